This design comes from an exercise in tuning for small area on the open sky130 flow, not from production work. At most, simulation tests tie the RTL to the original design; equivalence was not proved. Runs are listed by start time; runs that overlapped did not see each other's results, and the first one shown may already differ from the original design. The series may have gaps, and a smaller design here may also do less where the tests do not look. No functional check of the RTL was part of run 1.

### design/flow/run.sh
#!/bin/bash
# synth_recipe.tcl (not shown) runs the flow's synth.tcl, then flattens the netlist and writes it again
# the make line also repeats each setting of config.mk as NAME=value (left out here)
make -C /OpenROAD-flow-scripts/flow DESIGN_CONFIG=/design/flow/config.mk WORK_HOME=/design/flow/orfs CLKGATE_MAP_FILE= SYNTH_SCRIPT=/design/flow/synth_recipe.tcl finish
### design/flow/config.mk
export PLATFORM = sky130hd
export DESIGN_NAME = frag_to_world_vector
export DESIGN_NICKNAME = frag_to_world_vector
export VERILOG_FILES = /design/flow/design.v
export SDC_FILE = /design/flow/constraint.sdc
export NUM_CORES = 4
export LEC_CHECK = 0
export CAP_MARGIN = 20
export CORE_MARGIN = 2
export CORE_UTILIZATION = 45
export SLEW_MARGIN = 20
### design/flow/constraint.sdc
create_clock -name core_clock -period 35.0 [get_ports {i_clk}]
set_input_delay 7.0000 -clock core_clock [delete_from_list [all_inputs] [get_ports {i_clk}]]
set_output_delay 7.0000 -clock core_clock [all_outputs]
set_load 0.01 [all_outputs]
### design/flow/design.v
/*verilator lint_off DECLFILENAME*/
/*verilator lint_off WIDTHEXPAND*/
/*verilator lint_off WIDTHTRUNC*/
/*verilator lint_off UNUSEDSIGNAL*/
module Int2Fp (
    input signed [15:0] iInteger,
    output [26:0] oA
);
    wire        A_s;
    wire [ 7:0] A_e;
    wire [17:0] A_f;
    wire [15:0] abs_input;
    assign A_s = (iInteger < 0);
    assign abs_input = (iInteger < 0) ? -iInteger : iInteger;
    wire [7:0] shft_amt;
    assign shft_amt = abs_input[15] ? 8'd3 :
                      abs_input[14] ? 8'd4 : abs_input[13] ? 8'd5 :
                      abs_input[12] ? 8'd6 : abs_input[11] ? 8'd7 :
                      abs_input[10] ? 8'd8 : abs_input[9]  ? 8'd9 :
                      abs_input[8]  ? 8'd10 : abs_input[7]  ? 8'd11 :
                      abs_input[6]  ? 8'd12 : abs_input[5]  ? 8'd13 :
                      abs_input[4]  ? 8'd14 : abs_input[3]  ? 8'd15 :
                      abs_input[2]  ? 8'd16 : abs_input[1]  ? 8'd17 :
                      abs_input[0]  ? 8'd18 : 8'd19;
    assign A_e = 127 + 18 - shft_amt;
    wire [33:0] shift_buffer;
    assign shift_buffer = {16'b0, abs_input} << shft_amt;
    assign A_f = shift_buffer[17:0];
    assign oA = (iInteger == 0) ? 27'b0 : {A_s, A_e, A_f};
endmodule   
module Fp2Int (
    input [26:0] iA,
    output reg [15:0] oInteger
);
    wire        A_s;
    wire [ 7:0] A_e;
    wire [17:0] A_f;
    assign A_s = iA[26];
    assign A_e = iA[25:18];
    assign A_f = iA[17:0];
    wire [15:0] max_int = 16'h7fff;   
    wire [33:0] shift_buffer;
    assign shift_buffer = {15'b0, 1'b1, A_f} << (A_e - 127);
    always @(*) begin
        if (A_e < 127) oInteger = 16'b0;
        else if (A_e > 141) begin
            if (A_s) oInteger = -max_int;
            else oInteger = max_int;
        end else begin
            if (A_s) oInteger = -shift_buffer[33:18];
            else oInteger = shift_buffer[33:18];
        end
    end
endmodule   
module FpShift (
    input  [26:0] iA,
    input  [ 7:0] iShift,
    output [26:0] oShifted
);
    wire        A_s;
    wire [ 7:0] A_e;
    wire [17:0] A_f;
    assign A_s = iA[26];
    assign A_e = iA[25:18];
    assign A_f = iA[17:0];
    assign oShifted = {A_s, A_e + iShift, A_f};
endmodule   
module FpNegate (
    input  [26:0] iA,
    output [26:0] oNegative
);
    wire        A_s;
    wire [ 7:0] A_e;
    wire [17:0] A_f;
    assign A_s = iA[26];
    assign A_e = iA[25:18];
    assign A_f = iA[17:0];
    assign oNegative = {~A_s, A_e, A_f};
endmodule   
module FpAbs (
    input  [26:0] iA,
    output [26:0] oAbs
);
    wire        A_s;
    wire [ 7:0] A_e;
    wire [17:0] A_f;
    assign A_s  = iA[26];
    assign A_e  = iA[25:18];
    assign A_f  = iA[17:0];
    assign oAbs = {1'b0, A_e, A_f};
endmodule   
module FpCompare (
    input [26:0] iA,
    input [26:0] iB,
    output reg oA_larger
);
    wire        A_s;
    wire [ 7:0] A_e;
    wire [17:0] A_f;
    wire        B_s;
    wire [ 7:0] B_e;
    wire [17:0] B_f;
    assign A_s = iA[26];
    assign A_e = iA[25:18];
    assign A_f = iA[17:0];
    assign B_s = iB[26];
    assign B_e = iB[25:18];
    assign B_f = iB[17:0];
    wire A_mag_larger;
    assign A_mag_larger = (A_e > B_e) ? 1'b1 : ((A_e == B_e) && (A_f >= B_f)) ? 1'b1 : 1'b0;
    always @(*) begin
        if (A_s == 0 && B_s == 1) begin   
            oA_larger = 1'b1;
        end else if (A_s == 1 && B_s == 0) begin   
            oA_larger = 1'b0;
        end else if (A_s == 0 && B_s == 0) begin   
            oA_larger = A_mag_larger;
        end else if (A_s == 1 && B_s == 1) begin   
            oA_larger = ~A_mag_larger;
        end else begin
            oA_larger = 0;
        end
    end
endmodule   
module FpInvSqrt (
    input         iCLK,
    input  [26:0] iA,
    output [26:0] oInvSqrt
);
    wire        A_s;
    wire [ 7:0] A_e;
    wire [17:0] A_f;
    assign A_s = iA[26];
    assign A_e = iA[25:18];
    assign A_f = iA[17:0];
    wire [26:0] y_1, y_1_out, half_iA_1;
    assign y_1 = 27'd49920718 - (iA >> 1);
    assign half_iA_1 = {A_s, A_e - 8'd1, A_f};
    FpMul s1_mult (
        .iA(y_1),
        .iB(y_1),
        .oProd(y_1_out)
    );
    reg [26:0] y_2, mult_2_in, half_iA_2;
    wire [26:0] y_2_out;
    FpMul s2_mult (
        .iA(half_iA_2),
        .iB(mult_2_in),
        .oProd(y_2_out)
    );
    reg [26:0] y_3, add_3_in;
    wire [26:0] y_3_out;
    FpAdd s3_add (
        .iCLK(iCLK),
        .iA  ({~add_3_in[26], add_3_in[25:0]}),
        .iB  (27'd33423360),
        .oSum(y_3_out)
    );
    reg [26:0] y_4;
    reg [26:0] y_5, mult_5_in;
    FpMul s5_mult (
        .iA(y_5),
        .iB(mult_5_in),
        .oProd(oInvSqrt)
    );
    always @(posedge iCLK) begin
        y_2 <= y_1;
        mult_2_in <= y_1_out;
        half_iA_2 <= half_iA_1;
        y_3 <= y_2;
        add_3_in <= y_2_out;
        y_4 <= y_3;
        y_5 <= y_4;
        mult_5_in <= y_3_out;
    end
endmodule
module FpMul (
    input  [26:0] iA,     
    input  [26:0] iB,     
    output [26:0] oProd   
);
    wire        A_s;
    wire [ 7:0] A_e;
    wire [17:0] A_f;
    wire        B_s;
    wire [ 7:0] B_e;
    wire [17:0] B_f;
    assign A_s = iA[26];
    assign A_e = iA[25:18];
    assign A_f = {1'b1, iA[17:1]};
    assign B_s = iB[26];
    assign B_e = iB[25:18];
    assign B_f = {1'b1, iB[17:1]};
    wire oProd_s;
    assign oProd_s = A_s ^ B_s;
    wire [35:0] pre_prod_frac;
    assign pre_prod_frac = A_f * B_f;
    wire [8:0] pre_prod_exp;
    assign pre_prod_exp = A_e + B_e;
    wire [ 7:0] oProd_e;
    wire [17:0] oProd_f;
    assign oProd_e = pre_prod_frac[35] ? (pre_prod_exp - 9'd126) : (pre_prod_exp - 9'd127);
    assign oProd_f = pre_prod_frac[35] ? pre_prod_frac[34:17] : pre_prod_frac[33:16];
    wire underflow;
    assign underflow = pre_prod_exp < 9'h80;
    assign oProd = underflow        ? 27'b0 :
                   (B_e == 8'd0)    ? 27'b0 :
                   (A_e == 8'd0)    ? 27'b0 :
                   {oProd_s, oProd_e, oProd_f};
endmodule
module FpAdd (
    input             iCLK,
    input      [26:0] iA,
    input      [26:0] iB,
    output reg [26:0] oSum
);
    wire        A_s;
    wire [ 7:0] A_e;
    wire [17:0] A_f;
    wire        B_s;
    wire [ 7:0] B_e;
    wire [17:0] B_f;
    assign A_s = iA[26];
    assign A_e = iA[25:18];
    assign A_f = {1'b1, iA[17:1]};
    assign B_s = iB[26];
    assign B_e = iB[25:18];
    assign B_f = {1'b1, iB[17:1]};
    wire A_larger;
    wire [7:0] exp_diff_A;
    wire [7:0] exp_diff_B;
    wire [7:0] larger_exp;
    wire [36:0] A_f_shifted;
    wire [36:0] B_f_shifted;
    assign exp_diff_A = B_e - A_e;   
    assign exp_diff_B = A_e - B_e;   
    assign larger_exp = (B_e > A_e) ? B_e : A_e;
    assign A_f_shifted = A_larger             ? {1'b0,  A_f, 18'b0} :
                         (exp_diff_A > 9'd35) ? 37'b0 :
                         ({1'b0, A_f, 18'b0} >> exp_diff_A);
    assign B_f_shifted = ~A_larger            ? {1'b0,  B_f, 18'b0} :
                         (exp_diff_B > 9'd35) ? 37'b0 :
                         ({1'b0, B_f, 18'b0} >> exp_diff_B);
    assign A_larger = (A_e > B_e) ? 1'b1 : ((A_e == B_e) && (A_f > B_f)) ? 1'b1 : 1'b0;
    wire [36:0] pre_sum;
    assign pre_sum = ((A_s^B_s) &  A_larger) ? A_f_shifted - B_f_shifted :
                     ((A_s^B_s) & ~A_larger) ? B_f_shifted - A_f_shifted :
                     A_f_shifted + B_f_shifted;
    reg [36:0] buf_pre_sum;
    reg [ 7:0] buf_larger_exp;
    reg        buf_A_e_zero;
    reg        buf_B_e_zero;
    reg [26:0] buf_A;
    reg [26:0] buf_B;
    reg        buf_oSum_s;
    always @(posedge iCLK) begin
        buf_pre_sum    <= pre_sum;
        buf_larger_exp <= larger_exp;
        buf_A_e_zero   <= (A_e == 8'b0);
        buf_B_e_zero   <= (B_e == 8'b0);
        buf_A          <= iA;
        buf_B          <= iB;
        buf_oSum_s     <= A_larger ? A_s : B_s;
    end
    wire [36:0] pre_frac;
    assign pre_frac = buf_pre_sum;
    wire [17:0] oSum_f;
    wire [ 7:0] shft_amt;
    assign shft_amt = pre_frac[36] ? 8'd0  : pre_frac[35] ? 8'd1  :
                      pre_frac[34] ? 8'd2  : pre_frac[33] ? 8'd3  :
                      pre_frac[32] ? 8'd4  : pre_frac[31] ? 8'd5  :
                      pre_frac[30] ? 8'd6  : pre_frac[29] ? 8'd7  :
                      pre_frac[28] ? 8'd8  : pre_frac[27] ? 8'd9  :
                      pre_frac[26] ? 8'd10 : pre_frac[25] ? 8'd11 :
                      pre_frac[24] ? 8'd12 : pre_frac[23] ? 8'd13 :
                      pre_frac[22] ? 8'd14 : pre_frac[21] ? 8'd15 :
                      pre_frac[20] ? 8'd16 : pre_frac[19] ? 8'd17 :
                      pre_frac[18] ? 8'd18 : pre_frac[17] ? 8'd19 :
                      pre_frac[16] ? 8'd20 : pre_frac[15] ? 8'd21 :
                      pre_frac[14] ? 8'd22 : pre_frac[13] ? 8'd23 :
                      pre_frac[12] ? 8'd24 : pre_frac[11] ? 8'd25 :
                      pre_frac[10] ? 8'd26 : pre_frac[9]  ? 8'd27 :
                      pre_frac[8]  ? 8'd28 : pre_frac[7]  ? 8'd29 :
                      pre_frac[6]  ? 8'd30 : pre_frac[5]  ? 8'd31 :
                      pre_frac[4]  ? 8'd32 : pre_frac[3]  ? 8'd33 :
                      pre_frac[2]  ? 8'd34 : pre_frac[1]  ? 8'd35 :
                      pre_frac[0]  ? 8'd36 : 8'd37;
    wire [53:0] pre_frac_shft, uflow_shift;
    assign pre_frac_shft = {pre_frac, 17'b0} << (shft_amt + 1);   
    assign uflow_shift = {pre_frac, 17'b0} << (shft_amt);   
    assign oSum_f = pre_frac_shft[53:36];
    wire [7:0] oSum_e;
    assign oSum_e = buf_larger_exp - shft_amt + 8'd1;
    wire underflow;
    assign underflow = ~uflow_shift[53];
    always @(posedge iCLK) begin
        oSum <= (buf_A_e_zero && buf_B_e_zero)    ? 27'b0 :
                  buf_A_e_zero                     ? buf_B :
                  buf_B_e_zero                     ? buf_A :
                  underflow                        ? 27'b0 :
                  (pre_frac == 0)                  ? 27'b0 :
                  {buf_oSum_s, oSum_e, oSum_f};
    end   
endmodule
/*verilator lint_on DECLFILENAME*/
/*verilator lint_on WIDTHEXPAND*/
/*verilator lint_on WIDTHTRUNC*/
/*verilator lint_on UNUSEDSIGNAL*/
/*verilator lint_off DECLFILENAME*/
/*verilator lint_off UNUSEDSIGNAL*/
module FP_sqrt #(
    parameter PIPELINE_STAGES = 4
) (
    input i_clk,
    input [26:0] i_a,
    output [26:0] o_sqrt
);
    wire [26:0] inv_sqrt;
    reg  [26:0] i_a_pipe [PIPELINE_STAGES:0];
    FpInvSqrt inv_sq (
        .iCLK(i_clk),
        .iA(i_a),
        .oInvSqrt(inv_sqrt)
    );
    FpMul recip (
        .iA(inv_sqrt),
        .iB(i_a_pipe[PIPELINE_STAGES]),
        .oProd(o_sqrt)
    );
    genvar i;
    generate
        for (i = 0; i < PIPELINE_STAGES; i = i + 1) begin : g_ray_pipeline
            always @(posedge i_clk) begin
                i_a_pipe[i+1] <= (i == 0) ? i_a : i_a_pipe[i];
            end
        end
    endgenerate
endmodule
module VEC_add (
    input i_clk,
    input [26:0] i_a_x,
    input [26:0] i_a_y,
    input [26:0] i_a_z,
    input [26:0] i_b_x,
    input [26:0] i_b_y,
    input [26:0] i_b_z,
    output [26:0] o_add_x,
    output [26:0] o_add_y,
    output [26:0] o_add_z
);
    FpAdd x_add (
        .iCLK(i_clk),
        .iA  (i_a_x),
        .iB  (i_b_x),
        .oSum(o_add_x)
    );
    FpAdd y_add (
        .iCLK(i_clk),
        .iA  (i_a_y),
        .iB  (i_b_y),
        .oSum(o_add_y)
    );
    FpAdd z_add (
        .iCLK(i_clk),
        .iA  (i_a_z),
        .iB  (i_b_z),
        .oSum(o_add_z)
    );
endmodule
module VEC_el_mul (
    input i_clk,
    input [26:0] i_a_x,
    input [26:0] i_a_y,
    input [26:0] i_a_z,
    input [26:0] i_b_x,
    input [26:0] i_b_y,
    input [26:0] i_b_z,
    output [26:0] o_el_mul_x,
    output [26:0] o_el_mul_y,
    output [26:0] o_el_mul_z
);
    FpMul x_mul (
        .iA(i_a_x),
        .iB(i_b_x),
        .oProd(o_el_mul_x)
    );
    FpMul y_mul (
        .iA(i_a_y),
        .iB(i_b_y),
        .oProd(o_el_mul_y)
    );
    FpMul z_mul (
        .iA(i_a_z),
        .iB(i_b_z),
        .oProd(o_el_mul_z)
    );
endmodule
module VEC_dot (
    input i_clk,
    input [26:0] i_a_x,
    input [26:0] i_a_y,
    input [26:0] i_a_z,
    input [26:0] i_b_x,
    input [26:0] i_b_y,
    input [26:0] i_b_z,
    output [26:0] o_dot
);
    wire [26:0] x_prod, y_prod, xy_sum;
    wire [26:0] z_prod_0;
    reg [26:0] z_prod_pipe[2:1];
    FpMul x_prod_mul (
        .iA(i_a_x),
        .iB(i_b_x),
        .oProd(x_prod)
    );
    FpMul y_prod_mul (
        .iA(i_a_y),
        .iB(i_b_y),
        .oProd(y_prod)
    );
    FpMul z_prod_mul (
        .iA(i_a_z),
        .iB(i_b_z),
        .oProd(z_prod_0)
    );
    FpAdd xy_sum_add (
        .iCLK(i_clk),
        .iA  (x_prod),
        .iB  (y_prod),
        .oSum(xy_sum)
    );
    FpAdd xyz_sum (
        .iCLK(i_clk),
        .iA  (xy_sum),
        .iB  (z_prod_pipe[2]),
        .oSum(o_dot)
    );
    always @(posedge i_clk) begin
        z_prod_pipe[2] <= z_prod_pipe[1];
        z_prod_pipe[1] <= z_prod_0;
    end
endmodule
module VEC_norm (
    input i_clk,
    input [26:0] i_x,
    input [26:0] i_y,
    input [26:0] i_z,
    output [26:0] o_mag
);
    wire [26:0] x_squared, y_squared, z_squared, dot;
    VEC_dot sqr_dot (
        .i_clk(i_clk),
        .i_a_x(i_x),
        .i_a_y(i_y),
        .i_a_z(i_z),
        .i_b_x(i_x),
        .i_b_y(i_y),
        .i_b_z(i_z),
        .o_dot(dot)
    );
    FP_sqrt sqrt (
        .i_clk(i_clk),
        .i_a(dot),
        .o_sqrt(o_mag)
    );
endmodule
module VEC_normalize #(
    parameter PIPELINE_STAGES = 3
) (
    input i_clk,
    input [26:0] i_x,
    input [26:0] i_y,
    input [26:0] i_z,
    output [26:0] o_norm_x,
    output [26:0] o_norm_y,
    output [26:0] o_norm_z
);
    wire [26:0] dot, inv_sqrt;
    reg [26:0]
        point_x_pipe[PIPELINE_STAGES:0],
        point_y_pipe[PIPELINE_STAGES:0],
        point_z_pipe[PIPELINE_STAGES:0];
    VEC_dot sqr_dot (
        .i_clk(i_clk),
        .i_a_x(i_x),
        .i_a_y(i_y),
        .i_a_z(i_z),
        .i_b_x(i_x),
        .i_b_y(i_y),
        .i_b_z(i_z),
        .o_dot(dot)
    );
    FpInvSqrt inv_sq (
        .iCLK(i_clk),
        .iA(dot),
        .oInvSqrt(inv_sqrt)
    );
    FpMul x_scale_mul (
        .iA(point_x_pipe[PIPELINE_STAGES]),
        .iB(inv_sqrt),
        .oProd(o_norm_x)
    );
    FpMul y_scale_mul (
        .iA(point_y_pipe[PIPELINE_STAGES]),
        .iB(inv_sqrt),
        .oProd(o_norm_y)
    );
    FpMul z_scale_mul (
        .iA(point_z_pipe[PIPELINE_STAGES]),
        .iB(inv_sqrt),
        .oProd(o_norm_z)
    );
    always @(posedge i_clk) begin
        /*verilator lint_off BLKSEQ*/
        point_x_pipe[0] <= i_x;
        point_y_pipe[0] <= i_y;
        point_z_pipe[0] <= i_z;
    end
    genvar i;
    generate
        for (i = 0; i < PIPELINE_STAGES; i = i + 1) begin : g_ray_pipeline
            always @(posedge i_clk) begin
                point_x_pipe[i+1] <= point_x_pipe[i];
                point_y_pipe[i+1] <= point_y_pipe[i];
                point_z_pipe[i+1] <= point_z_pipe[i];
            end
        end
    endgenerate
endmodule
module VEC_3x3_mult (
    input i_clk,
    input [26:0] i_m_1_1,
    input [26:0] i_m_1_2,
    input [26:0] i_m_1_3,
    input [26:0] i_m_2_1,
    input [26:0] i_m_2_2,
    input [26:0] i_m_2_3,
    input [26:0] i_m_3_1,
    input [26:0] i_m_3_2,
    input [26:0] i_m_3_3,
    input [26:0] i_x,
    input [26:0] i_y,
    input [26:0] i_z,
    output [26:0] o_x,
    output [26:0] o_y,
    output [26:0] o_z
);
    VEC_dot x (
        .i_clk(i_clk),
        .i_a_x(i_m_1_1),
        .i_a_y(i_m_1_2),
        .i_a_z(i_m_1_3),
        .i_b_x(i_x),
        .i_b_y(i_y),
        .i_b_z(i_z),
        .o_dot(o_x)
    );
    VEC_dot y (
        .i_clk(i_clk),
        .i_a_x(i_m_2_1),
        .i_a_y(i_m_2_2),
        .i_a_z(i_m_2_3),
        .i_b_x(i_x),
        .i_b_y(i_y),
        .i_b_z(i_z),
        .o_dot(o_y)
    );
    VEC_dot z (
        .i_clk(i_clk),
        .i_a_x(i_m_3_1),
        .i_a_y(i_m_3_2),
        .i_a_z(i_m_3_3),
        .i_b_x(i_x),
        .i_b_y(i_y),
        .i_b_z(i_z),
        .o_dot(o_z)
    );
endmodule
/*verilator lint_on UNUSEDSIGNAL*/
/*verilator lint_on DECLFILENAME*/
/*verilator lint_off DECLFILENAME*/
/*verilator lint_off UNUSEDSIGNAL*/
module frag_to_world_vector (
    input i_clk,
    input [10-1:0] i_x,   
    input [10-1:0] i_y,
    input [26:0] look_at_1_1,   
    input [26:0] look_at_1_2,   
    input [26:0] look_at_1_3,
    input [26:0] look_at_2_1,
    input [26:0] look_at_2_2,
    input [26:0] look_at_2_3,
    input [26:0] look_at_3_1,
    input [26:0] look_at_3_2,
    input [26:0] look_at_3_3,
    output [26:0] o_x,   
    output [26:0] o_y,
    output [26:0] o_z
);
    wire signed [10:0] x_signed, y_signed, x_adj, y_adj;
    assign x_signed = {1'b0, i_x};
    assign y_signed = {1'b0, i_y};
    assign x_adj = x_signed - (640 >> 1);
    assign y_adj = y_signed - (480 >> 1);
    wire [26:0] x_fp, y_fp, z_fp, res_x_fp, res_y_fp;
    Int2Fp px_fp (
        .iInteger({{5{x_adj[10]}}, x_adj[10:0]}),
        .oA(x_fp)
    );
    Int2Fp py_fp (
        .iInteger({{5{y_adj[10]}}, y_adj[10:0]}),
        .oA(y_fp)
    );
    Int2Fp calc_res_x_fp (
        .iInteger(640),
        .oA(res_x_fp)
    );
    Int2Fp calc_res_y_fp (
        .iInteger(480),
        .oA(res_y_fp)
    );
    FpMul z_calc (
        .iA(res_y_fp),
        .iB(27'h1fc0000),
        .oProd(z_fp)
    );
    wire [26:0] x_norm_fp, y_norm_fp, z_norm_fp;
    VEC_normalize hi (
        .i_clk(i_clk),
        .i_x(x_fp),
        .i_y(y_fp),
        .i_z(z_fp),
        .o_norm_x(x_norm_fp),
        .o_norm_y(y_norm_fp),
        .o_norm_z(z_norm_fp)
    );
    wire [26:0] z_neg_fp;
    FpNegate negate_z (
        .iA(z_norm_fp),
        .oNegative(z_neg_fp)
    );
    VEC_3x3_mult oh_god (
        .i_clk(i_clk),
        .i_m_1_1(look_at_1_1),
        .i_m_1_2(look_at_1_2),
        .i_m_1_3(look_at_1_3),
        .i_m_2_1(look_at_2_1),
        .i_m_2_2(look_at_2_2),
        .i_m_2_3(look_at_2_3),
        .i_m_3_1(look_at_3_1),
        .i_m_3_2(look_at_3_2),
        .i_m_3_3(look_at_3_3),
        .i_x(x_norm_fp),
        .i_y(y_norm_fp),
        .i_z(z_neg_fp),
        .o_x(o_x),
        .o_y(o_y),
        .o_z(o_z)
    );
endmodule
/*verilator lint_on UNUSEDSIGNAL*/
/*verilator lint_on DECLFILENAME*/
==> results of run 1 <==
## worst paths after layout
kind,startpoint,to,slack (ns),cells after the start
worst max-delay path,hi.inv_sq.mult_5_in[7]$_DFF_P_,oh_god.x.xy_sum_add.buf_pre_sum[36]$_DFF_P_,1.80,139
worst min-delay path,hi.inv_sq.y_3[23]$_DFF_P_,hi.inv_sq.y_4[23]$_DFF_P_,0.29,0
worst max register to register,hi.inv_sq.mult_5_in[7]$_DFF_P_,oh_god.x.xy_sum_add.buf_pre_sum[36]$_DFF_P_,1.80,139
worst min register to register,hi.inv_sq.y_3[23]$_DFF_P_,hi.inv_sq.y_4[23]$_DFF_P_,0.29,0
## cell families (layout without fill, tap and decap cells)
kind of cell / after synthesis / in the layout / synth area share (%)
buffers and inverters: 7749 / 7734 / 9.80
AOI/OAI and AO/OA: 6214 / 6215 / 13.5
xor gates and xnor gates: 1501 / 1501 / 4.45
adders and majority gates: 6790 / 6790 / 38.6
other: 2 / 595 / 0.00252
muxes: 1301 / 1301 / 5.45
DFF: 1611 / 1611 / 10.8
and+or+nand+nor: 11200 / 11200 / 17.4
## cell type report
class	instances	area [sq um]	area share [%]
diodes	218	546	0.169
clock buffers	208	4600	1.42
clock inverters	100	1470	0.455
inverters	6197	23300	7.21
multi-input cells	27400	240000	74.2
flip-flops and latches	1611	32300	10.0
well taps	8729	10900	3.38
repair buffers	1229	10100	3.14
## cell usage in the layout (no fill, tap or decap), types with 237 or more instances in the layout
cell type and n:
xnor2_1 918, inv_1 6140, fa_1 4033, and2_1 1388
a211oi_1 254, conb_1 377, a21o_1 493, nand3_1 500
ha_1 2749, o21ai_0 1307, buf_4 886, nor4_1 237
nor3_1 766, mux4_2 244, mux2i_1 925, nand2_1 4345
a21oi_1 1706, clkdlybuf4s50_1 333, dfxtp_1 1597, xor2_1 517
nor2_1 2512, o21bai_1 286
## cells in the mapped netlist, drive strengths merged (45+ instances only)
cell / n
nor2b: 225
fa: 4034
a21oi: 1723
o22a: 48
or3: 191
a211o: 65
nor3: 792
or2: 126
inv: 6171
xnor2: 971
nor2: 2562
nand3: 504
mux2i: 929
a21o: 493
dfxtp: 1611
a2111oi: 56
a22oi: 202
a22o: 58
o21a: 170
o22ai: 229
mux2: 128
o21ai: 1383
o31ai: 157
ha: 2753
a221oi: 56
buf: 153
nand2: 4352
nor4: 243
and3: 225
o21bai: 286
a211oi: 268
xor2: 527
nand2b: 214
a21boi: 65
o41ai: 60
a31oi: 182
o2111ai: 45
o211ai: 141
and2: 1394
clkbuf: 1399
or4: 60
nand4: 166
mux4: 244
## stage by stage
stage	worst slack, ns	hold WS, ns	instance area [sq um]
final	1.80	0.289	323000
after global routing	-0.0312	0.301	323000
after CTS	1.16	0.284	322000
after detailed placement	1.29	0.312	316000
after global placement	1.47	0.310	316000
after floorplan	4.53	0.310	300000
## timing repair
item / in CTS / in global routing
endpoints found under the hold margin: 0 / 0
buffers inserted: 0 / 9
setup endpoints to repair: 0 / 22
resized for setup: 0 / 32
hold buffers: 0 / 0
## routing by layer
metal	global-route usage (%)	wire, um
met1	41.1	442000
met2	48.2	462000
met3	4.31	73900
met4	12.6	52400
met5	0	133
## sequential cells by signal, indices dropped and copies added, names as in the netlist, 54 cells and up
register	count
oh_god.z.z_prod_pipe	54
oh_god.y.z_prod_pipe	54
hi.point_y_pipe	104
hi.point_x_pipe	104
oh_god.x.z_prod_pipe	54
==> impl_metrics.yaml, run 1 <==
detailed_routing:
  wl_um: 1030000
  wl_per_cell_um: 22.6
  drcViolationCount: 0
  drtIter0Drc: 21800
  antenna_left: 0
  via_count: 258000
  first_pass_iters: 8
  routed_via_density: 5.64
cts:
  clock_sinks: 1611
  clockBufferDepth: 4
  tritoncts: "built"
  clock-root-buffer: "clkbuf_16"
  h-tree-depth: 4
  path_clk_slew_ns: 0.07
  cts_buffers: 170
  clock_latency_ns: 0.95
sta:
  fin_tns_setup_ns: 0
  finalCriticalPeriod_ns: 33.20
  skew_ns: 0.0771
  finalMaxSlewViolations: 0
  worstMarginPinSlew_ns: 1.42
  setup_viol: 0
  final_hold_viol_count: 0
  fin_crit_sh_pct: 94.8
  max_freq_ghz: 0.0301
  slew_headroom_pct: 4.67
cells_and_area:
  drive_gt1_share_pct: 5.66
  final_util_pct: 48.8
  nNetsFinal: 43700
  instances_no_fill: 45700
  syn2layout_area_growth_pct: 8.24
  fillers: 64700
placed_design:
  dp_cells: 45100
  dp_hpwl_um: 842000
  place_congestion: 0.990
  place.port_buffers: 335
synth:
  async_flop_share_pct: 0
  synth_edf_count: 0
  yosys.cell_types.count: 140
  synth_area_sq_um: 298000
  netlist_top_cells_area: "fa_1 (27%), ha_1 (12%), dfxtp_1 (11%)"
  synth_ff_type: "dfxtp_1"
  synth.top_cell.area_share_pct: 27.1
  synth_area_per_cell_sq_um: 8.20
  synth_warnings: 14
  synth-seq-cells: 1611
  syn_inst: 36400
  synth_largest_area_cell: "fa_1"
  yosysSeqAreaShare_pct: 10.8
outcome:
  status: "finished clean"
global_route:
  antenna_found_initial: 66
  grt_max_degree: 77
  grt_pass1_vias: 258000
  gr-total-overflow: 0
  grt_pass1_wl_um: 1570000
  grt_usage_pct: 30.2
die:
  start_util_pct: 45.1
  core_sq_um: 662000
  die_area_sq_um: 669000
  io_pins: 345
  rows: 299
  die_w_um: 818
  die_h_um: 818
worst_hold_path:
  hold_class: "reg2reg"
setup_path:
  cp.required_ns: 35.82
  crit_fanout: 22
  cp.arrival_ns: 34.01
  cp_slowest_cell: "a211oi_4"
  endpoint_kind: "register"
  critical-path-max-stage-delay_ns: 0.59
  start_kind: "register"
  crit_family: "compound AO/OA/AOI/OAI gates"
  setup.worst_path.class: "reg2reg"
  cp_num_buf_inv: 20
run:
  maxCapViolCount: 0
Power of run 1 is left out: the tool's default activity adds up to more than one toggle a clock period on the data nets, which glitch-free logic cannot reach.
--- run 2: outline of the changes from run 1 ---
design/flow/design.v: 662 -> 4559 lines; modules unchanged: 0
  mul18x18: new, 1910 lines, shown in part
  mul10x18: new, 1038 lines, not shown
  sq18: new, 956 lines, not shown
  sq10: new, 292 lines
  rca: new, 20 lines
  cmpgt: new, 17 lines
  fmul_post: new, 18 lines
  fmul: new, 12 lines
  fmul10: new, 14 lines
  fadd: new, 73 lines
  frag_to_world_vector: edited, 78 -> 166 lines
  int2fp10: new, 32 lines
  removed: Int2Fp, Fp2Int, FpShift, FpNegate, FpAbs, FpCompare, FpInvSqrt, FpMul, FpAdd, FP_sqrt, VEC_add, VEC_el_mul, VEC_dot, VEC_norm, VEC_normalize, VEC_3x3_mult
==> module mul18x18 as of run 2, first 142 of 1910 lines <==
module mul18x18 (input [17:0] a, input [17:0] b, output [35:0] p);
  wire n1;
  wire n2;
  wire n3;
  wire n4;
  wire n5;
  wire n6;
  wire n7;
  wire n8;
  wire n9;
  wire n10;
  wire n11;
  wire n12;
  wire n13;
  wire n14;
  wire n15;
  wire n16;
  wire n17;
  wire n18;
  wire n19;
  wire n20;
  wire n21;
  wire n22;
  wire n23;
  wire n24;
  wire n25;
  wire n26;
  wire n27;
  wire n28;
  wire n29;
  wire n30;
  wire n31;
  wire n32;
  wire n33;
  wire n34;
  wire n35;
  wire n36;
  wire n37;
  wire n38;
  wire n39;
  wire n40;
  wire n41;
  wire n42;
  wire n43;
  wire n44;
  wire n45;
  wire n46;
  wire n47;
  wire n48;
  wire n49;
  wire n50;
  wire n51;
  wire n52;
  wire n53;
  wire n54;
  wire n55;
  wire n56;
  wire n57;
  wire n58;
  wire n59;
  wire n60;
  wire n61;
  wire n62;
  wire n63;
  wire n64;
  wire n65;
  wire n66;
  wire n67;
  wire n68;
  wire n69;
  wire n70;
  wire n71;
  wire n72;
  wire n73;
  wire n74;
  wire n75;
  wire n76;
  wire n77;
  wire n78;
  wire n79;
  wire n80;
  wire n81;
  wire n82;
  wire n83;
  wire n84;
  wire n85;
  wire n86;
  wire n87;
  wire n88;
  wire n89;
  wire n90;
  wire n91;
  wire n92;
  wire n93;
  wire n94;
  wire n95;
  wire n96;
  wire n97;
  wire n98;
  wire n99;
  wire n100;
  wire n101;
  wire n102;
  wire n103;
  wire n104;
  wire n105;
  wire n106;
  wire n107;
  wire n108;
  wire n109;
  wire n110;
  wire n111;
  wire n112;
  wire n113;
  wire n114;
  wire n115;
  wire n116;
  wire n117;
  wire n118;
  wire n119;
  wire n120;
  wire n121;
  wire n122;
  wire n123;
  wire n124;
  wire n125;
  wire n126;
  wire n127;
  wire n128;
  wire n129;
  wire n130;
  wire n131;
  wire n132;
  wire n133;
  wire n134;
  wire n135;
  wire n136;
  wire n137;
  wire n138;
  wire n139;
  wire n140;
  wire n141;
==> module sq10 as of run 2 <==
module sq10 (input [9:0] a, output [19:0] p);
  wire n1;
  wire n2;
  wire n3;
  wire n4;
  wire n5;
  wire n6;
  wire n7;
  wire n8;
  wire n9;
  wire n10;
  wire n11;
  wire n12;
  wire n13;
  wire n14;
  wire n15;
  wire n16;
  wire n17;
  wire n18;
  wire n19;
  wire n20;
  wire n21;
  wire n22;
  wire n23;
  wire n24;
  wire n25;
  wire n26;
  wire n27;
  wire n28;
  wire n29;
  wire n30;
  wire n31;
  wire n32;
  wire n33;
  wire n34;
  wire n35;
  wire n36;
  wire n37;
  wire n38;
  wire n39;
  wire n40;
  wire n41;
  wire n42;
  wire n43;
  wire n44;
  wire n45;
  wire n46;
  wire n47;
  wire n48;
  wire n49;
  wire n50;
  wire n51;
  wire n52;
  wire n53;
  wire n54;
  wire n55;
  wire n56;
  wire n57;
  wire n58;
  wire n59;
  wire n60;
  wire n61;
  wire n62;
  wire n63;
  wire n64;
  wire n65;
  wire n66;
  wire n67;
  wire n68;
  wire n69;
  wire n70;
  wire n71;
  wire n72;
  wire n73;
  wire n74;
  wire n75;
  wire n76;
  wire n77;
  wire n78;
  wire n79;
  wire n80;
  wire n81;
  wire n82;
  wire n83;
  wire n84;
  wire n85;
  wire n86;
  wire n87;
  wire n88;
  wire n89;
  wire n90;
  wire n91;
  wire n92;
  wire n93;
  wire n94;
  wire n95;
  wire n96;
  wire n97;
  wire n98;
  wire n99;
  wire n100;
  wire n101;
  wire n102;
  wire n103;
  wire n104;
  wire n105;
  wire n106;
  wire n107;
  wire n108;
  wire n109;
  wire n110;
  wire n111;
  wire n112;
  wire n113;
  wire n114;
  wire n115;
  wire n116;
  wire n117;
  wire n118;
  wire n119;
  wire n120;
  wire n121;
  wire n122;
  wire n123;
  wire n124;
  wire n125;
  wire n126;
  wire n127;
  wire n128;
  wire n129;
  wire n130;
  wire n131;
  wire n132;
  wire n133;
  wire n134;
  wire n135;
  assign n1 = (a[0] & a[1]);
  assign n2 = (a[0] & a[2]);
  assign n3 = (a[0] & a[3]);
  assign n4 = (a[0] & a[4]);
  assign n5 = (a[0] & a[5]);
  assign n6 = (a[0] & a[6]);
  assign n7 = (a[0] & a[7]);
  assign n8 = (a[0] & a[8]);
  assign n9 = (a[0] & a[9]);
  assign n10 = (a[1] & a[2]);
  assign n11 = (a[1] & a[3]);
  assign n12 = (a[1] & a[4]);
  assign n13 = (a[1] & a[5]);
  assign n14 = (a[1] & a[6]);
  assign n15 = (a[1] & a[7]);
  assign n16 = (a[1] & a[8]);
  assign n17 = (a[1] & a[9]);
  assign n18 = (a[2] & a[3]);
  assign n19 = (a[2] & a[4]);
  assign n20 = (a[2] & a[5]);
  assign n21 = (a[2] & a[6]);
  assign n22 = (a[2] & a[7]);
  assign n23 = (a[2] & a[8]);
  assign n24 = (a[2] & a[9]);
  assign n25 = (a[3] & a[4]);
  assign n26 = (a[3] & a[5]);
  assign n27 = (a[3] & a[6]);
  assign n28 = (a[3] & a[7]);
  assign n29 = (a[3] & a[8]);
  assign n30 = (a[3] & a[9]);
  assign n31 = (a[4] & a[5]);
  assign n32 = (a[4] & a[6]);
  assign n33 = (a[4] & a[7]);
  assign n34 = (a[4] & a[8]);
  assign n35 = (a[4] & a[9]);
  assign n36 = (a[5] & a[6]);
  assign n37 = (a[5] & a[7]);
  assign n38 = (a[5] & a[8]);
  assign n39 = (a[5] & a[9]);
  assign n40 = (a[6] & a[7]);
  assign n41 = (a[6] & a[8]);
  assign n42 = (a[6] & a[9]);
  assign n43 = (a[7] & a[8]);
  assign n44 = (a[7] & a[9]);
  assign n45 = (a[8] & a[9]);
  assign n46 = n7 ^ n14;
  assign n47 = n7 & n14;
  assign n48 = n8 ^ n15;
  assign n49 = n8 & n15;
  assign n50 = n9 ^ n16 ^ n22;
  assign n51 = (n9 & n16) | (n9 & n22) | (n16 & n22);
  assign n52 = n27 ^ n31;
  assign n53 = n27 & n31;
  assign n54 = n17 ^ n23 ^ n28;
  assign n55 = (n17 & n23) | (n17 & n28) | (n23 & n28);
  assign n56 = n24 ^ n29 ^ n33;
  assign n57 = (n24 & n29) | (n24 & n33) | (n29 & n33);
  assign n58 = n5 ^ n12;
  assign n59 = n5 & n12;
  assign n60 = n6 ^ n13;
  assign n61 = n6 & n13;
  assign n62 = n46 ^ n20 ^ n25;
  assign n63 = (n46 & n20) | (n46 & n25) | (n20 & n25);
  assign n64 = n47 ^ n48 ^ n21;
  assign n65 = (n47 & n48) | (n47 & n21) | (n48 & n21);
  assign n66 = n49 ^ n50 ^ n52;
  assign n67 = (n49 & n50) | (n49 & n52) | (n50 & n52);
  assign n68 = n51 ^ n53 ^ n54;
  assign n69 = (n51 & n53) | (n51 & n54) | (n53 & n54);
  assign n70 = n55 ^ n56 ^ n36;
  assign n71 = (n55 & n56) | (n55 & n36) | (n56 & n36);
  assign n72 = n57 ^ n30 ^ n34;
  assign n73 = (n57 & n30) | (n57 & n34) | (n30 & n34);
  assign n74 = n35 ^ n38 ^ n40;
  assign n75 = (n35 & n38) | (n35 & n40) | (n38 & n40);
  assign n76 = n3 ^ n10;
  assign n77 = n3 & n10;
  assign n78 = n4 ^ n11;
  assign n79 = n4 & n11;
  assign n80 = n58 ^ n18 ^ a[3];
  assign n81 = (n58 & n18) | (n58 & a[3]) | (n18 & a[3]);
  assign n82 = n59 ^ n60 ^ n19;
  assign n83 = (n59 & n60) | (n59 & n19) | (n60 & n19);
  assign n84 = n61 ^ n62 ^ a[4];
  assign n85 = (n61 & n62) | (n61 & a[4]) | (n62 & a[4]);
  assign n86 = n63 ^ n64 ^ n26;
  assign n87 = (n63 & n64) | (n63 & n26) | (n64 & n26);
  assign n88 = n65 ^ n66 ^ a[5];
  assign n89 = (n65 & n66) | (n65 & a[5]) | (n66 & a[5]);
  assign n90 = n67 ^ n68 ^ n32;
  assign n91 = (n67 & n68) | (n67 & n32) | (n68 & n32);
  assign n92 = n69 ^ n70 ^ a[6];
  assign n93 = (n69 & n70) | (n69 & a[6]) | (n70 & a[6]);
  assign n94 = n71 ^ n72 ^ n37;
  assign n95 = (n71 & n72) | (n71 & n37) | (n72 & n37);
  assign n96 = n73 ^ n74 ^ a[7];
  assign n97 = (n73 & n74) | (n73 & a[7]) | (n74 & a[7]);
  assign n98 = n75 ^ n39 ^ n41;
  assign n99 = (n75 & n39) | (n75 & n41) | (n39 & n41);
  assign n100 = n42 ^ n43 ^ a[8];
  assign n101 = (n42 & n43) | (n42 & a[8]) | (n43 & a[8]);
  assign n102 = n1 ^ a[1];
  assign n103 = n1 & a[1];
  assign n104 = n2 ^ n103;
  assign n105 = n2 & n103;
  assign n106 = n76 ^ a[2] ^ n105;
  assign n107 = (n76 & a[2]) | (n76 & n105) | (a[2] & n105);
  assign n108 = n77 ^ n78 ^ n107;
  assign n109 = (n77 & n78) | (n77 & n107) | (n78 & n107);
  assign n110 = n79 ^ n80 ^ n109;
  assign n111 = (n79 & n80) | (n79 & n109) | (n80 & n109);
  assign n112 = n81 ^ n82 ^ n111;
  assign n113 = (n81 & n82) | (n81 & n111) | (n82 & n111);
  assign n114 = n83 ^ n84 ^ n113;
  assign n115 = (n83 & n84) | (n83 & n113) | (n84 & n113);
  assign n116 = n85 ^ n86 ^ n115;
  assign n117 = (n85 & n86) | (n85 & n115) | (n86 & n115);
  assign n118 = n87 ^ n88 ^ n117;
  assign n119 = (n87 & n88) | (n87 & n117) | (n88 & n117);
  assign n120 = n89 ^ n90 ^ n119;
  assign n121 = (n89 & n90) | (n89 & n119) | (n90 & n119);
  assign n122 = n91 ^ n92 ^ n121;
  assign n123 = (n91 & n92) | (n91 & n121) | (n92 & n121);
  assign n124 = n93 ^ n94 ^ n123;
  assign n125 = (n93 & n94) | (n93 & n123) | (n94 & n123);
  assign n126 = n95 ^ n96 ^ n125;
  assign n127 = (n95 & n96) | (n95 & n125) | (n96 & n125);
  assign n128 = n97 ^ n98 ^ n127;
  assign n129 = (n97 & n98) | (n97 & n127) | (n98 & n127);
  assign n130 = n99 ^ n100 ^ n129;
  assign n131 = (n99 & n100) | (n99 & n129) | (n100 & n129);
  assign n132 = n101 ^ n44 ^ n131;
  assign n133 = (n101 & n44) | (n101 & n131) | (n44 & n131);
  assign n134 = n45 ^ a[9] ^ n133;
  assign n135 = (n45 & a[9]) | (n45 & n133) | (a[9] & n133);
  assign p[0] = a[0];
  assign p[1] = 1'b0;
  assign p[2] = n102;
  assign p[3] = n104;
  assign p[4] = n106;
  assign p[5] = n108;
  assign p[6] = n110;
  assign p[7] = n112;
  assign p[8] = n114;
  assign p[9] = n116;
  assign p[10] = n118;
  assign p[11] = n120;
  assign p[12] = n122;
  assign p[13] = n124;
  assign p[14] = n126;
  assign p[15] = n128;
  assign p[16] = n130;
  assign p[17] = n132;
  assign p[18] = n134;
  assign p[19] = n135;
endmodule
==> module rca as of run 2 <==
module rca #(
    parameter N = 8
) (
    input  [N-1:0] a,
    input  [N-1:0] b,
    input          ci,
    output [N-1:0] s,
    output         co
);
    wire [N:0] c;
    assign c[0] = ci;
    genvar i;
    generate
        for (i = 0; i < N; i = i + 1) begin : g_bit
            assign s[i]   = a[i] ^ b[i] ^ c[i];
            assign c[i+1] = (a[i] & b[i]) | (a[i] & c[i]) | (b[i] & c[i]);
        end
    endgenerate
    assign co = c[N];
endmodule
==> module cmpgt as of run 2 <==
module cmpgt #(
    parameter N = 8
) (
    input  [N-1:0] a,
    input  [N-1:0] b,
    output         gt
);
    wire [N:0] c;
    assign c[0] = 1'b0;
    genvar i;
    generate
        for (i = 0; i < N; i = i + 1) begin : g_bit
            assign c[i+1] = (a[i] & ~b[i]) | (a[i] & c[i]) | (~b[i] & c[i]);
        end
    endgenerate
    assign gt = c[N];
endmodule
==> module fmul_post as of run 2 <==
module fmul_post (
    input  [7:0]  ae,
    input  [7:0]  be,
    input         s,
    input         m35,
    input  [17:0] mf,
    output [26:0] y
);
    wire [7:0] esum;
    wire       e8;
    rca #(8) u_es (.a(ae), .b(be), .ci(1'b0), .s(esum), .co(e8));
    wire [7:0] eo;
    wire       unused_c;
    rca #(8) u_eo (.a(esum), .b(8'd129), .ci(m35), .s(eo), .co(unused_c));
    wire underflow = ~e8 & ~esum[7];
    wire zero = underflow | (ae == 8'd0) | (be == 8'd0);
    assign y = zero ? 27'd0 : {s, eo, mf};
endmodule
==> module fmul as of run 2 <==
module fmul (
    input  [26:0] a,
    input  [26:0] b,
    output [26:0] y
);
    wire [35:0] m;
    mul18x18 u_m (.a({1'b1, a[17:1]}), .b({1'b1, b[17:1]}), .p(m));
    fmul_post u_post (
        .ae(a[25:18]), .be(b[25:18]), .s(a[26] ^ b[26]), .m35(m[35]),
        .mf(m[35] ? m[34:17] : m[33:16]), .y(y)
    );
endmodule
==> module fmul10 as of run 2 <==
module fmul10 (
    input         as,
    input  [7:0]  ae,
    input  [8:0]  af,
    input  [26:0] b,
    output [26:0] y
);
    wire [27:0] m;
    mul10x18 u_m (.a({1'b1, af}), .b({1'b1, b[17:1]}), .p(m));
    fmul_post u_post (
        .ae(ae), .be(b[25:18]), .s(as ^ b[26]), .m35(m[27]),
        .mf(m[27] ? m[26:9] : m[25:8]), .y(y)
    );
endmodule
==> module fadd as of run 2 <==
module fadd (
    input  [26:0] a,
    input  [26:0] b,
    output [26:0] y
);
    wire        as = a[26];
    wire        bs = b[26];
    wire [7:0]  ae = a[25:18];
    wire [7:0]  be = b[25:18];
    wire [16:0] af = a[17:1];   
    wire [16:0] bf = b[17:1];
    wire [7:0] dab;
    wire       a_ge;   
    rca #(8) u_dab (.a(ae), .b(~be), .ci(1'b1), .s(dab), .co(a_ge));
    wire b_gt = ~a_ge;
    wire e_eq = (dab == 8'd0);
    wire f_gt;
    cmpgt #(17) u_fgt (.a(af), .b(bf), .gt(f_gt));
    wire a_larger = e_eq ? f_gt : a_ge;
    wire [7:0] d;
    wire       unused_c0;
    rca #(8) u_neg (.a(dab ^ {8{b_gt}}), .b(8'd0), .ci(b_gt), .s(d), .co(unused_c0));
    wire [7:0]  lexp = b_gt ? be : ae;
    wire [16:0] lf = a_larger ? af : bf;
    wire [16:0] sf = a_larger ? bf : af;
    wire        sgn = a_larger ? as : bs;
    wire        sub = as ^ bs;
    wire [19:0] s0 = {1'b1, sf, 2'b00};
    wire [19:0] s1 = d[0] ? {1'b0, s0[19:1]} : s0;
    wire [19:0] s2 = d[1] ? {2'b0, s1[19:2]} : s1;
    wire [19:0] s3 = d[2] ? {4'b0, s2[19:4]} : s2;
    wire [19:0] s4 = d[3] ? {8'b0, s3[19:8]} : s3;
    wire [19:0] s5 = d[4] ? {16'b0, s4[19:16]} : s4;
    wire        dbig = (d[7:5] != 3'd0);
    wire [19:0] sw = dbig ? 20'd0 : s5;
    reg [16:0] smask;
    integer k;
    always @(*) begin
        for (k = 0; k < 17; k = k + 1) smask[k] = (d >= k + 3) && (d <= k + 18);
    end
    wire sticky = ((d >= 8'd20) && (d <= 8'd35)) | (|(sf & smask));
    wire [20:0] lw = {2'b01, lf, 2'b00};
    wire [20:0] r;
    wire        unused_c1;
    rca #(21) u_add (
        .a(lw), .b({1'b0, sw} ^ {21{sub}}), .ci(sub & ~sticky), .s(r), .co(unused_c1)
    );
    wire        z16 = (r[20:5] == 16'd0);
    wire [20:0] v1 = z16 ? {r[4:0], 16'd0} : r;
    wire        z8 = (v1[20:13] == 8'd0);
    wire [20:0] v2 = z8 ? {v1[12:0], 8'd0} : v1;
    wire        z4 = (v2[20:17] == 4'd0);
    wire [20:0] v3 = z4 ? {v2[16:0], 4'd0} : v2;
    wire        z2 = (v3[20:19] == 2'd0);
    wire [20:0] v4 = z2 ? {v3[18:0], 2'd0} : v3;
    wire        z1 = ~v4[20];
    wire [20:0] v5 = z1 ? {v4[19:0], 1'b0} : v4;
    wire [4:0]  lz = {z16, z8, z4, z2, z1};
    wire [7:0] lexp1;
    wire       unused_c2;
    rca #(8) u_inc (.a(lexp), .b(8'd0), .ci(1'b1), .s(lexp1), .co(unused_c2));
    wire [7:0] eo;
    wire       unused_c3;
    rca #(8) u_eo (.a(lexp1), .b(~{3'd0, lz}), .ci(1'b1), .s(eo), .co(unused_c3));
    wire ae0 = (ae == 8'd0);
    wire be0 = (be == 8'd0);
    wire rz = (r == 21'd0);
    assign y = (ae0 & be0) ? 27'd0 :
               ae0         ? b :
               be0         ? a :
               rz          ? 27'd0 :
               {sgn, eo, v5[19:2]};
endmodule
==> module frag_to_world_vector as of run 2 <==
module frag_to_world_vector (
    input i_clk,
    input [10-1:0] i_x,   
    input [10-1:0] i_y,
    input [26:0] look_at_1_1,   
    input [26:0] look_at_1_2,   
    input [26:0] look_at_1_3,
    input [26:0] look_at_2_1,
    input [26:0] look_at_2_2,
    input [26:0] look_at_2_3,
    input [26:0] look_at_3_1,
    input [26:0] look_at_3_2,
    input [26:0] look_at_3_3,
    output [26:0] o_x,   
    output [26:0] o_y,
    output [26:0] o_z
);
    reg [9:0] px0, py0, px1, py1, px2, py2;
    always @(posedge i_clk) begin
        px0 <= i_x;
        py0 <= i_y;
        px1 <= px0;
        py1 <= py0;
        px2 <= px1;
        py2 <= py1;
    end
    wire [10:0] tx, ty;
    wire        unused_tx, unused_ty;
    rca #(11) u_tx (.a({1'b0, px2}), .b(~11'd320), .ci(1'b1), .s(tx), .co(unused_tx));
    rca #(11) u_ty (.a({1'b0, py2}), .b(~11'd240), .ci(1'b1), .s(ty), .co(unused_ty));
    wire [9:0] mx_n, my_n;
    wire       unused_mx, unused_my;
    rca #(10) u_mx (.a(tx[9:0] ^ {10{tx[10]}}), .b(10'd0), .ci(tx[10]), .s(mx_n), .co(unused_mx));
    rca #(10) u_my (.a(ty[9:0] ^ {10{ty[10]}}), .b(10'd0), .ci(ty[10]), .s(my_n), .co(unused_my));
    reg       sx3, sy3;
    reg [9:0] mx3, my3;
    always @(posedge i_clk) begin
        sx3 <= tx[10];
        sy3 <= ty[10];
        mx3 <= mx_n;
        my3 <= my_n;
    end
    wire [19:0] x2, y2;
    sq10 u_x2 (.a(mx3), .p(x2));
    sq10 u_y2 (.a(my3), .p(y2));
    wire [19:0] x2t = x2[19] ? {x2[19:2], 2'b00} : x2[18] ? {x2[19:1], 1'b0} : x2;
    wire [19:0] y2t = y2[19] ? {y2[19:2], 2'b00} : y2[18] ? {y2[19:1], 1'b0} : y2;
    wire [19:0] s1l;
    wire        s1h;
    rca #(20) u_s1 (.a(x2t), .b(y2t), .ci(1'b0), .s(s1l), .co(s1h));
    wire [20:0] s1 = {s1h, s1l};
    wire [20:0] s1t = s1[20] ? {s1[20:3], 3'b000} :
                      s1[19] ? {s1[20:2], 2'b00} :
                      s1[18] ? {s1[20:1], 1'b0} : s1;
    wire [20:0] dsum;
    wire        unused_ds;
    rca #(21) u_dz (.a(s1t), .b(21'd230400), .ci(1'b0), .s(dsum), .co(unused_ds));
    wire [1:0]  dc = dsum[20] ? 2'd3 : dsum[19] ? 2'd2 : dsum[18] ? 2'd1 : 2'd0;
    wire [16:0] df = dsum[20] ? dsum[19:3] : dsum[19] ? dsum[18:2] :
                     dsum[18] ? dsum[17:1] : dsum[16:0];
    reg [1:0]  dc4, dc5, dc6;
    reg [16:0] df4, df5, df6;
    always @(posedge i_clk) begin
        dc4 <= dc;
        df4 <= df;
        dc5 <= dc4;
        df5 <= df4;
        dc6 <= dc5;
        df6 <= df5;
    end
    wire [26:0] y1_4, y1sq;
    wire        unused_y4;
    rca #(27) u_y1a (.a(27'd49920718), .b(~{2'b00, 6'b100100, dc4, df4}), .ci(1'b1),
                     .s(y1_4), .co(unused_y4));
    wire [35:0] y1m;
    sq18 u_sq (.a({1'b1, y1_4[17:1]}), .p(y1m));
    fmul_post u_sqp (
        .ae(y1_4[25:18]), .be(y1_4[25:18]), .s(1'b0), .m35(y1m[35]),
        .mf(y1m[35] ? y1m[34:17] : y1m[33:16]), .y(y1sq)
    );
    reg [26:0] sq5;
    always @(posedge i_clk) sq5 <= y1sq;
    wire [26:0] hp;
    wire [7:0] he5 = (dc5 == 2'd0) ? 8'd143 : {6'b100100, dc5 - 2'd1};
    fmul u_hp (.a({1'b0, he5, df5, 1'b0}), .b(sq5), .y(hp));
    reg [26:0] hp6;
    always @(posedge i_clk) hp6 <= hp;
    wire [26:0] tb;
    fadd u_tb (.a({~hp6[26], hp6[25:0]}), .b(27'd33423360), .y(tb));
    reg [26:0] tb7;
    always @(posedge i_clk) tb7 <= tb;
    wire [26:0] y1_6, inv;
    wire        unused_y6;
    rca #(27) u_y1b (.a(27'd49920718), .b(~{2'b00, 6'b100100, dc6, df6}), .ci(1'b1),
                     .s(y1_6), .co(unused_y6));
    fmul u_inv (.a(y1_6), .b(tb7), .y(inv));
    reg [26:0] inv_r;
    always @(posedge i_clk) inv_r <= inv;
    wire [7:0] ex, ey;
    wire [8:0] fx, fy;
    int2fp10 u_cx (.m(mx3), .e(ex), .f(fx));
    int2fp10 u_cy (.m(my3), .e(ey), .f(fy));
    wire [26:0] nx, ny, nz, nzn;
    fmul10 u_nx (.as(sx3), .ae(ex), .af(fx), .b(inv_r), .y(nx));
    fmul10 u_ny (.as(sy3), .ae(ey), .af(fy), .b(inv_r), .y(ny));
    wire [21:0] q15;
    wire        unused_q;
    rca #(22) u_q15 (.a({1'b1, inv_r[17:1], 4'b0000}), .b(~{4'b0000, 1'b1, inv_r[17:1]}), .ci(1'b1),
                     .s(q15), .co(unused_q));
    fmul_post u_nz (
        .ae(8'd135), .be(inv_r[25:18]), .s(inv_r[26]), .m35(q15[21]),
        .mf(q15[21] ? q15[20:3] : q15[19:2]), .y(nz)
    );
    assign nzn = {~nz[26], nz[25:0]};
    wire [26:0] p11, p12, p13, p21, p22, p23, p31, p32, p33;
    fmul u_p11 (.a(look_at_1_1), .b(nx), .y(p11));
    fmul u_p12 (.a(look_at_1_2), .b(ny), .y(p12));
    fmul u_p13 (.a(look_at_1_3), .b(nzn), .y(p13));
    fmul u_p21 (.a(look_at_2_1), .b(nx), .y(p21));
    fmul u_p22 (.a(look_at_2_2), .b(ny), .y(p22));
    fmul u_p23 (.a(look_at_2_3), .b(nzn), .y(p23));
    fmul u_p31 (.a(look_at_3_1), .b(nx), .y(p31));
    fmul u_p32 (.a(look_at_3_2), .b(ny), .y(p32));
    fmul u_p33 (.a(look_at_3_3), .b(nzn), .y(p33));
    reg [26:0] r11, r12, r13, r21, r22, r23, r31, r32, r33;
    always @(posedge i_clk) begin
        r11 <= p11;
        r12 <= p12;
        r13 <= p13;
        r21 <= p21;
        r22 <= p22;
        r23 <= p23;
        r31 <= p31;
        r32 <= p32;
        r33 <= p33;
    end
    wire [26:0] s1x, s1y, s1z;
    fadd u_s1x (.a(r11), .b(r12), .y(s1x));
    fadd u_s1y (.a(r21), .b(r22), .y(s1y));
    fadd u_s1z (.a(r31), .b(r32), .y(s1z));
    reg [26:0] xy_x, xy_y, xy_z, z_x, z_y, z_z;
    always @(posedge i_clk) begin
        xy_x <= s1x;
        xy_y <= s1y;
        xy_z <= s1z;
        z_x  <= r13;
        z_y  <= r23;
        z_z  <= r33;
    end
    wire [26:0] s2x, s2y, s2z;
    fadd u_s2x (.a(xy_x), .b(z_x), .y(s2x));
    fadd u_s2y (.a(xy_y), .b(z_y), .y(s2y));
    fadd u_s2z (.a(xy_z), .b(z_z), .y(s2z));
    reg [26:0] o1x, o1y, o1z, o0x, o0y, o0z;
    always @(posedge i_clk) begin
        o1x <= s2x;
        o1y <= s2y;
        o1z <= s2z;
        o0x <= o1x;
        o0y <= o1y;
        o0z <= o1z;
    end
    assign o_x = o0x;
    assign o_y = o0y;
    assign o_z = o0z;
endmodule
==> module int2fp10 as of run 2 <==
module int2fp10 (
    input  [9:0] m,
    output [7:0] e,
    output [8:0] f
);
    wire       z8 = (m[9:2] == 8'd0);
    wire [9:0] v1 = z8 ? {m[1:0], 8'd0} : m;
    wire       z4 = (v1[9:6] == 4'd0);
    wire [9:0] v2 = z4 ? {v1[5:0], 4'd0} : v1;
    wire       z2 = (v2[9:8] == 2'd0);
    wire [9:0] v3 = z2 ? {v2[7:0], 2'd0} : v2;
    wire       z1 = ~v3[9];
    wire [9:0] v4 = z1 ? {v3[8:0], 1'b0} : v3;
    wire [3:0] lz = {z8, z4, z2, z1};
    reg  [7:0] et;
    always @(*) begin
        case (lz)
            4'd0: et = 8'd136;
            4'd1: et = 8'd135;
            4'd2: et = 8'd134;
            4'd3: et = 8'd133;
            4'd4: et = 8'd132;
            4'd5: et = 8'd131;
            4'd6: et = 8'd130;
            4'd7: et = 8'd129;
            4'd8: et = 8'd128;
            default: et = 8'd127;
        endcase
    end
    assign e = (m == 10'd0) ? 8'd0 : et;
    assign f = v4[8:0];
endmodule
==> run 2 against run 1 <==
Utilization is 0.33 points lower. Wire length is 46% lower. Flip-flop and latch count is 806 lower.
==> impl_metrics.yaml, run 2 <==
cells_and_area:
  nNetsFinal: 23300
  fillers: 36000
  regArea_sq_um: 16100
  multi_input_area_sq_um: 135000
  final_common_cell: "inv_1"
  mostFrequentLayoutCells: "inv_1 (3797), fa_1 (3770), nand2_1 (2174)"
  drive_gt1_share_pct: 5.12
  syn2layout_area_growth_pct: 7.39
  design_area_sq_um: 182000
  final_util_pct: 48.4
placed_design:
  dp_hpwl_um: 424000
  post_dp_cell_area_sq_um: 178000
  place.port_buffers: 335
  place_congestion: 0.977
synth:
  synth-seq-cells: 805
  yosysSeqAreaShare_pct: 9.53
  synth_most_common_cell: "inv_1"
  synth_edf_count: 0
  synth_area_sq_um: 169000
  ys_top_cells_by_count: "inv_1 (3797), fa_1 (3770), nand2_1 (2176)"
  synth_area_per_cell_sq_um: 8.97
  yosys.cell_types.count: 108
  synth.top_cell.area_share_pct: 44.6
  async_flop_share_pct: 0
  netlist_top_cells_area: "fa_1 (45%), dfxtp_1 (9.5%), inv_1 (8.4%)"
  synth_largest_area_cell: "fa_1"
  syn_inst: 18800
  synth_ff_type: "dfxtp_1"
  synth_warnings: 3
detailed_routing:
  wl_um: 556000
  first_pass_iters: 12
  drcViolationCount: 0
  drtIter0Drc: 11300
  wl_per_cell_um: 23.4
  via_count: 132000
  routed_via_density: 5.54
  antenna_left: 0
sta:
  max_freq_ghz: 0.0343
  setup_viol: 0
  finalCriticalPeriod_ns: 29.12
  rsz0062_at_grt: "false"
  worstMarginPinSlew_ns: 1.24
  final_hold_viol_count: 0
  fin_crit_sh_pct: 83.2
  finalMaxSlewViolations: 0
  fin_tns_setup_ns: 0
  slew_headroom_pct: 17.3
  skew_ns: 0.0735
cts:
  hold_buffers: 0
  clock_sinks: 805
  path_clk_slew_ns: 0.07
  clock-root-buffer: "clkbuf_16"
  h-tree-depth: 3
  clock_latency_ns: 0.74
  cts_resized: 0
  cts_buffers: 88
  clockBufferDepth: 3
  tritoncts: "built"
  cts_setup_buffers: 0
die:
  start_util_pct: 45.1
  die_h_um: 617
  rows: 225
  core_sq_um: 375000
  die_area_sq_um: 381000
  io_pins: 345
  die_w_um: 617
setup_path:
  cp_common_cell: "fa_1"
  cp_slowest_cell: "o211ai_1"
  endpoint_kind: "register"
  cp.required_ns: 35.61
  cp.arrival_ns: 29.73
  critical-path-max-stage-delay_ns: 0.70
  crit_fanout: 29
  setup.worst_path.class: "reg2reg"
  crit_family: "adder cells"
  cp_num_buf_inv: 13
  start_kind: "register"
global_route:
  antenna_found_initial: 74
  grt_pass1_vias: 138000
  grt_usage_pct: 29.6
  grt_max_degree: 132
  gr-total-overflow: 0
  grt_pass1_wl_um: 855000
run:
  maxCapViolCount: 0
outcome:
  status: "finished clean"
worst_hold_path:
  hold_class: "reg2reg"
-- run 2: metal layers --
layer,routed length (um),share of wire (%),vias to the layer above,GRT usage [%]
met5,350,0.063,-,0.543
met4,33400,6.0,12,15.6
met3,46300,8.3,1175,5.44
met2,256000,46,5626,47.3
met1,220000,40,67300,38.2
li1,-,-,57400,-
-- run 2: kinds of logic (layout without fill, tap and decap cells) --
logic type / Yosys count / count (layout) / synth area share (%)
simple gates: 5879 / 5879 / 16.3
buf+inv: 4842 / 4716 / 10.8
fa+ha+maj: 4472 / 4472 / 49.7
compound gates: 1893 / 1893 / 7.39
flops: 805 / 805 / 9.53
mux: 666 / 666 / 4.74
xor+xnor: 277 / 277 / 1.50
other cells: 0 / 56 / 0
-- run 2: through the flow --
stage	instances	worst slack, ns	hold slack (ns)
after floorplan	18800	8.72	0.310
after global placement	23500	5.71	0.310
after detailed placement	23500	5.62	0.312
after CTS	23700	5.57	0.308
after global routing	23700	4.56	0.325
final	23800	5.88	0.315
-- run 2: path summary, 6_finish.rpt --
check	startpoint	slack, ns	cells after the start	end
worst max-delay path	mx3[3]$_DFF_P_	5.88	85	r31[24]$_SDFF_PP0_
worst max register to register	mx3[3]$_DFF_P_	5.88	85	r31[24]$_SDFF_PP0_
worst min register to register	r13[13]$_SDFF_PP0_	0.31	0	z_x[13]$_DFF_P_
worst min-delay path	r13[13]$_SDFF_PP0_	0.31	0	z_x[13]$_DFF_P_
-- run 2: area by class of cell --
cell class	instances	share of cell area (%)
Timing Repair Buffer	704	3.38
Multi-Input combinational cell	13200	74.5
Sequential cell	805	8.88
Tap cell	4994	3.44
Inverter	3850	7.96
Clock buffer	105	1.30
Antenna cell	56	0.0772
Clock inverter	57	0.460
Power of run 2 is left out for the same reason.
--- run 3: outline of the changes from run 2 ---
design/flow/design.v: 4559 -> 4491 lines; modules unchanged: 3
  mul18x18L_core: new, 1842 lines, shown in part
  mul18x18L: new, 5 lines
  mul10x18L_core: new, 986 lines, not shown
  mul10x18L: new, 5 lines
  sq18L_core: new, 963 lines, not shown
  sq18L: new, 5 lines
  sq10_core: new, 313 lines
  sq10: edited, 292 -> 5 lines
  fmul_post: edited, 18 -> 18 lines
  fmul: edited, 12 -> 12 lines
  fmul10: edited, 14 -> 14 lines
  fadd: edited, 73 -> 72 lines
  frag_to_world_vector: edited, 166 -> 171 lines
  removed: mul18x18, mul10x18, sq18
==> module mul18x18L_core as of run 3, first 140 of 1842 lines <==
module mul18x18L_core (input [16:0] a, input [16:0] b, output [35:0] pn);
  wire [16:0] na_ = ~a;
  wire [16:0] nb_ = ~b;
  wire n1;
  wire n2;
  wire n3;
  wire n4;
  wire n5;
  wire n6;
  wire n7;
  wire n8;
  wire n9;
  wire n10;
  wire n11;
  wire n12;
  wire n13;
  wire n14;
  wire n15;
  wire n16;
  wire n17;
  wire n18;
  wire n19;
  wire n20;
  wire n21;
  wire n22;
  wire n23;
  wire n24;
  wire n25;
  wire n26;
  wire n27;
  wire n28;
  wire n29;
  wire n30;
  wire n31;
  wire n32;
  wire n33;
  wire n34;
  wire n35;
  wire n36;
  wire n37;
  wire n38;
  wire n39;
  wire n40;
  wire n41;
  wire n42;
  wire n43;
  wire n44;
  wire n45;
  wire n46;
  wire n47;
  wire n48;
  wire n49;
  wire n50;
  wire n51;
  wire n52;
  wire n53;
  wire n54;
  wire n55;
  wire n56;
  wire n57;
  wire n58;
  wire n59;
  wire n60;
  wire n61;
  wire n62;
  wire n63;
  wire n64;
  wire n65;
  wire n66;
  wire n67;
  wire n68;
  wire n69;
  wire n70;
  wire n71;
  wire n72;
  wire n73;
  wire n74;
  wire n75;
  wire n76;
  wire n77;
  wire n78;
  wire n79;
  wire n80;
  wire n81;
  wire n82;
  wire n83;
  wire n84;
  wire n85;
  wire n86;
  wire n87;
  wire n88;
  wire n89;
  wire n90;
  wire n91;
  wire n92;
  wire n93;
  wire n94;
  wire n95;
  wire n96;
  wire n97;
  wire n98;
  wire n99;
  wire n100;
  wire n101;
  wire n102;
  wire n103;
  wire n104;
  wire n105;
  wire n106;
  wire n107;
  wire n108;
  wire n109;
  wire n110;
  wire n111;
  wire n112;
  wire n113;
  wire n114;
  wire n115;
  wire n116;
  wire n117;
  wire n118;
  wire n119;
  wire n120;
  wire n121;
  wire n122;
  wire n123;
  wire n124;
  wire n125;
  wire n126;
  wire n127;
  wire n128;
  wire n129;
  wire n130;
  wire n131;
  wire n132;
  wire n133;
  wire n134;
  wire n135;
  wire n136;
  wire n137;
==> module mul18x18L as of run 3 <==
module mul18x18L (input [16:0] a, input [16:0] b, output [35:0] p);
  wire [35:0] pn;
  mul18x18L_core u_c (.a(a), .b(b), .pn(pn));
  assign p = ~pn;
endmodule
==> module mul10x18L as of run 3 <==
module mul10x18L (input [8:0] a, input [16:0] b, output [27:0] p);
  wire [27:0] pn;
  mul10x18L_core u_c (.a(a), .b(b), .pn(pn));
  assign p = ~pn;
endmodule
==> module sq18L as of run 3 <==
module sq18L (input [16:0] a, output [35:0] p);
  wire [35:0] pn;
  sq18L_core u_c (.a(a), .pn(pn));
  assign p = ~pn;
endmodule
==> module sq10_core as of run 3 <==
module sq10_core (input [9:0] a, output [19:0] pn);
  wire [9:0] na_ = ~a;
  wire n1;
  wire n2;
  wire n3;
  wire n4;
  wire n5;
  wire n6;
  wire n7;
  wire n8;
  wire n9;
  wire n10;
  wire n11;
  wire n12;
  wire n13;
  wire n14;
  wire n15;
  wire n16;
  wire n17;
  wire n18;
  wire n19;
  wire n20;
  wire n21;
  wire n22;
  wire n23;
  wire n24;
  wire n25;
  wire n26;
  wire n27;
  wire n28;
  wire n29;
  wire n30;
  wire n31;
  wire n32;
  wire n33;
  wire n34;
  wire n35;
  wire n36;
  wire n37;
  wire n38;
  wire n39;
  wire n40;
  wire n41;
  wire n42;
  wire n43;
  wire n44;
  wire n45;
  wire n46;
  wire n47;
  wire n48;
  wire n49;
  wire n50;
  wire n51;
  wire n52;
  wire n53;
  wire n54;
  wire n55;
  wire n56;
  wire n57;
  wire n58;
  wire n59;
  wire n60;
  wire n61;
  wire n62;
  wire n63;
  wire n64;
  wire n65;
  wire n66;
  wire n67;
  wire n68;
  wire n69;
  wire n70;
  wire n71;
  wire n72;
  wire n73;
  wire n74;
  wire n75;
  wire n76;
  wire n77;
  wire n78;
  wire n79;
  wire n80;
  wire n81;
  wire n82;
  wire n83;
  wire n84;
  wire n85;
  wire n86;
  wire n87;
  wire n88;
  wire n89;
  wire n90;
  wire n91;
  wire n92;
  wire n93;
  wire n94;
  wire n95;
  wire n96;
  wire n97;
  wire n98;
  wire n99;
  wire n100;
  wire n101;
  wire n102;
  wire n103;
  wire n104;
  wire n105;
  wire n106;
  wire n107;
  wire n108;
  wire n109;
  wire n110;
  wire n111;
  wire n112;
  wire n113;
  wire n114;
  wire n115;
  wire n116;
  wire n117;
  wire n118;
  wire n119;
  wire n120;
  wire n121;
  wire n122;
  wire n123;
  wire n124;
  wire n125;
  wire n126;
  wire n127;
  wire n128;
  wire n129;
  wire n130;
  wire n131;
  wire n132;
  wire n133;
  wire n134;
  wire n135;
  wire n136;
  wire n137;
  wire n138;
  wire n139;
  wire n140;
  wire n141;
  wire n142;
  wire n143;
  wire n144;
  wire n145;
  assign n1 = na_[0] | na_[0];
  assign n2 = na_[0] | na_[1];
  assign n3 = na_[0] | na_[2];
  assign n4 = na_[0] | na_[3];
  assign n5 = na_[0] | na_[4];
  assign n6 = na_[0] | na_[5];
  assign n7 = na_[0] | na_[6];
  assign n8 = na_[0] | na_[7];
  assign n9 = na_[0] | na_[8];
  assign n10 = na_[0] | na_[9];
  assign n11 = na_[1] | na_[1];
  assign n12 = na_[1] | na_[2];
  assign n13 = na_[1] | na_[3];
  assign n14 = na_[1] | na_[4];
  assign n15 = na_[1] | na_[5];
  assign n16 = na_[1] | na_[6];
  assign n17 = na_[1] | na_[7];
  assign n18 = na_[1] | na_[8];
  assign n19 = na_[1] | na_[9];
  assign n20 = na_[2] | na_[2];
  assign n21 = na_[2] | na_[3];
  assign n22 = na_[2] | na_[4];
  assign n23 = na_[2] | na_[5];
  assign n24 = na_[2] | na_[6];
  assign n25 = na_[2] | na_[7];
  assign n26 = na_[2] | na_[8];
  assign n27 = na_[2] | na_[9];
  assign n28 = na_[3] | na_[3];
  assign n29 = na_[3] | na_[4];
  assign n30 = na_[3] | na_[5];
  assign n31 = na_[3] | na_[6];
  assign n32 = na_[3] | na_[7];
  assign n33 = na_[3] | na_[8];
  assign n34 = na_[3] | na_[9];
  assign n35 = na_[4] | na_[4];
  assign n36 = na_[4] | na_[5];
  assign n37 = na_[4] | na_[6];
  assign n38 = na_[4] | na_[7];
  assign n39 = na_[4] | na_[8];
  assign n40 = na_[4] | na_[9];
  assign n41 = na_[5] | na_[5];
  assign n42 = na_[5] | na_[6];
  assign n43 = na_[5] | na_[7];
  assign n44 = na_[5] | na_[8];
  assign n45 = na_[5] | na_[9];
  assign n46 = na_[6] | na_[6];
  assign n47 = na_[6] | na_[7];
  assign n48 = na_[6] | na_[8];
  assign n49 = na_[6] | na_[9];
  assign n50 = na_[7] | na_[7];
  assign n51 = na_[7] | na_[8];
  assign n52 = na_[7] | na_[9];
  assign n53 = na_[8] | na_[8];
  assign n54 = na_[8] | na_[9];
  assign n55 = na_[9] | na_[9];
  assign n56 = ~(n8 ^ n16);
  assign n57 = n8 | n16;
  assign n58 = ~(n9 ^ n17);
  assign n59 = n9 | n17;
  assign n60 = n10 ^ n18 ^ n25;
  assign n61 = (n10 & n18) | (n10 & n25) | (n18 & n25);
  assign n62 = ~(n31 ^ n36);
  assign n63 = n31 | n36;
  assign n64 = n19 ^ n26 ^ n32;
  assign n65 = (n19 & n26) | (n19 & n32) | (n26 & n32);
  assign n66 = n27 ^ n33 ^ n38;
  assign n67 = (n27 & n33) | (n27 & n38) | (n33 & n38);
  assign n68 = ~(n6 ^ n14);
  assign n69 = n6 | n14;
  assign n70 = ~(n7 ^ n15);
  assign n71 = n7 | n15;
  assign n72 = n56 ^ n23 ^ n29;
  assign n73 = (n56 & n23) | (n56 & n29) | (n23 & n29);
  assign n74 = n57 ^ n58 ^ n24;
  assign n75 = (n57 & n58) | (n57 & n24) | (n58 & n24);
  assign n76 = n59 ^ n60 ^ n62;
  assign n77 = (n59 & n60) | (n59 & n62) | (n60 & n62);
  assign n78 = n61 ^ n63 ^ n64;
  assign n79 = (n61 & n63) | (n61 & n64) | (n63 & n64);
  assign n80 = n65 ^ n66 ^ n42;
  assign n81 = (n65 & n66) | (n65 & n42) | (n66 & n42);
  assign n82 = n67 ^ n34 ^ n39;
  assign n83 = (n67 & n34) | (n67 & n39) | (n34 & n39);
  assign n84 = n40 ^ n44 ^ n47;
  assign n85 = (n40 & n44) | (n40 & n47) | (n44 & n47);
  assign n86 = ~(n4 ^ n12);
  assign n87 = n4 | n12;
  assign n88 = ~(n5 ^ n13);
  assign n89 = n5 | n13;
  assign n90 = n68 ^ n21 ^ n28;
  assign n91 = (n68 & n21) | (n68 & n28) | (n21 & n28);
  assign n92 = n69 ^ n70 ^ n22;
  assign n93 = (n69 & n70) | (n69 & n22) | (n70 & n22);
  assign n94 = n71 ^ n72 ^ n35;
  assign n95 = (n71 & n72) | (n71 & n35) | (n72 & n35);
  assign n96 = n73 ^ n74 ^ n30;
  assign n97 = (n73 & n74) | (n73 & n30) | (n74 & n30);
  assign n98 = n75 ^ n76 ^ n41;
  assign n99 = (n75 & n76) | (n75 & n41) | (n76 & n41);
  assign n100 = n77 ^ n78 ^ n37;
  assign n101 = (n77 & n78) | (n77 & n37) | (n78 & n37);
  assign n102 = n79 ^ n80 ^ n46;
  assign n103 = (n79 & n80) | (n79 & n46) | (n80 & n46);
  assign n104 = n81 ^ n82 ^ n43;
  assign n105 = (n81 & n82) | (n81 & n43) | (n82 & n43);
  assign n106 = n83 ^ n84 ^ n50;
  assign n107 = (n83 & n84) | (n83 & n50) | (n84 & n50);
  assign n108 = n85 ^ n45 ^ n48;
  assign n109 = (n85 & n45) | (n85 & n48) | (n45 & n48);
  assign n110 = n49 ^ n51 ^ n53;
  assign n111 = (n49 & n51) | (n49 & n53) | (n51 & n53);
  assign n112 = ~(n2 ^ n11);
  assign n113 = n2 | n11;
  assign n114 = ~(n3 ^ n113);
  assign n115 = n3 | n113;
  assign n116 = n86 ^ n20 ^ n115;
  assign n117 = (n86 & n20) | (n86 & n115) | (n20 & n115);
  assign n118 = n87 ^ n88 ^ n117;
  assign n119 = (n87 & n88) | (n87 & n117) | (n88 & n117);
  assign n120 = n89 ^ n90 ^ n119;
  assign n121 = (n89 & n90) | (n89 & n119) | (n90 & n119);
  assign n122 = n91 ^ n92 ^ n121;
  assign n123 = (n91 & n92) | (n91 & n121) | (n92 & n121);
  assign n124 = n93 ^ n94 ^ n123;
  assign n125 = (n93 & n94) | (n93 & n123) | (n94 & n123);
  assign n126 = n95 ^ n96 ^ n125;
  assign n127 = (n95 & n96) | (n95 & n125) | (n96 & n125);
  assign n128 = n97 ^ n98 ^ n127;
  assign n129 = (n97 & n98) | (n97 & n127) | (n98 & n127);
  assign n130 = n99 ^ n100 ^ n129;
  assign n131 = (n99 & n100) | (n99 & n129) | (n100 & n129);
  assign n132 = n101 ^ n102 ^ n131;
  assign n133 = (n101 & n102) | (n101 & n131) | (n102 & n131);
  assign n134 = n103 ^ n104 ^ n133;
  assign n135 = (n103 & n104) | (n103 & n133) | (n104 & n133);
  assign n136 = n105 ^ n106 ^ n135;
  assign n137 = (n105 & n106) | (n105 & n135) | (n106 & n135);
  assign n138 = n107 ^ n108 ^ n137;
  assign n139 = (n107 & n108) | (n107 & n137) | (n108 & n137);
  assign n140 = n109 ^ n110 ^ n139;
  assign n141 = (n109 & n110) | (n109 & n139) | (n110 & n139);
  assign n142 = n111 ^ n52 ^ n141;
  assign n143 = (n111 & n52) | (n111 & n141) | (n52 & n141);
  assign n144 = n54 ^ n55 ^ n143;
  assign n145 = (n54 & n55) | (n54 & n143) | (n55 & n143);
  assign pn[0] = n1;
  assign pn[1] = 1'b1;
  assign pn[2] = n112;
  assign pn[3] = n114;
  assign pn[4] = n116;
  assign pn[5] = n118;
  assign pn[6] = n120;
  assign pn[7] = n122;
  assign pn[8] = n124;
  assign pn[9] = n126;
  assign pn[10] = n128;
  assign pn[11] = n130;
  assign pn[12] = n132;
  assign pn[13] = n134;
  assign pn[14] = n136;
  assign pn[15] = n138;
  assign pn[16] = n140;
  assign pn[17] = n142;
  assign pn[18] = n144;
  assign pn[19] = n145;
endmodule
==> module sq10 as of run 3 <==
module sq10 (input [9:0] a, output [19:0] p);
  wire [19:0] pn;
  sq10_core u_c (.a(a), .pn(pn));
  assign p = ~pn;
endmodule
==> module fmul_post, changes in run 3 <==
@@ -14,5 +14,5 @@
     rca #(8) u_eo (.a(esum), .b(8'd129), .ci(m35), .s(eo), .co(unused_c));
     wire underflow = ~e8 & ~esum[7];
-    wire zero = underflow | (ae == 8'd0) | (be == 8'd0);
-    assign y = zero ? 27'd0 : {s, eo, mf};
+    wire nz = ~underflow & (ae != 8'd0) & (be != 8'd0);
+    assign y = {s, eo, mf} & {27{nz}};
 endmodule
==> module fmul as of run 3 <==
module fmul (
    input  [26:0] a,
    input  [26:0] b,
    output [26:0] y
);
    wire [35:0] m;
    mul18x18L u_m (.a(a[17:1]), .b(b[17:1]), .p(m));
    fmul_post u_post (
        .ae(a[25:18]), .be(b[25:18]), .s(a[26] ^ b[26]), .m35(m[35]),
        .mf(m[35] ? m[34:17] : m[33:16]), .y(y)
    );
endmodule
==> module fmul10 as of run 3 <==
module fmul10 (
    input         as,
    input  [7:0]  ae,
    input  [8:0]  af,
    input  [26:0] b,
    output [26:0] y
);
    wire [27:0] m;
    mul10x18L u_m (.a(af), .b(b[17:1]), .p(m));
    fmul_post u_post (
        .ae(ae), .be(b[25:18]), .s(as ^ b[26]), .m35(m[27]),
        .mf(m[27] ? m[26:9] : m[25:8]), .y(y)
    );
endmodule
==> module fadd, changes in run 3 <==
@@ -66,8 +66,7 @@
     wire be0 = (be == 8'd0);
     wire rz = (r == 21'd0);
-    assign y = (ae0 & be0) ? 27'd0 :
-               ae0         ? b :
-               be0         ? a :
-               rz          ? 27'd0 :
-               {sgn, eo, v5[19:2]};
+    wire sel_b = ae0 & ~be0;
+    wire sel_a = be0 & ~ae0;
+    wire sel_n = ~ae0 & ~be0 & ~rz;
+    assign y = (b & {27{sel_b}}) | (a & {27{sel_a}}) | ({sgn, eo, v5[19:2]} & {27{sel_n}});
 endmodule
==> module frag_to_world_vector, changes in run 3 <==
@@ -56,5 +56,5 @@
     wire        unused_ds;
     rca #(21) u_dz (.a(s1t), .b(21'd230400), .ci(1'b0), .s(dsum), .co(unused_ds));
-    wire [1:0]  dc = dsum[20] ? 2'd3 : dsum[19] ? 2'd2 : dsum[18] ? 2'd1 : 2'd0;
+    wire [1:0]  dc = {dsum[20] | dsum[19], dsum[20] | (~dsum[19] & dsum[18])};
     wire [16:0] df = dsum[20] ? dsum[19:3] : dsum[19] ? dsum[18:2] :
                      dsum[18] ? dsum[17:1] : dsum[16:0];
@@ -69,32 +69,37 @@
         df6 <= df5;
     end
-    wire [26:0] y1_4, y1sq;
-    wire        unused_y4;
-    rca #(27) u_y1a (.a(27'd49920718), .b(~{2'b00, 6'b100100, dc4, df4}), .ci(1'b1),
-                     .s(y1_4), .co(unused_y4));
+    wire [26:0] y1_6, y1sq;
+    wire        unused_y6;
+    rca #(27) u_y1 (.a(27'd49920718), .b(~{2'b00, 6'b100100, dc6, df6}), .ci(1'b1),
+                    .s(y1_6), .co(unused_y6));
     wire [35:0] y1m;
-    sq18 u_sq (.a({1'b1, y1_4[17:1]}), .p(y1m));
+    sq18L u_sq (.a(y1_6[17:1]), .p(y1m));
     fmul_post u_sqp (
-        .ae(y1_4[25:18]), .be(y1_4[25:18]), .s(1'b0), .m35(y1m[35]),
+        .ae(y1_6[25:18]), .be(y1_6[25:18]), .s(1'b0), .m35(y1m[35]),
         .mf(y1m[35] ? y1m[34:17] : y1m[33:16]), .y(y1sq)
     );
-    reg [26:0] sq5;
-    always @(posedge i_clk) sq5 <= y1sq;
     wire [26:0] hp;
-    wire [7:0] he5 = (dc5 == 2'd0) ? 8'd143 : {6'b100100, dc5 - 2'd1};
-    fmul u_hp (.a({1'b0, he5, df5, 1'b0}), .b(sq5), .y(hp));
-    reg [26:0] hp6;
-    always @(posedge i_clk) hp6 <= hp;
-    wire [26:0] tb;
-    fadd u_tb (.a({~hp6[26], hp6[25:0]}), .b(27'd33423360), .y(tb));
-    reg [26:0] tb7;
-    always @(posedge i_clk) tb7 <= tb;
-    wire [26:0] y1_6, inv;
-    wire        unused_y6;
-    rca #(27) u_y1b (.a(27'd49920718), .b(~{2'b00, 6'b100100, dc6, df6}), .ci(1'b1),
-                     .s(y1_6), .co(unused_y6));
-    fmul u_inv (.a(y1_6), .b(tb7), .y(inv));
-    reg [26:0] inv_r;
-    always @(posedge i_clk) inv_r <= inv;
+    wire [7:0] he6 = (dc6 == 2'd0) ? 8'd143 : {6'b100100, dc6 - 2'd1};
+    fmul u_hp (.a({1'b0, he6, df6, 1'b0}), .b(y1sq), .y(hp));
+    reg        hpe7;
+    reg [16:0] hpf7;
+    always @(posedge i_clk) begin
+        hpe7 <= hp[18];
+        hpf7 <= hp[17:1];
+    end
+    wire [19:0] ps = hpe7 ? {2'b00, 1'b1, hpf7} : {1'b0, 1'b1, hpf7, 1'b0};
+    wire [20:0] tr;
+    wire        unused_tr;
+    rca #(21) u_tr (.a({2'b01, 17'h10000, 2'b00}), .b(~{1'b0, ps}), .ci(1'b1), .s(tr), .co(unused_tr));
+    wire [26:0] tb = tr[19] ? {1'b0, 8'd127, tr[18:1]} : {1'b0, 8'd126, tr[17:0]};
+    wire [26:0] inv;
+    fmul u_inv (.a(y1_6), .b(tb), .y(inv));
+    reg [1:0]  inv_c;
+    reg [17:0] inv_f;
+    always @(posedge i_clk) begin
+        inv_c <= {inv[19], inv[18]};
+        inv_f <= inv[17:0];
+    end
+    wire [26:0] inv_r = {1'b0, 6'b011101, inv_c, inv_f};
     wire [7:0] ex, ey;
     wire [8:0] fx, fy;
removed: design/flow/run.sh
==> design/flow/flow/run.sh (new file) <==
#!/bin/bash
# Own flow: the standard layout (standard synthesis unchanged), with the
# port buffers that global placement inserts on every input and output made
# with buf_1 cells. Logs: standard.log (and ORFS's own logs under orfs/logs).
set -euo pipefail
bash standard.sh "BUFFER_PORTS_ARGS=-buffer_cell sky130_fd_sc_hd__buf_1" finish > standard.log 2>&1
==> design/flow/standard.sh (new file) <==
#!/bin/bash
# synth_recipe.tcl (not shown) runs the flow's synth.tcl, then flattens the netlist and writes it again
# the make line also repeats each setting of config.mk as NAME=value (left out here)
make -C /OpenROAD-flow-scripts/flow DESIGN_CONFIG=/design/flow/config.mk WORK_HOME=/design/flow/orfs CLKGATE_MAP_FILE= SYNTH_SCRIPT=/design/flow/synth_recipe.tcl "${@:-finish}"
--- a/design/flow/config.mk
+++ b/design/flow/config.mk
@@ -8,4 +8,6 @@
 export CAP_MARGIN = 20
 export CORE_MARGIN = 2
-export CORE_UTILIZATION = 45
+export CORE_UTILIZATION = 65
+export CTS_CLUSTER_DIAMETER = 120
+export CTS_CLUSTER_SIZE = 25
 export SLEW_MARGIN = 20
==> run 3 against run 2 <==
Still clean on timing, DRC and antenna. Fmax is 2.2% lower. Global-route usage is 12 points higher. Synthesized area is 5.1% lower. Sequential share of layout area hardly changed. Worst setup slack worse by 0.67 ns. First-iteration DRC count is 16% higher. Clock skew is 0.037 ns lower. Critical path type unchanged. Highest routed layer unchanged.
==> impl_metrics.yaml, run 3 <==
die:
  die_h_um: 501
  core_sq_um: 246000
  io_pins: 345
  rows: 182
  die_w_um: 501
  die_area_sq_um: 251000
  start_util_pct: 65.3
cts:
  clock_sinks: 743
  hold_buffers: 0
  h-tree-depth: 2
  clock-root-buffer: "clkbuf_16"
  cts_resized: 0
  tritoncts: "built"
  cts_setup_buffers: 0
  path_clk_slew_ns: 0.10
  cts_buffers: 41
  clock_latency_ns: 0.70
  clockBufferDepth: 3
detailed_routing:
  antenna_left: 0
  drcViolationCount: 0
  via_count: 127000
  wl_per_cell_um: 24.0
  routed_via_density: 6.00
  first_pass_iters: 10
  wl_um: 505000
  drtIter0Drc: 13000
synth:
  synth_area_per_cell_sq_um: 8.95
  syn_inst: 17900
  synth_area_sq_um: 160000
  netlist_top_cells_area: "fa_1 (47%), dfxtp_1 (9.3%), inv_1 (8.8%)"
  yosys.cell_types.count: 102
  yosysSeqAreaShare_pct: 9.27
  synth_most_common_cell: "inv_1"
  synth_largest_area_cell: "fa_1"
  ys_top_cells_by_count: "inv_1 (3760), fa_1 (3747), nor2_1 (2243)"
  synth-seq-cells: 743
  synth_ff_type: "dfxtp_1"
  async_flop_share_pct: 0
  synth_warnings: 3
  synth.top_cell.area_share_pct: 46.8
  synth_edf_count: 0
global_route:
  gr-usage-met3_pct: 12.0
  antenna_found_initial: 61
  grt_use_met1_pct: 57.4
  gr-total-overflow: 0
  grt_busiest_layer: "met2"
  met2_usage_pct: 60.6
  grt_pass1_vias: 130000
  grt_pass1_wl_um: 780000
  grt_usage_pct: 41.1
  grt_max_degree: 55
sta:
  final_hold_viol_count: 0
  slew_headroom_pct: 16.1
  finalMaxSlewViolations: 0
  rsz0062_at_grt: "false"
  fin_crit_sh_pct: 85.1
  max_freq_ghz: 0.0336
  setup_viol: 0
  worstMarginPinSlew_ns: 1.22
  fin_tns_setup_ns: 0
  finalCriticalPeriod_ns: 29.79
  skew_ns: 0.0366
worst_hold_path:
  hold_class: "reg2reg"
setup_path:
  setup.worst_path.class: "reg2reg"
  cp_common_cell: "fa_1"
  endpoint_kind: "register"
  cp.arrival_ns: 30.35
  cp_slowest_cell: "mux2i_1"
  crit_fanout: 33
  crit_family: "adder cells"
  critical-path-max-stage-delay_ns: 0.99
  cp.required_ns: 35.57
  cp_num_buf_inv: 9
  start_kind: "register"
outcome:
  status: "finished clean"
cells_and_area:
  final_common_cell: "inv_1"
  drive_gt1_share_pct: 4.77
  syn2layout_area_growth_pct: 4.34
  mostFrequentLayoutCells: "inv_1 (3760), fa_1 (3747), nor2_1 (2237)"
  final_util_pct: 68.1
  nNetsFinal: 22400
placed_design:
  place.port_buffers: 335
  dp_hpwl_um: 390000
  place_congestion: 1.03
run:
  maxCapViolCount: 0
run 3: cell types whose count changed after synthesis, moves of 95 or more:
cell	change
and2_1	-665
clkbuf_1	-125
nor2_1	+925
nor3_1	-294
nand2_1	-303
a21oi_1	-95
run 3: stage by stage:
step / cells / worst slack [ns] / area, sq um / hold WS [ns]
floorplan: 17900 / 7.83 / 160000 / 0.310
global placement: 21000 / 5.71 / 166000 / 0.310
detailed placement: 21000 / 5.47 / 166000 / 0.312
CTS: 21000 / 5.35 / 167000 / 0.313
global route: 21100 / 3.90 / 167000 / 0.309
finish: 21100 / 5.21 / 167000 / 0.313
run 3: routing by layer:
metal  routed length (um)  vias to the layer above  part of all wire [%]
li1                     -                    54000                     -
met1               196000                    63800                    39
met2               217000                     7408                    43
met3                67200                     1277                    13
met4                23900                       44                   4.7
met5                  299                        -                 0.059
run 3: path summary, 6_finish.rpt:
| check | start | to | slack [ns] | depth (start not counted) |
|---|---|---|---|---|
| setup reg to reg | my3[4]$_DFF_P_ | r32[25]$_DFF_P_ | 5.21 | 87 |
| hold reg to reg | px1[7]$_DFF_P_ | px2[7]$_DFF_P_ | 0.31 | 0 |
| setup / recovery | my3[4]$_DFF_P_ | r32[25]$_DFF_P_ | 5.21 | 87 |
| hold / removal | px1[7]$_DFF_P_ | px2[7]$_DFF_P_ | 0.31 | 0 |
run 3: area by class of cell:
cell class | count | area, sq um
diodes | 38 | 95.1
flip-flops and latches | 743 | 14900
multi-input cells | 12500 | 129000
inverters | 3853 | 14500
repair buffers | 699 | 4000
well taps | 3220 | 4030
fillers | 20500 | 78300
clock buffers | 42 | 1040
clock inverters | 16 | 258
run 3: cells by family (layout without fill, tap and decap cells):
kind of cell	count (synthesis)	count (layout)	share of synthesized area [%]
multiplexers	608	608	4.46
buffers and inverters	4730	4610	11.1
flip-flops	743	743	9.27
other	0	38	0
XOR/XNOR	242	242	1.37
AO/OA/AOI/OAI	1675	1675	7.05
adder cells (fa/ha/maj)	4379	4379	51.5
AND/OR/NAND/NOR	5557	5557	15.2
Power of run 3 is left out for the same reason.
==> run 4, diff against run 3 <==
==> design/flow/run.sh (new file) <==
#!/bin/bash
# synth_recipe.tcl (not shown) runs the flow's synth.tcl, then flattens the netlist and writes it again
# the make line also repeats each setting of config.mk as NAME=value (left out here)
make -C /OpenROAD-flow-scripts/flow DESIGN_CONFIG=/design/flow/config.mk WORK_HOME=/design/flow/orfs CLKGATE_MAP_FILE= SYNTH_SCRIPT=/design/flow/synth_recipe.tcl finish
removed: design/flow/flow/run.sh
removed: design/flow/standard.sh
==> run 4 against run 3 <==
Cell area is 1.0% higher. Cell count is 0.20% lower. Wire length up 0.39%. Critical path depth unchanged. Worst setup slack got worse by 0.083 ns. Sequential share of layout area down 0.092 points. Critical path type unchanged.
==> impl_metrics.yaml, run 4 <==
sta:
  finalMaxSlewViolations: 0
  fin_ws_ns: 5.13
  max_freq_ghz: 0.0335
  final_hold_viol_count: 0
  skew_ns: 0.0720
  setup_viol: 0
  slew_headroom_pct: 10.7
  worstMarginPinSlew_ns: 1.30
  fin_tns_setup_ns: 0
  rsz0062_at_grt: "false"
  finalCriticalPeriod_ns: 29.87
  hold_ws_ns: 0.270
  fin_crit_sh_pct: 85.3
global_route:
  antenna_found_initial: 58
  grt_usage_pct: 41.4
  grt_max_degree: 55
  grt_pass1_wl_um: 786000
  grt_pass1_vias: 131000
  gr-total-overflow: 0
setup_path:
  start_kind: "register"
  crit_path_start: "my3[4]$_DFF_P_"
  cp.arrival_ns: 30.40
  cp_common_cell: "fa_1"
  cp_slowest_cell: "mux2i_1"
  setup.worst_path.class: "reg2reg"
  cp.required_ns: 35.53
  reg2reg_depth: 87
  r2r_start: "my3[4]$_DFF_P_"
  endpoint_kind: "register"
  r2r_setup_slack_ns: 5.13
  regToRegEndpoint: "r32[25]$_DFF_P_"
  critical-path-max-stage-delay_ns: 1.01
  crit_end: "r32[25]$_DFF_P_"
  crit_fanout: 30
cells_and_area:
  drive_gt1_share_pct: 4.55
  multi_input_area_sq_um: 129000
  nNetsFinal: 22300
  mostFrequentLayoutCells: "inv_1 (3760), fa_1 (3747), nor2_1 (2237)"
  fillers: 20000
  regArea_sq_um: 14900
  final_common_cell: "inv_1"
  syn2layout_area_growth_pct: 5.43
die:
  rows: 182
  start_util_pct: 65.3
  io_pins: 345
  core_sq_um: 246000
  die_h_um: 501
  die_w_um: 501
  die_area_sq_um: 251000
run:
  maxCapViolCount: 0
cts:
  tritoncts: "built"
  hold_buffers: 0
  h-tree-depth: 2
  cts_resized: 0
  clock_sinks: 743
  clockBufferDepth: 3
  path_clk_slew_ns: 0.10
  cts_setup_buffers: 0
  cts_buffers: 40
  clock-root-buffer: "clkbuf_16"
  clock_latency_ns: 0.70
detailed_routing:
  first_pass_iters: 12
  routed_via_density: 6.03
  wl_um: 507000
  antenna_left: 0
  via_count: 127000
  wl_per_cell_um: 24.1
  drcViolationCount: 0
  drtIter0Drc: 13200
synth:
  synth.top_cell.area_share_pct: 46.8
  syn_inst: 17900
  yosys.cell_types.count: 102
  synth_area_sq_um: 160000
  ys_top_cells_by_count: "inv_1 (3760), fa_1 (3747), nor2_1 (2243)"
  synth-seq-cells: 743
  async_flop_share_pct: 0
  synth_area_per_cell_sq_um: 8.95
  synth_largest_area_cell: "fa_1"
  synth_warnings: 3
  synth_edf_count: 0
  yosysSeqAreaShare_pct: 9.27
  synth_most_common_cell: "inv_1"
  synth_ff_type: "dfxtp_1"
  netlist_top_cells_area: "fa_1 (47%), dfxtp_1 (9.3%), inv_1 (8.8%)"
placed_design:
  dp_hpwl_um: 390000
  place_congestion: 1.02
  place.port_buffers: 335
  pre_cts_ws_ns: 5.52
worst_hold_path:
  hold_class: "reg2reg"
outcome:
  status: "finished clean"
[run 4: cell counts after synthesis]
No cell type changed its count.
[run 4: area by class of cell]
class / count / area share (%)
timing repair buffer: 663 / 3.44
clock inverter: 14 / 0.137
multi-input combinational: 12500 / 76.0
tap: 3220 / 2.38
clock buffer: 42 / 0.608
antenna: 33 / 0.0488
inverter: 3853 / 8.56
sequential: 743 / 8.79
[run 4: how the worst min path moves through the flow]
stage                        start             end  slack, ns  cells after the start
floorplan           dc4[0]$_DFF_P_  dc5[0]$_DFF_P_       0.31                      0
finish              o1z[3]$_DFF_P_  o0z[3]$_DFF_P_       0.27                      0
CTS                 o1z[3]$_DFF_P_  o0z[3]$_DFF_P_       0.26                      0
global placement    py0[0]$_DFF_P_  py1[0]$_DFF_P_       0.31                      0
global route        o1z[3]$_DFF_P_  o0z[3]$_DFF_P_       0.28                      0
detailed placement  df4[4]$_DFF_P_  df5[4]$_DFF_P_       0.31                      0
[run 4: logic make-up (layout without fill, tap and decap cells)]
logic type,after synthesis,in the layout,share of synthesized area (%)
buffers and inverters,4730,4572,11.1
flip-flops,743,743,9.27
multiplexers,608,608,4.46
AO/OA/AOI/OAI,1675,1675,7.05
XOR/XNOR,242,242,1.37
adder cells (fa/ha/maj),4379,4379,51.5
AND/OR/NAND/NOR,5557,5557,15.2
other,0,33,0
[run 4: metal layers]
layer | routed length, um | share of wire [%] | track usage, %
met5 | 268 | 0.053 | 0
met4 | 26100 | 5.2 | 17.5
met3 | 69900 | 14 | 12.4
met2 | 217000 | 43 | 60.8
met1 | 194000 | 38 | 57.4
[run 4: worst max-delay path, delay by kind of cell (launching register included)]
| kind | cells | cell delay, ns |
|---|---|---|
| AO/OA/AOI/OAI | 10 | 2.53 |
| XOR/XNOR | 1 | 0.13 |
| adder cells (fa/ha/maj) | 57 | 21.75 |
| buffers and inverters | 9 | 1.59 |
| flip-flops | 1 | 0.52 |
| multiplexers | 2 | 1.24 |
| AND/OR/NAND/NOR | 8 | 1.88 |
[run 4: per-stage QoR]
| step | instance area (sq um) | utilization (%) | cells |
|---|---|---|---|
| finish | 169000 | 68.8 | 21000 |
| detailed placement | 168000 | 68.3 | 20900 |
| global placement | 168000 | 68.3 | 20900 |
| CTS | 169000 | 68.8 | 21000 |
| global route | 169000 | 68.8 | 21000 |
| floorplan | 160000 | - | 17900 |
Power of run 4 is left out for the same reason.

-- separate check: timing with driven ports --
Ports are ideal in the flow. The routed layouts listed here were re-timed in OpenROAD. Step 1 assumes that a clkbuf_16 drives the clock port and a buf_2 every other input. Step 2 adds t to the input delays and takes it off the output delays; t is the mean of the earliest and latest rising clock arrival at the registers after step 1. Input paths then give back, and output paths get back, about the clock's delay inside the block. Three values: ideal ports, drivers, drivers and shift; two values: the first two.
run	t (ns)	slack for setup (ns)	hold WS [ns]	cell pins on the clock port's net
run 1	1.036	1.804 / 1.804 / 1.804	0.289 / 0.289 / 0.289	1
run 2	0.819	5.881 / 5.881 / 5.881	0.315 / 0.315 / 0.315	1
run 3	0.757	5.213 / 5.213 / 5.213	0.313 / 0.313 / 0.313	1
run 4	0.748	5.131 / 5.131 / 5.131	0.270 / 0.270 / 0.270	1
After both steps setup and hold are still met in every run listed.
